Context: an optimization exercise on an open-source flow, tuned for small area. The choices shown serve that exercise and are no tape-out recipe.
RTL that was checked went through simulation tests only; none was proved equivalent to the original.
Order is by start time. A run may have started before the one above it ended, and the first run may already hold edits.
Some runs may be left out. An edit can pass the tests and still lose a function that they never use.
Only the layout flow was run in run 1; the RTL was not checked for function there.
Power figures rest on the tool's default switching activity, not on a simulated workload.

$ cat flow/design.v
`timescale 1ns / 1ps
module display_controller(
	input clk,
	input rst,
	output hSync, vSync,
	output reg bright,
	output reg[9:0] hCount, 
	output reg [9:0] vCount  
	);
	reg [1:0] div;
	wire clk25 = (div == 2'd0);
	always @(posedge clk)
		if (rst)
			div <= 2'd0;
		else
			div <= div + 2'd1;
	always @ (posedge clk)
		if (rst)
			begin
			hCount <= 0;
			vCount <= 0;
			end
		else if (clk25)
		begin
		if (hCount < 10'd799)
			begin
			hCount <= hCount + 1;
			end
		else if (vCount < 10'd524)
			begin
			hCount <= 0;
			vCount <= vCount + 1;
			end
		else
			begin
			hCount <= 0;
			vCount <= 0;
			end
		end
	assign hSync = (hCount < 96) ? 1:0;
	assign vSync = (vCount < 2) ? 1:0;
	always @(posedge clk)
		if (rst)
			bright <= 0;
		else if (clk25)
		begin
		if(hCount > 10'd143 && hCount < 10'd784 && vCount > 10'd34 && vCount < 10'd516)
			bright <= 1;
		else
			bright <= 0;
		end	
endmodule
`timescale 1ns / 1ps
module vga_bitchange(
	input clk,
	input rst,
	input [18:0] fallDiv,
	input bright,
	input button,
	input [9:0] hCount, vCount,
	output reg [11:0] rgb,
	output reg [15:0] score
   );
	parameter BLACK  = 12'b0000_0000_0000;
	parameter RED    = 12'b1111_0000_0000;
	parameter PINK   = 12'b1111_0010_1000;
	parameter PURPLE = 12'b0111_0000_1011;
	parameter BLUE   = 12'b0011_0000_1010;
	parameter TEAL   = 12'b0100_1100_1111;
	wire bottomLineZone;
	wire pinkBlock, purpleBlock, blueBlock, tealBlock;
	reg reset;
	reg[9:0] pinkBlockY, purpleBlockY, blueBlockY, tealBlockY;
	reg[49:0] pinkBlockSpeed, purpleBlockSpeed, blueBlockSpeed, tealBlockSpeed;
	wire[49:0] pinkBlockSpeedNext   = pinkBlockSpeed + 1'b1;
	wire[49:0] purpleBlockSpeedNext = purpleBlockSpeed + 1'b1;
	wire[49:0] blueBlockSpeedNext   = blueBlockSpeed + 1'b1;
	wire[49:0] tealBlockSpeedNext   = tealBlockSpeed + 1'b1;
	wire[9:0] pinkBlockYNext   = pinkBlockY + 10'd1;
	wire[9:0] purpleBlockYNext = purpleBlockY + 10'd1;
	wire[9:0] blueBlockYNext   = blueBlockY + 10'd1;
	wire[9:0] tealBlockYNext   = tealBlockY + 10'd1;
    always@ (*)
    if (~bright)
        rgb = BLACK;
    else if (pinkBlock)
        rgb = PINK;
    else if (purpleBlock)
        rgb = PURPLE;
    else if (blueBlock == 1)
        rgb = BLUE;
    else if (tealBlock)
        rgb = TEAL;
	else if (bottomLineZone == 1)
		rgb = RED;
	else
		rgb = BLACK;
	always@ (posedge clk)
		if (rst)
			begin
			pinkBlockSpeed <= 50'd0;
			pinkBlockY <= 10'd0;
			end
		else if (pinkBlockSpeedNext >= {31'd0, fallDiv})
			begin
			pinkBlockSpeed <= 50'd0;
			pinkBlockY <= (pinkBlockYNext == 10'd999) ? 10'd0 : pinkBlockYNext;
			end
		else
			pinkBlockSpeed <= pinkBlockSpeedNext;
	always@ (posedge clk)
		if (rst)
			begin
			purpleBlockSpeed <= 50'd0;
			purpleBlockY <= 10'd0;
			end
		else if (purpleBlockSpeedNext >= {31'd0, fallDiv})
			begin
			purpleBlockSpeed <= 50'd0;
			purpleBlockY <= (purpleBlockYNext == 10'd900) ? 10'd0 : purpleBlockYNext;
			end
		else
			purpleBlockSpeed <= purpleBlockSpeedNext;
	always@ (posedge clk)
		if (rst)
			begin
			blueBlockSpeed <= 50'd0;
			blueBlockY <= 10'd320;
			end
		else if (blueBlockSpeedNext >= {31'd0, fallDiv})
			begin
			blueBlockSpeed <= 50'd0;
			blueBlockY <= (blueBlockYNext == 10'd950) ? 10'd0 : blueBlockYNext;
			end
		else
			blueBlockSpeed <= blueBlockSpeedNext;
	always@ (posedge clk)
		if (rst)
			begin
			tealBlockSpeed <= 50'd0;
			tealBlockY <= 10'd0;
			end
		else if (tealBlockSpeedNext >= {31'd0, fallDiv})
			begin
			tealBlockSpeed <= 50'd0;
			tealBlockY <= (tealBlockYNext == 10'd859) ? 10'd0 : tealBlockYNext;
			end
		else
			tealBlockSpeed <= tealBlockSpeedNext;
	always@ (posedge clk)
		if (rst)
			begin
			score <= 16'd0;
			reset <= 1'b0;
			end
		else if ((reset == 1'b0) && (button == 1'b1) && (hCount >= 10'd144) && (hCount <= 10'd784) && (blueBlockY >= 10'd400) && (blueBlockY <= 10'd475))
			begin
			score <= score + 16'd1;
			reset <= 1'b1;
			end
		else if (blueBlockY <= 10'd20)
			begin
			reset <= 1'b0;
			end
	assign pinkBlock = ((10'd220 <= hCount) && (hCount <= 10'd280)) && ((pinkBlockY <= vCount) && (vCount <= pinkBlockY + 10'd60)) ? 1 : 0;
	assign purpleBlock = ((10'd320 <= hCount) && (hCount <= 10'd380)) && ((purpleBlockY <= vCount) && (vCount <= purpleBlockY + 10'd90)) ? 1 : 0;
	assign blueBlock = ((10'd420 <= hCount) && (hCount <= 10'd480)) && ((blueBlockY <= vCount) && (vCount <= blueBlockY + 10'd70)) ? 1 : 0;
	assign tealBlock = ((10'd520 <= hCount) && (hCount <= 10'd580)) && ((tealBlockY <= vCount) && (vCount <= tealBlockY + 10'd100)) ? 1 : 0;
	assign bottomLineZone = ((10'd144 <= hCount) && (hCount <= 10'd784)) && ((10'd500 <= vCount) && (vCount <= 10'd516)) ? 1 : 0;
endmodule
`timescale 1ns / 1ps
module counter(
	input clk,
	input rst,
	input[15:0] displayNumber,
	output reg [3:0] anode,
	output reg [6:0] ssdOut	
    );
	reg [20:0] refresh;
	reg [3:0] LEDNumber;
	wire [1:0] LEDCounter;
	always @ (posedge clk)
	begin
		if (rst)
			refresh <= 21'd0;
		else
			refresh <= refresh + 21'd1;
	end
	assign LEDCounter = refresh[20:19];
	always @ (*)
	 begin
		case (LEDCounter)
		2'b00: begin
			anode = 4'b0111;
			LEDNumber = displayNumber/1000;
				end
		2'b01: begin
			anode = 4'b1011;
			LEDNumber = (displayNumber % 1000)/100;
				end
		2'b10: begin
			anode = 4'b1101;
			LEDNumber = ((displayNumber % 1000)%100)/10;
				end
		2'b11: begin
			anode = 4'b1110;
			LEDNumber = ((displayNumber % 1000)%100)%10;
				end		
		endcase
	end
	always @ (*)
    begin
        case (LEDNumber)
        4'b0000: ssdOut = 7'b0000001;     
        4'b0001: ssdOut = 7'b1001111; 
        4'b0010: ssdOut = 7'b0010010; 
        4'b0011: ssdOut = 7'b0000110;  
        4'b0100: ssdOut = 7'b1001100;  
        4'b0101: ssdOut = 7'b0100100; 
        4'b0110: ssdOut = 7'b0100000;  
        4'b0111: ssdOut = 7'b0001111;  
        4'b1000: ssdOut = 7'b0000000;     
        4'b1001: ssdOut = 7'b0000100; 
        default: ssdOut = 7'b0000001; 
        endcase
    end
endmodule
`timescale 1ns / 1ps
module vga_top(
	input ClkPort,
	input BtnC,                  
        input BtnU, BtnD, BtnL, BtnR,
	input [18:0] FallDiv,        
	output hSync, vSync,
	output [3:0] vgaR, vgaG, vgaB,
	output An0, An1, An2, An3, An4, An5, An6, An7,
	output Ca, Cb, Cc, Cd, Ce, Cf, Cg, Dp,
	output MemOE, MemWR, RamCS, QuadSpiFlashCS
	);
	wire bright;
	wire[9:0] hc, vc;
	wire[15:0] score;
	wire [6:0] ssdOut;
	wire [3:0] anode;
	wire [11:0] rgb;
	wire button = BtnU | BtnD | BtnL | BtnR;
	display_controller dc(.clk(ClkPort), .rst(BtnC), .hSync(hSync), .vSync(vSync), .bright(bright), .hCount(hc), .vCount(vc));
        vga_bitchange vbc(.clk(ClkPort), .rst(BtnC), .fallDiv(FallDiv), .bright(bright), .button(button), .hCount(hc), .vCount(vc), .rgb(rgb), .score(score));
	counter cnt(.clk(ClkPort), .rst(BtnC), .displayNumber(score), .anode(anode), .ssdOut(ssdOut));
	assign Dp = 1;
	assign {Ca, Cb, Cc, Cd, Ce, Cf, Cg} = ssdOut[6 : 0];
    assign {An7, An6, An5, An4, An3, An2, An1, An0} = {4'b1111, anode};
	assign vgaR = rgb[11 : 8];
	assign vgaG = rgb[7  : 4];
	assign vgaB = rgb[3  : 0];
	assign {MemOE, MemWR, RamCS, QuadSpiFlashCS} = 4'b1111;
endmodule
$ cat flow/run.sh
#!/bin/bash
# synth_recipe.tcl (not shown) runs the flow's synth.tcl, then flattens the netlist and writes it again
# the make line also repeats each setting of config.mk as NAME=value (left out here)
make -C /OpenROAD-flow-scripts/flow DESIGN_CONFIG=/design/flow/config.mk WORK_HOME=/design/flow/orfs CLKGATE_MAP_FILE= SYNTH_SCRIPT=/design/flow/synth_recipe.tcl finish
$ cat flow/config.mk
export PLATFORM = sky130hd
export DESIGN_NAME = vga_top
export DESIGN_NICKNAME = vga_top
export VERILOG_FILES = /design/flow/design.v
export SDC_FILE = /design/flow/constraint.sdc
export NUM_CORES = 4
export LEC_CHECK = 0
export CAP_MARGIN = 20
export CORE_MARGIN = 2
export CORE_UTILIZATION = 40
export SLEW_MARGIN = 20
$ cat flow/constraint.sdc
create_clock -name core_clock -period 100.0 [get_ports {ClkPort}]
set_input_delay 20.0000 -clock core_clock [delete_from_list [all_inputs] [get_ports {ClkPort}]]
set_output_delay 20.0000 -clock core_clock [all_outputs]
set_load 0.01 [all_outputs]
==> results of run 1 <==
critical path, delay by kind of cell, from the launching register on:
kind / cells / cell delay [ps]
adders and majority gates: 2 / 460
and+or+nand+nor: 8 / 2220
AOI/OAI and AO/OA: 25 / 6640
xor gates and xnor gates: 2 / 1130
DFF: 1 / 640
buffers and inverters: 3 / 770
muxes: 6 / 1970
metrics by stage:
step           instances  cell area, um2  hold WS [ps]  setup slack [ps]
6_report            3595           24600           409             65600
5_1_grt             3595           24600           432             64490
4_1_cts             3595           24600           413             65690
3_5_place_dp        3534           23500           405             66300
3_3_place_gp        3534           23500           401             66770
2_1_floorplan       2884           22600           393             68890
power groups by stage:
stage,combinational (mW),sequential [mW],clock (mW)
final,0.0161,0.128,0.124
after global routing,0.0187,0.129,0.132
after CTS,0.0162,0.128,0.128
after detailed placement,0.0160,0.130,0
after global placement,0.0155,0.130,0
after floorplan,0.0125,0.129,0
Yosys cell counts (all sizes together) (14+ instances only):
cell    count
a211oi     23
a21o       48
a21oi     153
a31oi      36
and2       22
and3       89
and4       14
buf        37
clkbuf     71
dfxtp     301
ha        189
inv       111
mux2i      27
nand2     194
nand2b     34
nand3     155
nand4      87
nor2      275
nor2b      89
nor3       89
nor4       24
o211ai     19
o21ai     130
o22ai      31
o31ai      23
or2        18
or3        25
xnor2     137
xor2       79
layout make-up:
| class | count | area share |
|---|---|---|
| Multi-Input combinational cell | 2360 | 0.636 |
| Sequential cell | 301 | 0.245 |
| Clock buffer | 51 | 0.0409 |
| Tap cell | 704 | 0.0357 |
| Timing Repair Buffer | 54 | 0.0211 |
| Inverter | 115 | 0.0175 |
| Clock inverter | 10 | 0.00386 |
cells in the final DEF (no fill, tap or decap), types with 25 or more instances in the layout:
cell and n:
dfxtp_1 301, nor2_1 272, nand2_1 193, ha_1 189
nand3_1 153, a21oi_1 145, xnor2_1 135, conb_1 134
o21ai_0 113, inv_1 111, nor2b_1 89, and3_1 88
nor3_1 86, nand4_1 85, xor2_1 79, a21o_1 48
clkdlybuf4s50_1 47, clkbuf_16 36, a31oi_1 34, nand2b_1 33
o22ai_1 31, mux2i_1 27, or3_1 25
kinds of logic after synthesis:
family                   count (synthesis)  share of synthesized area
AO/OA/AOI/OAI                          631                      0.206
multiplexers                            36                     0.0170
buffers and inverters                  223                     0.0424
XOR/XNOR                               217                     0.0871
AND/OR/NAND/NOR                       1151                      0.267
flip-flops                             301                      0.272
adder cells (fa/ha/maj)                191                      0.108
other                                    2                   0.000339
state kept, by name, summed over array words and instances, names as in the netlist:
register and cells:
vbc.blueBlockY 10, vbc.purpleBlockSpeed 50, vbc.tealBlockSpeed 50, vbc.tealBlockY 10, dc.hCount 10, dc.vCount 10, dc.div 2, vbc.pinkBlockSpeed 50
vbc.purpleBlockY 10, vbc.blueBlockSpeed 50, cnt.refresh 21, dc.bright 1, vbc.pinkBlockY 10, vbc.score 16, vbc.reset 1
path summary, 6_finish.rpt:
path	startpoint	to	slack [ps]	cells past startpoint
max	vbc.score[14]	Ce	65600	46
min	dc.div[0]	dc.div[0]	410	1
min reg2reg	dc.div[0]	dc.div[0]	410	1
max reg2reg	vbc.pinkBlockSpeed[0]	vbc.pinkBlockY[4]	94380	20
metal layers:
metal / share of wire / global-route usage
met5: 0 / 0
met3: 0.046 / 0.0233
met4: 0.023 / 0.0574
met2: 0.47 / 0.331
met1: 0.46 / 0.255
==> implementation parameters, run 1 <==
Parameter                              Value

Status
  Run status  timing/DRC/antenna clean

Clock tree
  Clock Path Buffers    3
  Clock Tree Root    clkbuf_16
  Clock-pin slew reported for the worst setup and hold paths after clock tree synthesis    approximately 60 ps
  Post-CTS repair timing setup buffer count    0
  Worst-skew pair later-pin latency    between 500 and 600 ps
  Number of buffers created by CTS    36
  Total number of clock tree sinks    around 300
  H-tree depth reported by CTS    2
  Hold-fix buffer count after cts    0
  TritonCTS clock tree    yes
  Post-cts resize count    0

STA
  Fmax    between 20 and 30 MHz
  Worst Skew    between 20 and 30 ps
  Post-route setup TNS    0 ps
  Unrepaired setup endpoints after global routing    no
  Max-slew violation count    0
  Remaining max-slew budget at the tightest pin    0.294
  Share of the clock period used by the worst path    0.344
  Final setup fails    0
  Transition time at the pin with the least slew margin    around 1100 ps
  Time the worst path needs with I/O delays and setup    roughly 34,000 ps
  Fin. Hold Viols    0

Drt
  DRC violations left    0
  Detailed-router iteration count before antenna repair    8
  Antenna-violating nets left    0
  Final routed wire length divided by cell count    15.5 um
  Sum of routed wire length over all layers    roughly 56,000 um
  Drt initial violations    between 1,000 and 1,500
  Via count    roughly 20,000
  Number of vias per cell    roughly 5.6

Placement
  Number of buffers inserted by port buffering    48
  Post-DP HPWL    41,800 um
  Weighted congestion reported at the end of routability-driven placement    between 0.8 and 0.9

Power and ir drop
  Gate power share    0.060
  Part of the power in the clock network    0.462
  Total leakage power    around 10 nW
  Switching portion of total power    0.240
  Portion of total power attributed to sequential cells    0.478
  Power consumption    0.268 mW
  Pwr dens    10.9 mW/mm2
  Power spent charging and discharging nets    0.0641 mW
  Largest vdd supply drop    between 0.01 and 0.015 mV
  Cell-internal power    between 0.2 and 0.25 mW

Die
  Effective utilization at floorplan    0.403
  Die extent in x    between 200 and 250 um
  Ports placed on the boundary    slightly below 60
  Die H    approximately 240 um
  Cell Rows    86
  Die footprint    between 0.05 and 0.06 mm2
  Core area    0.0549 mm2

Global route
  Initial antenna violation count    0
  Vias in the first global route    19,000
  Maximum number of pins on one net before global-route repair    60
  Global route total overflow    0
  Global-route wire length before repair    93,300 um
  Global router's overall resource usage    0.194

Synthesis
  Proportion of synthesized flip-flops having asynchronous set or reset    0
  Fraction of post-synthesis cell area in the top cell type by area    0.272
  Cells taking the most area after synthesis    dfxtp_1 27%, ha_1 11%, xnor2_1 5.3%, nor2_1 4.6%, nand3_1 3.5%
  Synth area leader    dfxtp_1
  Cell count after synthesis    2,752
  Yosys cell types    about 130
  Warnings, synthesis    3
  Netlist area before placement    around 0.022 mm2
  Avg Inst Size Synth    just over 8 um2
  Flip-flop cell with the highest count after synthesis    dfxtp_1
  Count of state elements after synthesis    between 300 and 400
  Sequential area share after synthesis    0.272
  Count of flip-flops with a built-in enable after synthesis    0

Layout
  Filler cell count    about 5,400
  Combined flip-flop and latch cell area    about 0.006 mm2
  Net count reported at finish    between 3,000 and 4,000
  Area of the multi-input gates    around 0.016 mm2
  Layout cells sized above 1    0.0533
  Area growth from synthesis to layout    11.3%
  Diode count    0
  Post-layout utilization of the core    0.449

Worst setup path
  Crit Path Category    register to output port
  Arrival time of data at the critical path endpoint    14,400 ps
  Master of the slowest instance on the critical path    xnor2_1
  Type of element launching the critical path    register
  Delay of the slowest cell on the worst path    between 700 and 800 ps
  Max FO, Critical Path    16
  Data required time at the worst endpoint    80,000 ps
  Setup crit end kind    output port

Hold path
  Type of the worst min-delay path    register to register

Job
  # Max-Cap Violations    0
==> run 2, diff against run 1 <==
==> flow/design.v (replaced) <==
module display_controller(
	input clk,
	input rst,
	input tick,
	output hSync, vSync,
	output reg [9:0] hCount,
	output reg [9:0] vCount
	);
	wire hEnd = &{hCount[9:8], hCount[4:0]};
	wire vEnd = vCount[9] & vCount[3] & vCount[2];
	wire vStep = tick & hEnd;
	wire [9:0] hInc, vInc;
	ripple_inc #(10) hi(.q(hCount), .cin(tick & ~hEnd), .d(hInc));
	ripple_inc #(10) vi(.q(vCount), .cin(vStep), .d(vInc));
	always @(posedge clk) begin
		hCount <= (rst | vStep) ? 10'd0 : hInc;
		vCount <= (rst | (vStep & vEnd)) ? 10'd0 : vInc;
	end
	assign hSync = (hCount < 10'd96);
	assign vSync = (vCount < 10'd2);
endmodule
module ripple_inc #(parameter W = 10) (
	input [W-1:0] q,
	input cin,
	output [W-1:0] d
	);
	wire [W:0] c;
	assign c[0] = cin;
	genvar i;
	generate
		for (i = 0; i < W; i = i + 1) begin : bit_
			assign d[i] = q[i] ^ c[i];
			assign c[i+1] = q[i] & c[i];
		end
	endgenerate
endmodule
module vga_bitchange(
	input clk,
	input rst,
	input [18:0] fallDiv,
	input button,
	input [9:0] hCount, vCount,
	output reg [11:0] rgb,
	output reg [6:0] kilo,       
	output reg [3:0] hund,       
	output reg [3:0] tens,
	output reg [3:0] ones
	);
	parameter BLACK  = 12'b0000_0000_0000;
	parameter RED    = 12'b1111_0000_0000;
	parameter PINK   = 12'b1111_0010_1000;
	parameter PURPLE = 12'b0111_0000_1011;
	parameter BLUE   = 12'b0011_0000_1010;
	parameter TEAL   = 12'b0100_1100_1111;
	reg [18:0] speed;
	wire [18:0] speedInc;
	ripple_inc #(19) si(.q(speed), .cin(1'b1), .d(speedInc));
	wire [19:0] cmp;
	assign cmp[0] = 1'b1;
	genvar i;
	generate
		for (i = 0; i < 19; i = i + 1) begin : cmp_
			assign cmp[i+1] = (speedInc[i] & ~fallDiv[i]) | (cmp[i] & (speedInc[i] | ~fallDiv[i]));
		end
	endgenerate
	wire fall = cmp[19];
	always @(posedge clk)
		speed <= (rst | fall) ? 19'd0 : speedInc;
	reg [9:0] pinkY, purpleY, blueY, tealY;
	wire pinkEnd   = &{pinkY[9:5], pinkY[2:1]};                     
	wire purpleEnd = &{purpleY[9:7], purpleY[1:0]};                 
	wire blueEnd   = &{blueY[9:7], blueY[5:4], blueY[2], blueY[0]};  
	wire tealEnd   = &{tealY[9:8], tealY[6], tealY[4:3], tealY[1]};  
	wire [9:0] pinkInc, purpleInc, blueInc, tealInc;
	ripple_inc #(10) pi(.q(pinkY),   .cin(fall), .d(pinkInc));
	ripple_inc #(10) ui(.q(purpleY), .cin(fall), .d(purpleInc));
	ripple_inc #(10) bi(.q(blueY),   .cin(fall), .d(blueInc));
	ripple_inc #(10) ti(.q(tealY),   .cin(fall), .d(tealInc));
	always @(posedge clk) begin
		pinkY   <= (rst | (fall & pinkEnd))   ? 10'd0 : pinkInc;
		purpleY <= (rst | (fall & purpleEnd)) ? 10'd0 : purpleInc;
		blueY   <= rst ? 10'd320 : (fall & blueEnd) ? 10'd0 : blueInc;
		tealY   <= (rst | (fall & tealEnd))   ? 10'd0 : tealInc;
	end
	reg hitFlag;
	wire hZone = (hCount >= 10'd144) && (hCount <= 10'd784);
	wire hit = !hitFlag && button && hZone && (blueY >= 10'd400) && (blueY <= 10'd475);
	wire o9 = ones[3] & ones[0];
	wire t9 = tens[3] & tens[0];
	wire h9 = hund[3] & hund[0];
	wire wrap = kilo[6] & kilo[0] & (hund == 4'd5) & (tens == 4'd3) & (ones == 4'd5);
	wire clrAll = rst | (hit & wrap);
	wire [3:0] onesInc, tensInc, hundInc;
	wire [6:0] kiloInc;
	ripple_inc #(4) oi(.q(ones), .cin(hit), .d(onesInc));
	ripple_inc #(4) tni(.q(tens), .cin(hit & o9), .d(tensInc));
	ripple_inc #(4) hdi(.q(hund), .cin(hit & o9 & t9), .d(hundInc));
	ripple_inc #(7) ki(.q(kilo), .cin(hit & o9 & t9 & h9), .d(kiloInc));
	always @(posedge clk) begin
		ones <= (clrAll | (hit & o9)) ? 4'd0 : onesInc;
		tens <= (clrAll | (hit & o9 & t9)) ? 4'd0 : tensInc;
		hund <= (clrAll | (hit & o9 & t9 & h9)) ? 4'd0 : hundInc;
		kilo <= clrAll ? 7'd0 : kiloInc;
		hitFlag <= rst ? 1'b0 : hit ? 1'b1 : (blueY <= 10'd20) ? 1'b0 : hitFlag;
	end
	wire bright = (hCount >= 10'd145) && (hCount <= 10'd784) && (vCount >= 10'd35) && (vCount <= 10'd515);
	wire selTeal   = hCount[9];
	wire selBlue   = ~hCount[9] & hCount[8] & hCount[7];
	wire selPurple = ~hCount[9] & hCount[8] & ~hCount[7] & hCount[6];
	wire selPink   = ~selTeal & ~selBlue & ~selPurple;
	wire [9:0] ySel = selTeal ? tealY : selBlue ? blueY : selPurple ? purpleY : pinkY;
	wire [10:0] dy = {1'b0, vCount} - {1'b0, ySel};
	wire rowHit = !dy[10] && (selTeal   ? dy[9:0] <= 10'd100 :
	                          selBlue   ? dy[9:0] <= 10'd70 :
	                          selPurple ? dy[9:0] <= 10'd90 : dy[9:0] <= 10'd60);
	wire colHit = ((hCount >= 10'd220) && (hCount <= 10'd280)) ||
	              ((hCount >= 10'd320) && (hCount <= 10'd380)) ||
	              ((hCount >= 10'd420) && (hCount <= 10'd480)) ||
	              ((hCount >= 10'd520) && (hCount <= 10'd580));
	wire [11:0] blockColor = selTeal ? TEAL : selBlue ? BLUE : selPurple ? PURPLE : PINK;
	wire bottomLineZone = (vCount >= 10'd500);
	always @(*)
		if (~bright)
			rgb = BLACK;
		else if (colHit & rowHit)
			rgb = blockColor;
		else if (bottomLineZone)
			rgb = RED;
		else
			rgb = BLACK;
endmodule
module counter(
	input clk,
	input rst,
	input [3:0] kilo, hund, tens, ones,
	output tick,
	output reg [3:0] anode,
	output reg [6:0] ssdOut
	);
	reg [20:0] refresh;
	reg [3:0] LEDNumber;
	wire [20:0] refreshInc;
	ripple_inc #(21) ri(.q(refresh), .cin(1'b1), .d(refreshInc));
	always @(posedge clk)
		refresh <= rst ? 21'd0 : refreshInc;
	assign tick = (refresh[1:0] == 2'd0);
	always @(*)
		case (refresh[20:19])
		2'b00: begin anode = 4'b0111; LEDNumber = kilo; end
		2'b01: begin anode = 4'b1011; LEDNumber = hund; end
		2'b10: begin anode = 4'b1101; LEDNumber = tens; end
		default: begin anode = 4'b1110; LEDNumber = ones; end
		endcase
	always @(*)
		case (LEDNumber)
		4'b0000: ssdOut = 7'b0000001;
		4'b0001: ssdOut = 7'b1001111;
		4'b0010: ssdOut = 7'b0010010;
		4'b0011: ssdOut = 7'b0000110;
		4'b0100: ssdOut = 7'b1001100;
		4'b0101: ssdOut = 7'b0100100;
		4'b0110: ssdOut = 7'b0100000;
		4'b0111: ssdOut = 7'b0001111;
		4'b1000: ssdOut = 7'b0000000;
		4'b1001: ssdOut = 7'b0000100;
		default: ssdOut = 7'b0000001;
		endcase
endmodule
module vga_top(
	input ClkPort,
	input BtnC,                  
	input BtnU, BtnD, BtnL, BtnR,
	input [18:0] FallDiv,        
	output hSync, vSync,
	output [3:0] vgaR, vgaG, vgaB,
	output An0, An1, An2, An3, An4, An5, An6, An7,
	output Ca, Cb, Cc, Cd, Ce, Cf, Cg, Dp,
	output MemOE, MemWR, RamCS, QuadSpiFlashCS
	);
	wire tick;
	wire [9:0] hc, vc;
	wire [6:0] k;
	wire [3:0] dH, dT, dO;
	wire [6:0] ssdOut;
	wire [3:0] anode;
	wire [11:0] rgb;
	wire button = BtnU | BtnD | BtnL | BtnR;
	display_controller dc(.clk(ClkPort), .rst(BtnC), .tick(tick), .hSync(hSync), .vSync(vSync), .hCount(hc), .vCount(vc));
	vga_bitchange vbc(.clk(ClkPort), .rst(BtnC), .fallDiv(FallDiv), .button(button), .hCount(hc), .vCount(vc),
		.rgb(rgb), .kilo(k), .hund(dH), .tens(dT), .ones(dO));
	counter cnt(.clk(ClkPort), .rst(BtnC), .kilo(k[3:0]), .hund(dH), .tens(dT), .ones(dO), .tick(tick), .anode(anode), .ssdOut(ssdOut));
	assign Dp = 1;
	assign {Ca, Cb, Cc, Cd, Ce, Cf, Cg} = ssdOut[6 : 0];
	assign {An7, An6, An5, An4, An3, An2, An1, An0} = {4'b1111, anode};
	assign vgaR = rgb[11 : 8];
	assign vgaG = rgb[7  : 4];
	assign vgaB = rgb[3  : 0];
	assign {MemOE, MemWR, RamCS, QuadSpiFlashCS} = 4'b1111;
endmodule
==> implementation parameters, run 2 <==
Parameter                              Value

Clock tree
  H-tree depth reported by CTS    4 (was 2)
  Clock Tree Root    clkbuf_16 (unchanged)
  Clock-pin slew reported for the worst setup and hold paths after clock tree synthesis    50 ps (was 60 ps)
  Post-cts resize count    0 (unchanged)
  Number of buffers created by CTS    17 (was 36)
  Hold-fix buffer count after cts    0 (unchanged)
  Worst-skew pair later-pin latency    410 ps (was 540 ps)
  TritonCTS clock tree    yes (unchanged)
  Post-CTS repair timing setup buffer count    0 (unchanged)
  Total number of clock tree sinks    120 (was 301)
  Clock Path Buffers    2 (was 3)

Layout
  Number of flip-flops under the largest register name    21
  Largest register by flop count    cnt.refresh
  Area growth from synthesis to layout    17.9% (was 11.3%)
  Net count reported at finish    893 (was 3,082)
  Top library cells by usage in the layout, fill and taps aside    120 x ha_1, 120 x dfxtp_1, 55 x nor2b_1 (was 301 x dfxtp_1, 272 x nor2_1, 193 x nand2_1)
  Diode count    0 (unchanged)
  Registers with the most flip-flops    cnt.refresh: 21 flops, vbc.speed: 19 flops
  Layout cells sized above 1    0.0658 (was 0.0533)

Synthesis
  Count of flip-flops with a built-in enable after synthesis    0 (unchanged)
  Warnings, synthesis    3 (unchanged)
  Fraction of post-synthesis cell area in the top cell type by area    0.355 (was 0.272)
  Leading cell types by count after synthesis    120 x dfxtp_1, 120 x ha_1, 55 x nor2b_1, 41 x and2_1, 38 x inv_1 (was 301 x dfxtp_1, 272 x nor2_1, 193 x nand2_1, 189 x ha_1, 153 x nand3_1)
  Yosys cell types    64 (was 129)
  Count of state elements after synthesis    120 (was 301)
  Proportion of synthesized flip-flops having asynchronous set or reset    0 (unchanged)
  Avg Inst Size Synth    9.67 um2 (was 8.05 um2)
  Cells taking the most area after synthesis    dfxtp_1 36%, ha_1 22%, nor2b_1 5.1%, and2_1 3.8%, inv_1 2.1% (was dfxtp_1 27%, ha_1 11%, xnor2_1 5.3%, nor2_1 4.6%, nand3_1 3.5%)
  Synth area leader    dfxtp_1 (unchanged)
  Cell count after synthesis    699 (was 2,752)
  Netlist area before placement    0.00676 mm2 (was 0.0221 mm2)
  Flip-flop cell with the highest count after synthesis    dfxtp_1 (unchanged)
  Sequential area share after synthesis    0.355 (was 0.272)

STA
  Transition time at the pin with the least slew margin    1020 ps (was 1060 ps)
  Post-route setup TNS    0 ps (unchanged)
  Fin. Hold Viols    0 (unchanged)
  Final setup fails    0 (unchanged)
  Max-slew violation count    0 (unchanged)
  Time the worst path needs with I/O delays and setup    25,570 ps (was 34,400 ps)
  Share of the clock period used by the worst path    0.256 (was 0.344)
  Remaining max-slew budget at the tightest pin    0.315 (was 0.294)
  Unrepaired setup endpoints after global routing    no (unchanged)
  Fmax    39.1 MHz (was 29.1 MHz)
  Final worst setup slack    74,430 ps (was 65,600 ps)
  Worst Skew    5.70 ps (was 26.9 ps)

Worst setup path
  Type of element launching the critical path    register (unchanged)
  Master of the slowest instance on the critical path    or4_1 (was xnor2_1)
  Cell breakdown of the critical path    nor2b_1 > nand2_1 > o22ai_1 > nor3_1 > ha_1 > fa_1 > nor2b_1 > o211ai_1 > a31oi_1 > o221ai_1 > a22oi_2 > nand4_2 > or4_1 > nor2_1 > clkdlybuf4s50_1
  Setup crit end kind    output port (unchanged)
  Delay of the slowest cell on the worst path    690 ps (was 750 ps)
  Number of buffer and inverter instances along the worst setup path    1 (was 3)
  Crit Path Category    register to output port (unchanged)
  Data required time at the worst endpoint    80,000 ps (about the same)
  Critical Path Most Common Cell    nor2b_1
  Top Family by Delay on Critical Path    simple AND/OR/NAND/NOR gates (was compound AO/OA/AOI/OAI gates)
  Max FO, Critical Path    15 (was 16)
  Arrival time of data at the critical path endpoint    5570 ps (was 14,400 ps)

Die
  Core area    0.0165 mm2 (was 0.0549 mm2)
  Ports placed on the boundary    59 (unchanged)
  Die footprint    0.0180 mm2 (was 0.0573 mm2)
  Cell Rows    47 (was 86)
  Die H    134 um (was 239 um)
  Die extent in x    134 um (was 239 um)
  Effective utilization at floorplan    0.409 (was 0.403)

Placement
  Number of buffers inserted by port buffering    48 (unchanged)
  Weighted congestion reported at the end of routability-driven placement    0.913 (was 0.867)
  Worst setup slack before clock tree synthesis    74,900 ps (was 66,300 ps)
  Post-DP HPWL    10,800 um (was 41,800 um)

Job
  # Max-Cap Violations    0 (unchanged)

Power and ir drop
  Total leakage power    3.81 nW (was 9.97 nW)
  Pwr dens    13.9 mW/mm2 (was 10.9 mW/mm2)
  Largest vdd supply drop    0.0125 mV (was 0.0123 mV)

Status
  Run status  timing/DRC/antenna clean (unchanged)

Drt
  Detailed-router iteration count before antenna repair    5 (was 8)
  Amount of wire on met3 after detailed routing    576 um (was 2580 um)
  Drt initial violations    273 (was 1,258)
  Via count    5,139 (was 20,100)
  Met2 wire length    7060 um (was 26,100 um)
  DRC violations left    0 (unchanged)
  Antenna-violating nets left    0 (unchanged)
  Number of vias per cell    5.24 (was 5.60)
  Sum of routed wire length over all layers    14,300 um (was 55,900 um)
  Top sig layer    met4 (unchanged)
  Final routed wire length divided by cell count    14.5 um (was 15.5 um)
  M1 wire length    6300 um (was 25,900 um)

Global route
  Vias in the first global route    4,969 (was 19,000)
  Global router's overall resource usage    0.166 (was 0.194)
  Global route total overflow    0 (unchanged)
  Initial antenna violation count    0 (unchanged)
  Maximum number of pins on one net before global-route repair    52 (was 60)
  Global-route wire length before repair    23,600 um (was 93,300 um)

Hold path
  Type of the worst min-delay path    register to register (unchanged)
run 2: layer usage:
metal / up-vias / GRT usage
met5: - / 0
met4: 0 / 0.0680
met3: 27 / 0.0514
met2: 88 / 0.284
met1: 2446 / 0.194
li1: 2578 / -
run 2: cells by family (layout without fill, tap and decap cells):
logic type / Yosys count / after routing / synth area share
flip-flops: 120 / 120 / 0.355
adder cells (fa/ha/maj): 127 / 127 / 0.234
XOR/XNOR: 18 / 18 / 0.0233
multiplexers: 9 / 9 / 0.0207
other: 2 / 10 / 0.00111
buffers and inverters: 67 / 120 / 0.0448
AND/OR/NAND/NOR: 259 / 259 / 0.219
AO/OA/AOI/OAI: 97 / 97 / 0.102
run 2: report_power, final:
part / switching (mW) / leakage [nW] / internal [mW] / total [mW]
Sequential: 0.000362 / 0.968 / 0.0482 / 0.0486
Clock: 0.0210 / 0.278 / 0.0378 / 0.0588
Combinational: 0.00179 / 2.57 / 0.00166 / 0.00346
run 2: cell type report:
class	instances	area (um2)
timing repair buffer	50	490
tap	220	275
fill	1511	8550
clock inverter	8	96.3
multi-input combinational	520	4090
sequential	120	2400
inverter	38	143
clock buffer	24	472
run 2: stage by stage:
step	std cells	power [mW]	hold slack (ps)	utilization	area [um2]
6_report	980	0.111	452	0.482	7970
5_1_grt	980	0.115	467	0.482	7970
4_1_cts	980	0.112	461	0.482	7960
3_5_place_dp	948	0.0530	449	0.448	7400
3_3_place_gp	948	0.0529	427	0.448	7400
2_1_floorplan	707	0.0517	417	-	6790
run 2: path summary, 6_finish.rpt:
check | start | end | slack (ps) | cells past startpoint
hold / removal | cnt.refresh[0] | cnt.refresh[0] | 450 | 1
hold reg to reg | cnt.refresh[0] | cnt.refresh[0] | 450 | 1
setup / recovery | dc.hCount[9] | vgaG[2] | 74430 | 15
setup reg to reg | vbc.speed[0] | vbc.blueY[9] | 93070 | 34
==> run 3, diff against run 2 <==
==> flow/flow/run.sh (new file) <==
#!/bin/bash
# Layout flow: the standard synthesis, then an area-oriented re-mapping of
# its combinational logic (registers untouched), then the standard ORFS steps
# with minimum-size port buffers and a clock tree of small buffers.
set -euo pipefail
HERE=$(pwd)
FLOWDIR=$HERE/flow
RES=$HERE/orfs/results/$FLOW_PLATFORM/vga_top/base
LIB=$FLOW_HOME/platforms/$FLOW_PLATFORM/lib/sky130_fd_sc_hd__tt_025C_1v80.lib

# 1. standard synthesis
bash standard.sh synth > synth.log 2>&1

# 2. re-map the combinational logic for area; flip-flops keep their names and cells
cp $RES/1_2_yosys.v $HERE/std_synth.v
DU="-dont_use sky130_fd_sc_hd__lpflow_bleeder_1 -dont_use sky130_fd_sc_hd__lpflow_clkbufkapwr_1 -dont_use sky130_fd_sc_hd__lpflow_clkbufkapwr_16 -dont_use sky130_fd_sc_hd__lpflow_clkbufkapwr_2 -dont_use sky130_fd_sc_hd__lpflow_clkbufkapwr_4 -dont_use sky130_fd_sc_hd__lpflow_clkbufkapwr_8 -dont_use sky130_fd_sc_hd__lpflow_clkinvkapwr_1 -dont_use sky130_fd_sc_hd__lpflow_clkinvkapwr_16 -dont_use sky130_fd_sc_hd__lpflow_clkinvkapwr_2 -dont_use sky130_fd_sc_hd__lpflow_clkinvkapwr_4 -dont_use sky130_fd_sc_hd__lpflow_clkinvkapwr_8 -dont_use sky130_fd_sc_hd__lpflow_decapkapwr_12 -dont_use sky130_fd_sc_hd__lpflow_decapkapwr_3 -dont_use sky130_fd_sc_hd__lpflow_decapkapwr_4 -dont_use sky130_fd_sc_hd__lpflow_decapkapwr_6 -dont_use sky130_fd_sc_hd__lpflow_decapkapwr_8 -dont_use sky130_fd_sc_hd__lpflow_inputiso0n_1 -dont_use sky130_fd_sc_hd__lpflow_inputiso0p_1 -dont_use sky130_fd_sc_hd__lpflow_inputiso1n_1 -dont_use sky130_fd_sc_hd__lpflow_inputiso1p_1 -dont_use sky130_fd_sc_hd__lpflow_inputisolatch_1 -dont_use sky130_fd_sc_hd__lpflow_isobufsrc_1 -dont_use sky130_fd_sc_hd__lpflow_isobufsrc_16 -dont_use sky130_fd_sc_hd__lpflow_isobufsrc_2 -dont_use sky130_fd_sc_hd__lpflow_isobufsrc_4 -dont_use sky130_fd_sc_hd__lpflow_isobufsrc_8 -dont_use sky130_fd_sc_hd__lpflow_isobufsrckapwr_16 -dont_use sky130_fd_sc_hd__lpflow_lsbuf_lh_hl_isowell_tap_1 -dont_use sky130_fd_sc_hd__lpflow_lsbuf_lh_hl_isowell_tap_2 -dont_use sky130_fd_sc_hd__lpflow_lsbuf_lh_hl_isowell_tap_4 -dont_use sky130_fd_sc_hd__lpflow_lsbuf_lh_isowell_4 -dont_use sky130_fd_sc_hd__lpflow_lsbuf_lh_isowell_tap_1 -dont_use sky130_fd_sc_hd__lpflow_lsbuf_lh_isowell_tap_2 -dont_use sky130_fd_sc_hd__lpflow_lsbuf_lh_isowell_tap_4 -dont_use sky130_fd_sc_hd__probe_p_8 -dont_use sky130_fd_sc_hd__probec_p_8"
cat > reopt.ys <<EOS
read_liberty -ignore_miss_func -ignore_miss_dir $LIB
setattr -mod -set keep_hierarchy 1 sky130_fd_sc_hd__dfxtp_1
read_verilog $HERE/std_synth.v
hierarchy -top vga_top
flatten
rename -hide w:_*_.*
opt_clean -purge
select vga_top
techmap
opt -fast -purge
abc -script $FLOWDIR/reopt.abc -liberty $LIB $DU
opt_clean -purge
hilomap -singleton -hicell sky130_fd_sc_hd__conb_1 HI -locell sky130_fd_sc_hd__conb_1 LO
splitnets
opt_clean -purge
select -clear
tee -o $HERE/reopt_stat.txt stat -liberty $LIB
delete sky130_fd_sc_hd__dfxtp_1
write_verilog -noattr -nohex -nodec $HERE/reopt.v
EOS
yosys -s reopt.ys > reopt.log 2>&1
cp $HERE/reopt.v $RES/1_2_yosys.v
rm -f $RES/1_synth.odb $RES/1_synth.sdc

# 3. the rest of the standard flow
bash standard.sh BUFFER_PORTS_ARGS="-buffer_cell sky130_fd_sc_hd__buf_1" \
  CTS_BUF_LIST="sky130_fd_sc_hd__clkbuf_4" finish > layout.log 2>&1
==> flow/flow/reopt.abc (new file) <==
strash
&get -n
&st
&deepsyn -T 20
&dch -f
&nf -a
&put
topo
==> flow/standard.sh (new file) <==
#!/bin/bash
# synth_recipe.tcl (not shown) runs the flow's synth.tcl, then flattens the netlist and writes it again
# the make line also repeats each setting of config.mk as NAME=value (left out here)
make -C /OpenROAD-flow-scripts/flow DESIGN_CONFIG=/design/flow/config.mk WORK_HOME=/design/flow/orfs CLKGATE_MAP_FILE= SYNTH_SCRIPT=/design/flow/synth_recipe.tcl "${@:-finish}"
removed: flow/run.sh
==> implementation parameters, run 3 <==
Parameter                              Value

Status
  Run status  timing/DRC/antenna clean (unchanged)

Global route
  Global route total overflow    0 (unchanged)
  Global router's overall resource usage    0.184 (was 0.166)
  Vias in the first global route    4,728 (was 4,969)
  Initial antenna violation count    1 (was 0)
  Maximum number of pins on one net before global-route repair    41 (was 52)
  Global-route wire length before repair    22,100 um (was 23,600 um)

Power and ir drop
  Total leakage power    2.35 nW (was 3.81 nW)
  Largest vdd supply drop    0.00605 mV (was 0.0125 mV)
  Pwr dens    12.8 mW/mm2 (was 13.9 mW/mm2)

Worst setup path
  Crit Path Category    register to output port (unchanged)
  Delay of the slowest cell on the worst path    540 ps (was 690 ps)
  Master of the slowest instance on the critical path    dfxtp_1 (was or4_1)
  Cell breakdown of the critical path    nand3b_1 > nand3_1 > nor2_1 > or4_1 > o21ai_0 > and3_1 > o21a_1 > a21oi_1 > maj3_1 > maj3_1 > maj3_1 > a221o_1 > and4b_1 > nand2b_1 > o21a_1 > buf_1 (was nor2b_1 > nand2_1 > o22ai_1 > nor3_1 > ha_1 > fa_1 > nor2b_1 > o211ai_1 > a31oi_1 > o221ai_1 > a22oi_2 > nand4_2 > or4_1 > nor2_1 > clkdlybuf4s50_1)
  Data required time at the worst endpoint    80,000 ps (about the same)
  Type of element launching the critical path    register (unchanged)
  Max FO, Critical Path    12 (was 15)
  Top Family by Delay on Critical Path    simple AND/OR/NAND/NOR gates (unchanged)
  Arrival time of data at the critical path endpoint    5610 ps (was 5570 ps)
  Setup crit end kind    output port (unchanged)
  Critical Path Most Common Cell    maj3_1 (was nor2b_1)
  Number of buffer and inverter instances along the worst setup path    1 (unchanged)

Clock tree
  Hold-fix buffer count after cts    0 (unchanged)
  Worst-skew pair later-pin latency    520 ps (was 410 ps)
  Clock Tree Root    clkbuf_4 (was clkbuf_16)
  Number of buffers created by CTS    17 (unchanged)
  H-tree depth reported by CTS    4 (unchanged)
  Clock-pin slew reported for the worst setup and hold paths after clock tree synthesis    100 ps (was 50 ps)
  Post-cts resize count    0 (unchanged)
  TritonCTS clock tree    yes (unchanged)
  Clock Path Buffers    2 (unchanged)
  Post-CTS repair timing setup buffer count    0 (unchanged)
  Total number of clock tree sinks    120 (unchanged)

Drt
  Final routed wire length divided by cell count    14.0 um (was 14.5 um)
  Number of vias per cell    5.60 (was 5.24)
  DRC violations left    0 (unchanged)
  Antenna-violating nets left    0 (unchanged)
  Detailed-router iteration count before antenna repair    8 (was 5)
  Sum of routed wire length over all layers    13,300 um (was 14,300 um)
  Drt initial violations    346 (was 273)
  Via count    5,324 (was 5,139)

Layout
  Most common cell after layout, fill and taps aside    dfxtp_1
  Registers with the most flip-flops    cnt.refresh: 21 flops, vbc.speed: 19 flops (unchanged)
  Area growth from synthesis to layout    12.4% (was 17.9%)
  Largest register by flop count    cnt.refresh (unchanged)
  Layout cells sized above 1    0.0429 (was 0.0658)
  Net count reported at finish    781 (was 893)
  Post-layout utilization of the core    0.459 (was 0.482)
  Number of flip-flops under the largest register name    21 (unchanged)
  Top library cells by usage in the layout, fill and taps aside    120 x dfxtp_1, 95 x nor2_1, 63 x a21oi_1 (was 120 x ha_1, 120 x dfxtp_1, 55 x nor2b_1)

Die
  Die extent in x    123 um (was 134 um)
  Ports placed on the boundary    59 (unchanged)
  Die H    123 um (was 134 um)
  Cell Rows    43 (was 47)
  Core area    0.0139 mm2 (was 0.0165 mm2)
  Die footprint    0.0152 mm2 (was 0.0180 mm2)
  Effective utilization at floorplan    0.409 (about the same)

STA
  Post-route setup TNS    0 ps (unchanged)
  Unrepaired setup endpoints after global routing    no (unchanged)
  Hold slack final    462 ps (was 452 ps)
  Time the worst path needs with I/O delays and setup    25,610 ps (was 25,570 ps)
  Worst Skew    11.2 ps (was 5.70 ps)
  Share of the clock period used by the worst path    0.256 (about the same)
  Transition time at the pin with the least slew margin    641 ps (was 1020 ps)
  Fin. Hold Viols    0 (unchanged)
  Final worst setup slack    74,390 ps (was 74,430 ps)
  Remaining max-slew budget at the tightest pin    0.573 (was 0.315)
  Fmax    39.0 MHz (was 39.1 MHz)
  Final setup fails    0 (unchanged)
  Max-slew violation count    0 (unchanged)

Synthesis
  Cell count after synthesis    678 (was 699)
  Warnings, synthesis    3 (unchanged)
  Avg Inst Size Synth    8.37 um2 (was 9.67 um2)
  Netlist area before placement    0.00568 mm2 (was 0.00676 mm2)

Hold path
  Type of the worst min-delay path    register to register (unchanged)

Placement
  Weighted congestion reported at the end of routability-driven placement    0.923 (was 0.913)
  Post-DP HPWL    9850 um (was 10,800 um)
  Worst setup slack before clock tree synthesis    75,060 ps (was 74,900 ps)
  Number of buffers inserted by port buffering    48 (unchanged)

Job
  # Max-Cap Violations    0 (unchanged)
[run 3: worst paths after layout]
check / startpoint / to / slack (ps) / cells past startpoint
setup / recovery: dc.hCount[6] / vgaR[2] / 74390 / 16
hold / removal: cnt.refresh[0] / cnt.refresh[0] / 460 / 1
setup reg to reg: vbc.speed[0] / vbc.pinkY[5] / 94910 / 16
hold reg to reg: cnt.refresh[0] / cnt.refresh[0] / 460 / 1
[run 3: where the power goes]
| part | internal [mW] | leakage, nW | switching [mW] | total (mW) |
|---|---|---|---|---|
| clock | 0.0130 | 0.139 | 0.0173 | 0.0303 |
| combinational | 0.000983 | 1.24 | 0.00167 | 0.00266 |
| sequential | 0.0481 | 0.968 | 0.000378 | 0.0484 |
[run 3: per-stage QoR]
step	cell area, um2	total power, mW	instances
3_3_place_gp	6130	0.0521	917
4_1_cts	6370	0.0828	949
2_1_floorplan	5710	0.0511	686
6_report	6380	0.0814	950
5_1_grt	6380	0.0856	950
3_5_place_dp	6130	0.0522	917
[run 3: final cells by class]
| type | count | area, um2 |
|---|---|---|
| fillers | 1432 | 7500 |
| multi-input cells | 552 | 3250 |
| flip-flops and latches | 120 | 2400 |
| well taps | 180 | 225 |
| repair buffers | 51 | 204 |
| clock buffers | 21 | 158 |
| clock inverters | 11 | 82.6 |
| inverters | 14 | 52.6 |
| diodes | 1 | 2.50 |
[run 3: worst register-to-register path: stages (launching register included)]
cell and delay [ps]:
dfxtp_1 380, and4_1 260, and3_1 230, or2_0 310, a222oi_1 330, o32a_1 190
o21ai_0 90, a222oi_1 300, o21ai_0 150, a222oi_1 310, o21ai_0 160, a222oi_1 440
o21a_1 620, or2_0 440, buf_4 280, and2_0 380, nor3_1 110
[run 3: metal layers]
metal,routed length [um],track usage,vias up,share of wire
met2,6230,0.291,144,0.47
met3,672,0.0540,18,0.050
met4,207,0.0675,0,0.016
met1,6210,0.238,2466,0.47
met5,0,0,-,0
li1,-,-,2696,-
==> run 4, diff against run 3 <==
--- a/flow/flow/run.sh
+++ b/flow/flow/run.sh
@@ -2,5 +2,6 @@
 # Layout flow: the standard synthesis, then an area-oriented re-mapping of
 # its combinational logic (registers untouched), then the standard ORFS steps
-# with minimum-size port buffers and a clock tree of small buffers.
+# with minimum-size port buffers and a clock tree of small buffers without
+# dummy balancing loads.
 set -euo pipefail
 HERE=$(pwd)
@@ -42,3 +43,4 @@
 # 3. the rest of the standard flow
 bash standard.sh BUFFER_PORTS_ARGS="-buffer_cell sky130_fd_sc_hd__buf_1" \
-  CTS_BUF_LIST="sky130_fd_sc_hd__clkbuf_4" finish > layout.log 2>&1
+  CTS_ARGS="-sink_clustering_enable -repair_clock_nets -buf_list sky130_fd_sc_hd__clkbuf_4 -dont_use_dummy_load" \
+  finish > layout.log 2>&1
==> flow/flow/reopt.abc (replaced) <==
strash
&get -n
&deepsyn -T 20
&put
dch -f
amap
topo
==> implementation parameters, run 4 <==
Parameter                              Value

Status
  Run status  timing/DRC/antenna clean (unchanged)

Synthesis
  Cell count after synthesis    754 (was 678)
  Avg Inst Size Synth    7.33 um2 (was 8.37 um2)
  Netlist area before placement    0.00553 mm2 (was 0.00568 mm2)
  Warnings, synthesis    3 (unchanged)

Die
  Die footprint    0.0148 mm2 (was 0.0152 mm2)
  Core area    0.0133 mm2 (was 0.0139 mm2)
  Die extent in x    122 um (was 123 um)
  Die H    122 um (was 123 um)
  Ports placed on the boundary    59 (unchanged)
  Effective utilization at floorplan    0.414 (was 0.409)
  Cell Rows    42 (was 43)

Job
  # Max-Cap Violations    0 (unchanged)

Layout
  Non-Filler Cell Area, Final    0.00610 mm2 (was 0.00638 mm2)
  Registers with the most flip-flops    cnt.refresh: 21 flops, vbc.speed: 19 flops (unchanged)
  Number of flip-flops under the largest register name    21 (unchanged)
  Filler cell count    1,385 (was 1,432)
  Layout cells sized above 1    0.0241 (was 0.0429)
  Most common cell after layout, fill and taps aside    nor2_1 (was dfxtp_1)
  Top library cells by usage in the layout, fill and taps aside    178 x nor2_1, 120 x dfxtp_1, 77 x clkinv_1 (was 120 x dfxtp_1, 95 x nor2_1, 63 x a21oi_1)
  Combined flip-flop and latch cell area    0.00240 mm2 (unchanged)
  Area growth from synthesis to layout    10.5% (was 12.4%)
  Area of the multi-input gates    0.00287 mm2 (was 0.00325 mm2)
  Diode count    0 (was 1)
  Largest register by flop count    cnt.refresh (unchanged)
  Post-layout utilization of the core    0.457 (was 0.459)
  Net count reported at finish    856 (was 781)

Global route
  Global route total overflow    0 (unchanged)
  Global router's overall resource usage    0.187 (was 0.184)
  Global-route wire length before repair    22,000 um (was 22,100 um)
  Vias in the first global route    4,815 (was 4,728)
  Initial antenna violation count    0 (was 1)
  Maximum number of pins on one net before global-route repair    22 (was 41)

Worst setup path
  Setup crit end kind    output port (unchanged)
  Master of the slowest instance on the critical path    dfxtp_1 (unchanged)
  Type of element launching the critical path    register (unchanged)
  Crit Path Category    register to output port (unchanged)
  Critical Path Most Common Cell    nor2_1 (was maj3_1)
  Cell breakdown of the critical path    clkinv_1 > nor2_1 > clkinv_1 > nor2_1 > clkinv_1 > nand2_1 > o21ai_0 > nor2_1 > a21oi_1 > nor2_1 > nand2_1 > o21ai_0 > a21oi_1 > o21ai_0 > nand2_1 > a211oi_1 > nor2_1 > a21oi_1 > o2111ai_1 > clkinv_1 > nor2_1 > a31oi_1 > buf_1 (was nand3b_1 > nand3_1 > nor2_1 > or4_1 > o21ai_0 > and3_1 > o21a_1 > a21oi_1 > maj3_1 > maj3_1 > maj3_1 > a221o_1 > and4b_1 > nand2b_1 > o21a_1 > buf_1)
  Max FO, Critical Path    11 (was 12)
  Register-to-register path setup slack    94,290 ps (was 94,910 ps)
  Delay of the slowest cell on the worst path    400 ps (was 540 ps)
  Arrival time of data at the critical path endpoint    4870 ps (was 5610 ps)
  Data required time at the worst endpoint    80,000 ps (about the same)

Drt
  Via count    5,467 (was 5,324)
  Detailed-router iteration count before antenna repair    5 (was 8)
  Sum of routed wire length over all layers    13,300 um (about the same)
  Antenna-violating nets left    0 (unchanged)
  Final routed wire length divided by cell count    13.2 um (was 14.0 um)
  Number of vias per cell    5.44 (was 5.60)
  Drt initial violations    433 (was 346)
  DRC violations left    0 (unchanged)

Power and ir drop
  Pwr dens    12.0 mW/mm2 (was 12.8 mW/mm2)
  Total leakage power    2.05 nW (was 2.35 nW)
  Largest vdd supply drop    0.00690 mV (was 0.00605 mV)
  Power consumption    0.0731 mW (was 0.0814 mW)

Placement
  Weighted congestion reported at the end of routability-driven placement    0.901 (was 0.923)
  Number of buffers inserted by port buffering    48 (unchanged)
  Post-DP HPWL    10,000 um (was 9850 um)
  Post-detailed-placement cell area    0.00597 mm2 (was 0.00613 mm2)
  Worst setup slack before clock tree synthesis    75,480 ps (was 75,060 ps)

STA
  Time the worst path needs with I/O delays and setup    24,870 ps (was 25,610 ps)
  Post-route setup TNS    0 ps (unchanged)
  Remaining max-slew budget at the tightest pin    0.385 (was 0.573)
  Final worst setup slack    75,130 ps (was 74,390 ps)
  Max-slew violation count    0 (unchanged)
  Transition time at the pin with the least slew margin    923 ps (was 641 ps)
  Fin. Hold Viols    0 (unchanged)
  Worst Skew    35.7 ps (was 11.2 ps)
  Unrepaired setup endpoints after global routing    no (unchanged)
  Final setup fails    0 (unchanged)
  Fmax    40.2 MHz (was 39.0 MHz)
  Share of the clock period used by the worst path    0.249 (was 0.256)

Hold path
  Type of the worst min-delay path    register to register (unchanged)

Clock tree
  Post-cts resize count    0 (unchanged)
  Clock Path Buffers    2 (unchanged)
  Clock Tree Root    clkbuf_4 (unchanged)
  H-tree depth reported by CTS    4 (unchanged)
  TritonCTS clock tree    yes (unchanged)
  Post-CTS repair timing setup buffer count    0 (unchanged)
  Clock-pin slew reported for the worst setup and hold paths after clock tree synthesis    90 ps (was 100 ps)
  Number of buffers created by CTS    17 (unchanged)
  Worst-skew pair later-pin latency    510 ps (was 520 ps)
  Hold-fix buffer count after cts    0 (unchanged)
  Total number of clock tree sinks    120 (unchanged)
run 4: metal layers:
layer  wire (um)  GRT usage  vias to the layer above  share of wire
li1            -          -                     2828              -
met1        6630      0.251                     2476           0.50
met2        5670      0.297                      143           0.43
met3         726     0.0473                       20          0.055
met4         227     0.0568                        0          0.017
met5           0          0                        -              0
run 4: layout make-up:
class	count	area share
clock buffers	17	0.0209
inverters	77	0.0474
multi-input cells	565	0.470
flip-flops and latches	120	0.394
well taps	176	0.0361
repair buffers	50	0.0320
run 4: through the flow:
stage                     instances  hold slack, ps
after floorplan                 762             418
after global placement          988             435
after detailed placement        988             443
after CTS                      1005             460
after global routing           1005             486
final                          1005             458
run 4: final timing paths:
path                                startpoint              to  cells past startpoint
worst max-delay path              dc.hCount[6]         vgaR[2]                     23
worst min-delay path            cnt.refresh[0]  cnt.refresh[0]                      1
worst max register to register    vbc.speed[0]    vbc.blueY[8]                     47
worst min register to register  cnt.refresh[0]  cnt.refresh[0]                      1
run 4: report_power, final:
part           leakage, nW  internal, mW  switching, mW  total (mW)
Clock               0.0782       0.00777         0.0148      0.0225
Sequential           0.968        0.0480       0.000172      0.0482
Combinational        0.999      0.000714        0.00170     0.00242
run 4: critical path: cells and delay by family (launching register included):
kind	cells	cell delay (ps)
flip-flops	1	400
AO/OA/AOI/OAI	9	1710
buffers and inverters	5	920
AND/OR/NAND/NOR	9	1360
==> run 5, diff against run 4 <==
--- a/flow/flow/run.sh
+++ b/flow/flow/run.sh
@@ -44,3 +44,3 @@
 bash standard.sh BUFFER_PORTS_ARGS="-buffer_cell sky130_fd_sc_hd__buf_1" \
   CTS_ARGS="-sink_clustering_enable -repair_clock_nets -buf_list sky130_fd_sc_hd__clkbuf_4 -dont_use_dummy_load" \
-  finish > layout.log 2>&1
+  SKIP_REPAIR_TIE_FANOUT=1 finish > layout.log 2>&1
==> implementation parameters, run 5 <==
Parameter                              Value

Clock tree
  Worst-skew pair later-pin latency    520 ps (was 510 ps)
  Clock Tree Root    clkbuf_4 (unchanged)
  Total number of clock tree sinks    120 (unchanged)
  Clock Path Buffers    2 (unchanged)
  Clock-pin slew reported for the worst setup and hold paths after clock tree synthesis    90 ps (about the same)
  Post-CTS repair timing setup buffer count    0 (unchanged)
  TritonCTS clock tree    yes (unchanged)
  H-tree depth reported by CTS    4 (unchanged)
  Hold-fix buffer count after cts    0 (unchanged)
  Number of buffers created by CTS    17 (unchanged)
  Post-cts resize count    0 (unchanged)

STA
  Remaining max-slew budget at the tightest pin    0.361 (was 0.385)
  Final setup fails    0 (unchanged)
  Time the worst path needs with I/O delays and setup    25,000 ps (was 24,870 ps)
  Transition time at the pin with the least slew margin    959 ps (was 923 ps)
  Post-route setup TNS    0 ps (unchanged)
  Share of the clock period used by the worst path    0.250 (was 0.249)
  Fmax    40.0 MHz (was 40.2 MHz)
  Unrepaired setup endpoints after global routing    no (unchanged)
  Final worst setup slack    75,000 ps (was 75,130 ps)
  Max-slew violation count    0 (unchanged)
  Worst Skew    26.1 ps (was 35.7 ps)
  Fin. Hold Viols    0 (unchanged)
  Hold slack final    457 ps (was 458 ps)

Drt
  Number of vias per cell    5.42 (was 5.44)
  Sum of routed wire length over all layers    13,100 um (was 13,300 um)
  DRC violations left    0 (unchanged)
  Via count    5,408 (was 5,467)
  Detailed-router iteration count before antenna repair    6 (was 5)
  Final routed wire length divided by cell count    13.1 um (was 13.2 um)
  Antenna-violating nets left    0 (unchanged)
  Drt initial violations    404 (was 433)

Synthesis
  Cell count after synthesis    754 (unchanged)
  Netlist area before placement    0.00553 mm2 (unchanged)
  Warnings, synthesis    3 (unchanged)
  Avg Inst Size Synth    7.33 um2 (unchanged)

Layout
  Top library cells by usage in the layout, fill and taps aside    178 x nor2_1, 120 x dfxtp_1, 77 x clkinv_1 (unchanged)
  Area growth from synthesis to layout    9.92% (was 10.5%)
  Combined flip-flop and latch cell area    0.00240 mm2 (unchanged)
  Area of the multi-input gates    0.00284 mm2 (was 0.00287 mm2)
  Largest register by flop count    cnt.refresh (unchanged)
  Net count reported at finish    848 (was 856)
  Most common cell after layout, fill and taps aside    nor2_1 (unchanged)
  Number of flip-flops under the largest register name    21 (unchanged)
  Filler cell count    1,382 (was 1,385)
  Layout cells sized above 1    0.0244 (was 0.0241)
  Post-layout utilization of the core    0.455 (was 0.457)
  Diode count    0 (unchanged)
  Registers with the most flip-flops    cnt.refresh: 21 flops, vbc.speed: 19 flops (unchanged)

Die
  Core area    0.0133 mm2 (unchanged)
  Die H    122 um (unchanged)
  Effective utilization at floorplan    0.414 (unchanged)
  Ports placed on the boundary    59 (unchanged)
  Die footprint    0.0148 mm2 (unchanged)
  Cell Rows    42 (unchanged)
  Die extent in x    122 um (unchanged)

Power and ir drop
  Pwr dens    12.0 mW/mm2 (about the same)
  Total leakage power    2.02 nW (was 2.05 nW)
  Largest vdd supply drop    0.00668 mV (was 0.00690 mV)

Placement
  Weighted congestion reported at the end of routability-driven placement    0.903 (was 0.901)
  Number of buffers inserted by port buffering    48 (unchanged)
  Post-DP HPWL    10,000 um (about the same)
  Worst setup slack before clock tree synthesis    75,440 ps (was 75,480 ps)

Global route
  Vias in the first global route    4,782 (was 4,815)
  Global route total overflow    0 (unchanged)
  Global-route wire length before repair    21,800 um (was 22,000 um)
  Initial antenna violation count    0 (unchanged)
  Global router's overall resource usage    0.185 (was 0.187)
  Maximum number of pins on one net before global-route repair    22 (unchanged)

Worst setup path
  Max FO, Critical Path    11 (unchanged)
  Arrival time of data at the critical path endpoint    5000 ps (was 4870 ps)
  Crit Path Category    register to output port (unchanged)
  Type of element launching the critical path    register (unchanged)
  Data required time at the worst endpoint    80,000 ps (about the same)
  Setup crit end kind    output port (unchanged)

Job
  # Max-Cap Violations    0 (unchanged)

Hold path
  Type of the worst min-delay path    register to register (unchanged)

Status
  Run status  timing/DRC/antenna clean (unchanged)
run 5: per-layer routing:
metal  track usage  routed length (um)  vias up
met5             0                   0        -
met2         0.290                5710      137
li1              -                   -     2807
met3        0.0407                 753       14
met4        0.0675                 182        0
met1         0.251                6430     2450
run 5: power breakdown:
| group | total, mW | switching, mW | internal, mW |
|---|---|---|---|
| logic | 0.00239 | 0.00167 | 0.000713 |
| clock network | 0.0224 | 0.0146 | 0.00775 |
| registers | 0.0482 | 0.000181 | 0.0480 |
| total | 0.0729 | 0.0165 | 0.0565 |
run 5: through the flow:
| step | cells | total power, mW | cell area (um2) |
|---|---|---|---|
| floorplan | 754 | 0.0507 | 5530 |
| global placement | 980 | 0.0516 | 5940 |
| detailed placement | 980 | 0.0517 | 5940 |
| CTS | 997 | 0.0741 | 6070 |
| global route | 997 | 0.0765 | 6070 |
| finish | 997 | 0.0729 | 6070 |
run 5: critical path, cell delays in order (launching register included):
cell,delay (ps)
dfxtp_1,410
clkinv_1,160
nor2_1,260
clkinv_1,150
nor2_1,190
clkinv_1,330
nand2_1,350
o21ai_0,170
nor2_1,150
a21oi_1,50
nor2_1,110
nand2_1,70
o21ai_0,140
a21oi_1,160
o21ai_0,410
nand2_1,100
a211oi_1,230
nor2_1,60
a21oi_1,200
o2111ai_1,250
nor2_1,260
nor2_1,110
buf_1,140
run 5: layout make-up:
class	count	share of cell area
multi-input cells	557	0.467
well taps	176	0.0363
clock buffers	17	0.0210
inverters	77	0.0476
repair buffers	50	0.0321
flip-flops and latches	120	0.396
run 5: path summary, 6_finish.rpt:
path,to,start,slack (ps),depth (start not counted)
hold reg to reg,cnt.refresh[18],cnt.refresh[18],460,1
setup reg to reg,vbc.blueY[8],vbc.speed[0],94280,47
setup / recovery,vgaR[0],dc.hCount[6],75000,22
hold / removal,cnt.refresh[18],cnt.refresh[18],460,1
==> run 6, diff against run 5 <==
--- a/flow/flow/run.sh
+++ b/flow/flow/run.sh
@@ -44,3 +44,4 @@
 bash standard.sh BUFFER_PORTS_ARGS="-buffer_cell sky130_fd_sc_hd__buf_1" \
   CTS_ARGS="-sink_clustering_enable -repair_clock_nets -buf_list sky130_fd_sc_hd__clkbuf_4 -dont_use_dummy_load" \
-  SKIP_REPAIR_TIE_FANOUT=1 finish > layout.log 2>&1
+  SKIP_REPAIR_TIE_FANOUT=1 GPL_TIMING_DRIVEN=0 CAP_MARGIN=0 SLEW_MARGIN=0 \
+  finish > layout.log 2>&1
==> implementation parameters, run 6 <==
Parameter                              Value

Job
  # Max-Cap Violations    0 (unchanged)

Layout
  Filler cell count    1,373 (was 1,382)
  Most common cell after layout, fill and taps aside    nor2_1 (unchanged)
  Layout cells sized above 1    0.0232 (was 0.0244)
  Largest register by flop count    cnt.refresh (unchanged)
  Non-Filler Cell Area, Final    0.00607 mm2 (about the same)
  Area growth from synthesis to layout    9.87% (was 9.92%)
  Number of flip-flops under the largest register name    21 (unchanged)
  Registers with the most flip-flops    cnt.refresh: 21 flops, vbc.speed: 19 flops (unchanged)
  Top library cells by usage in the layout, fill and taps aside    178 x nor2_1, 120 x dfxtp_1, 77 x clkinv_1 (unchanged)
  Net count reported at finish    846 (was 848)

Die
  Cell Rows    42 (unchanged)
  Effective utilization at floorplan    0.414 (unchanged)
  Die H    122 um (unchanged)
  Die extent in x    122 um (unchanged)
  Ports placed on the boundary    59 (unchanged)
  Core area    0.0133 mm2 (unchanged)
  Die footprint    0.0148 mm2 (unchanged)

Placement
  Worst setup slack before clock tree synthesis    75,420 ps (was 75,440 ps)
  Post-DP HPWL    9800 um (was 10,000 um)
  Weighted congestion reported at the end of routability-driven placement    0.920 (was 0.903)
  Number of buffers inserted by port buffering    48 (unchanged)
  Post-detailed-placement cell area    0.00594 mm2 (unchanged)

Global route
  Maximum number of pins on one net before global-route repair    22 (unchanged)
  Global router's overall resource usage    0.187 (was 0.185)
  Initial antenna violation count    1 (was 0)
  Global route total overflow    0 (unchanged)
  Vias in the first global route    4,872 (was 4,782)
  Global-route wire length before repair    22,100 um (was 21,800 um)

Drt
  Number of vias per cell    5.37 (was 5.42)
  Sum of routed wire length over all layers    13,000 um (was 13,100 um)
  DRC violations left    0 (unchanged)
  Antenna-violating nets left    0 (unchanged)
  Via count    5,346 (was 5,408)
  Detailed-router iteration count before antenna repair    5 (was 6)
  Final routed wire length divided by cell count    13.0 um (was 13.1 um)
  Drt initial violations    352 (was 404)

Worst setup path
  Cell breakdown of the critical path    clkinv_1 > nor2_1 > clkinv_1 > nor2_1 > clkinv_1 > nand2_1 > o21ai_0 > nor2_1 > a21oi_1 > nor2_1 > nand2_1 > o21ai_0 > a21oi_1 > o21ai_0 > nand2_1 > a211oi_1 > nor2_1 > a21oi_1 > o2111ai_1 > clkinv_1 > nor2_1 > a31oi_1 > buf_1 (was clkinv_1 > nor2_1 > clkinv_1 > nor2_1 > clkinv_1 > nand2_1 > o21ai_0 > nor2_1 > a21oi_1 > nor2_1 > nand2_1 > o21ai_0 > a21oi_1 > o21ai_0 > nand2_1 > a211oi_1 > nor2_1 > a21oi_1 > o2111ai_1 > nor2_1 > nor2_1 > buf_1)
  Max FO, Critical Path    11 (unchanged)
  Arrival time of data at the critical path endpoint    5230 ps (was 5000 ps)
  Delay of the slowest cell on the worst path    410 ps (about the same)
  Top Family by Delay on Critical Path    compound AO/OA/AOI/OAI gates (was simple AND/OR/NAND/NOR gates)
  Type of element launching the critical path    register (unchanged)
  Master of the slowest instance on the critical path    dfxtp_1 (unchanged)
  Critical Path Most Common Cell    nor2_1 (unchanged)
  Data required time at the worst endpoint    80,000 ps (about the same)
  Crit Path Category    register to output port (unchanged)
  Number of buffer and inverter instances along the worst setup path    5 (was 4)
  Setup crit end kind    output port (unchanged)

Clock tree
  Clock Path Buffers    2 (unchanged)
  Worst-skew pair later-pin latency    530 ps (was 520 ps)
  Post-CTS repair timing setup buffer count    0 (unchanged)
  Hold-fix buffer count after cts    0 (unchanged)
  Clock-pin slew reported for the worst setup and hold paths after clock tree synthesis    70 ps (was 90 ps)
  Clock Tree Root    clkbuf_4 (unchanged)
  Post-cts resize count    0 (unchanged)
  H-tree depth reported by CTS    4 (unchanged)
  TritonCTS clock tree    yes (unchanged)
  Total number of clock tree sinks    120 (unchanged)
  Number of buffers created by CTS    17 (unchanged)

Status
  Run status  timing/DRC/antenna clean (unchanged)

Hold path
  Type of the worst min-delay path    register to register (unchanged)

STA
  Transition time at the pin with the least slew margin    1140 ps (was 959 ps)
  Fin. Hold Viols    0 (unchanged)
  Unrepaired setup endpoints after global routing    no (unchanged)
  Remaining max-slew budget at the tightest pin    0.232 (was 0.361)
  Max-slew violation count    0 (unchanged)
  Worst Skew    36.5 ps (was 26.1 ps)
  Final worst setup slack    74,770 ps (was 75,000 ps)
  Share of the clock period used by the worst path    0.252 (was 0.250)
  Final setup fails    0 (unchanged)
  Fmax    39.6 MHz (was 40.0 MHz)
  Post-route setup TNS    0 ps (unchanged)
  Time the worst path needs with I/O delays and setup    25,230 ps (was 25,000 ps)

Power and ir drop
  Total leakage power    2.02 nW (about the same)
  Largest vdd supply drop    0.00926 mV (was 0.00668 mV)
  Power consumption    0.0733 mW (was 0.0729 mW)
  Pwr dens    12.1 mW/mm2 (was 12.0 mW/mm2)

Synthesis
  Warnings, synthesis    3 (unchanged)
  Avg Inst Size Synth    7.33 um2 (unchanged)
  Cell count after synthesis    754 (unchanged)
  Netlist area before placement    0.00553 mm2 (unchanged)
-- run 6: cell type report --
class                      count  area, um2  share of cell area
multi-input combinational    557       2850               0.469
sequential                   120       2400               0.396
inverter                      77        289              0.0476
tap                          176        220              0.0363
timing repair buffer          48        180              0.0297
clock buffer                  17        128              0.0210
antenna                        1       2.50            0.000412
-- run 6: final timing paths --
path             startpoint              to  slack, ps  cells after the start
max            dc.hCount[6]         vgaR[2]      74770                     23
min          cnt.refresh[0]  cnt.refresh[0]        450                      1
max reg2reg    vbc.speed[0]    vbc.blueY[8]      94360                     38
min reg2reg  cnt.refresh[0]  cnt.refresh[0]        450                      1
-- run 6: through the flow --
| stage | hold slack (ps) | std cells | utilization |
|---|---|---|---|
| 2_1_floorplan | 418 | 754 | - |
| 3_3_place_gp | 430 | 978 | 0.444 |
| 3_5_place_dp | 439 | 978 | 0.445 |
| 4_1_cts | 457 | 995 | 0.455 |
| 5_1_grt | 492 | 996 | 0.455 |
| 6_report | 453 | 996 | 0.455 |
-- run 6: per-layer routing --
layer / vias up / global-route usage / part of all wire
li1: 2827 / - / -
met1: 2396 / 0.252 / 0.50
met2: 104 / 0.295 / 0.44
met3: 19 / 0.0501 / 0.046
met4: 0 / 0.0524 / 0.013
met5: - / 0 / 0
-- run 6: power breakdown --
group	internal (mW)	total (mW)	switching (mW)
Combinational	0.000674	0.00236	0.00168
Sequential	0.0480	0.0482	0.000174
Clock	0.00774	0.0228	0.0150
Total	0.0564	0.0733	0.0169
==> run 7, diff against run 6 <==
--- a/flow/design.v
+++ b/flow/design.v
@@ -2,17 +2,21 @@
 	input clk,
 	input rst,
-	input tick,
+	input [4:0] hLow,          
+	input hLowWrap,            
 	output hSync, vSync,
-	output reg [9:0] hCount,
+	output [9:0] hCount,
 	output reg [9:0] vCount
 	);
-	wire hEnd = &{hCount[9:8], hCount[4:0]};
+	reg [4:0] hHigh;
+	assign hCount = {hHigh, hLow};
+	wire hHighEnd = hHigh[4] & hHigh[3];
 	wire vEnd = vCount[9] & vCount[3] & vCount[2];
-	wire vStep = tick & hEnd;
-	wire [9:0] hInc, vInc;
-	ripple_inc #(10) hi(.q(hCount), .cin(tick & ~hEnd), .d(hInc));
+	wire vStep = hLowWrap & hHighEnd;    
+	wire [4:0] hHighInc;
+	wire [9:0] vInc;
+	ripple_inc #(5) hi(.q(hHigh), .cin(hLowWrap), .d(hHighInc));
 	ripple_inc #(10) vi(.q(vCount), .cin(vStep), .d(vInc));
 	always @(posedge clk) begin
-		hCount <= (rst | vStep) ? 10'd0 : hInc;
+		hHigh <= (rst | vStep) ? 5'd0 : hHighInc;
 		vCount <= (rst | (vStep & vEnd)) ? 10'd0 : vInc;
 	end
@@ -134,17 +138,20 @@
 	input rst,
 	input [3:0] kilo, hund, tens, ones,
-	output tick,
+	output [4:0] hLow,         
+	output hLowWrap,           
 	output reg [3:0] anode,
 	output reg [6:0] ssdOut
 	);
-	reg [20:0] refresh;
+	reg [20:0] rfsh3;
 	reg [3:0] LEDNumber;
-	wire [20:0] refreshInc;
-	ripple_inc #(21) ri(.q(refresh), .cin(1'b1), .d(refreshInc));
+	wire [20:0] rfsh3Inc;
+	ripple_inc #(21) ri(.q(rfsh3), .cin(1'b1), .d(rfsh3Inc));
 	always @(posedge clk)
-		refresh <= rst ? 21'd0 : refreshInc;
-	assign tick = (refresh[1:0] == 2'd0);
+		rfsh3 <= rst ? 21'd3 : rfsh3Inc;
+	assign hLow = rfsh3[6:2];
+	assign hLowWrap = &rfsh3[6:0];
+	wire [1:0] digit = rfsh3[20:19] - {1'b0, ~(|rfsh3[18:2]) & ~(rfsh3[1] & rfsh3[0])};
 	always @(*)
-		case (refresh[20:19])
+		case (digit)
 		2'b00: begin anode = 4'b0111; LEDNumber = kilo; end
 		2'b01: begin anode = 4'b1011; LEDNumber = hund; end
@@ -178,5 +185,6 @@
 	output MemOE, MemWR, RamCS, QuadSpiFlashCS
 	);
-	wire tick;
+	wire hLowWrap;
+	wire [4:0] hLow;
 	wire [9:0] hc, vc;
 	wire [6:0] k;
@@ -186,8 +194,8 @@
 	wire [11:0] rgb;
 	wire button = BtnU | BtnD | BtnL | BtnR;
-	display_controller dc(.clk(ClkPort), .rst(BtnC), .tick(tick), .hSync(hSync), .vSync(vSync), .hCount(hc), .vCount(vc));
+	display_controller dc(.clk(ClkPort), .rst(BtnC), .hLow(hLow), .hLowWrap(hLowWrap), .hSync(hSync), .vSync(vSync), .hCount(hc), .vCount(vc));
 	vga_bitchange vbc(.clk(ClkPort), .rst(BtnC), .fallDiv(FallDiv), .button(button), .hCount(hc), .vCount(vc),
 		.rgb(rgb), .kilo(k), .hund(dH), .tens(dT), .ones(dO));
-	counter cnt(.clk(ClkPort), .rst(BtnC), .kilo(k[3:0]), .hund(dH), .tens(dT), .ones(dO), .tick(tick), .anode(anode), .ssdOut(ssdOut));
+	counter cnt(.clk(ClkPort), .rst(BtnC), .kilo(k[3:0]), .hund(dH), .tens(dT), .ones(dO), .hLow(hLow), .hLowWrap(hLowWrap), .anode(anode), .ssdOut(ssdOut));
 	assign Dp = 1;
 	assign {Ca, Cb, Cc, Cd, Ce, Cf, Cg} = ssdOut[6 : 0];
==> implementation parameters, run 7 <==
Parameter                              Value

Die
  Die H    120 um (was 122 um)
  Die footprint    0.0144 mm2 (was 0.0148 mm2)
  Core area    0.0132 mm2 (was 0.0133 mm2)
  Effective utilization at floorplan    0.407 (was 0.414)
  Cell Rows    42 (unchanged)
  Ports placed on the boundary    59 (unchanged)
  Die extent in x    120 um (was 122 um)

Worst setup path
  Critical Path Most Common Cell    nor2_1 (unchanged)
  Max FO, Critical Path    15 (was 11)
  Data required time at the worst endpoint    80,000 ps (about the same)
  Setup crit end kind    output port (unchanged)
  Arrival time of data at the critical path endpoint    5900 ps (was 5230 ps)
  Crit Path Category    register to output port (unchanged)
  Type of element launching the critical path    register (unchanged)
  Delay of the slowest cell on the worst path    450 ps (was 410 ps)
  Master of the slowest instance on the critical path    dfxtp_1 (unchanged)

Global route
  Global router's overall resource usage    0.186 (was 0.187)
  Global route total overflow    0 (unchanged)
  Initial antenna violation count    0 (was 1)
  Vias in the first global route    4,852 (was 4,872)
  Global-route wire length before repair    21,500 um (was 22,100 um)
  Maximum number of pins on one net before global-route repair    22 (unchanged)

Clock tree
  Total number of clock tree sinks    115 (was 120)
  H-tree depth reported by CTS    4 (unchanged)
  Clock Tree Root    clkbuf_4 (unchanged)
  Number of buffers created by CTS    17 (unchanged)
  Post-CTS repair timing setup buffer count    0 (unchanged)
  Post-cts resize count    0 (unchanged)
  Hold-fix buffer count after cts    0 (unchanged)
  Clock-pin slew reported for the worst setup and hold paths after clock tree synthesis    100 ps (was 70 ps)
  Clock Path Buffers    2 (unchanged)
  Worst-skew pair later-pin latency    520 ps (was 530 ps)
  TritonCTS clock tree    yes (unchanged)

Drt
  Sum of routed wire length over all layers    12,600 um (was 13,000 um)
  Final routed wire length divided by cell count    12.7 um (was 13.0 um)
  Via count    5,247 (was 5,346)
  Antenna-violating nets left    0 (unchanged)
  Amount of wire on met3 after detailed routing    666 um (was 600 um)
  DRC violations left    0 (unchanged)
  Drt initial violations    440 (was 352)
  Met2 wire length    5690 um (was 5700 um)
  Top sig layer    met4 (unchanged)
  M1 wire length    5950 um (was 6510 um)
  Number of vias per cell    5.31 (was 5.37)
  Detailed-router iteration count before antenna repair    7 (was 5)

Synthesis
  Avg Inst Size Synth    7.20 um2 (was 7.33 um2)
  Cell count after synthesis    746 (was 754)
  Netlist area before placement    0.00537 mm2 (was 0.00553 mm2)
  Warnings, synthesis    3 (unchanged)

Power and ir drop
  Power consumption    0.0710 mW (was 0.0733 mW)
  Largest vdd supply drop    0.00939 mV (was 0.00926 mV)
  Total leakage power    1.91 nW (was 2.02 nW)
  Pwr dens    12.0 mW/mm2 (was 12.1 mW/mm2)

Layout
  Non-Filler Cell Area, Final    0.00591 mm2 (was 0.00607 mm2)
  Layout cells sized above 1    0.0234 (was 0.0232)
  Area growth from synthesis to layout    10.1% (was 9.87%)
  Post-layout utilization of the core    0.448 (was 0.455)
  Top library cells by usage in the layout, fill and taps aside    167 x nor2_1, 115 x dfxtp_1, 95 x clkinv_1 (was 178 x nor2_1, 120 x dfxtp_1, 77 x clkinv_1)
  Most common cell after layout, fill and taps aside    nor2_1 (unchanged)
  Non-filler instance count after layout    988 (was 996)
  Number of flip-flops under the largest register name    21 (unchanged)
  Net count reported at finish    839 (was 846)
  Registers with the most flip-flops    cnt.rfsh3: 21 flops, vbc.speed: 19 flops (was cnt.refresh: 21 flops, vbc.speed: 19 flops)
  Diode count    0 (was 1)
  Filler cell count    1,335 (was 1,373)
  Largest register by flop count    cnt.rfsh3 (was cnt.refresh)

Job
  # Max-Cap Violations    0 (unchanged)

Placement
  Post-DP HPWL    9670 um (was 9800 um)
  Worst setup slack before clock tree synthesis    74,680 ps (was 75,420 ps)
  Placed insts    971 (was 978)
  Number of buffers inserted by port buffering    48 (unchanged)
  Weighted congestion reported at the end of routability-driven placement    0.877 (was 0.920)
  Post-detailed-placement cell area    0.00578 mm2 (was 0.00594 mm2)

STA
  Unrepaired setup endpoints after global routing    no (unchanged)
  Final setup fails    0 (unchanged)
  Remaining max-slew budget at the tightest pin    0.188 (was 0.232)
  Fin. Hold Viols    0 (unchanged)
  Post-route setup TNS    0 ps (unchanged)
  Max-slew violation count    0 (unchanged)
  Fmax    38.6 MHz (was 39.6 MHz)
  Worst Skew    30.3 ps (was 36.5 ps)
  Hold slack final    417 ps (was 453 ps)
  Transition time at the pin with the least slew margin    1210 ps (was 1140 ps)
  Share of the clock period used by the worst path    0.259 (was 0.252)
  Time the worst path needs with I/O delays and setup    25,900 ps (was 25,230 ps)
  Final worst setup slack    74,100 ps (was 74,770 ps)

Status
  Run status  timing/DRC/antenna clean (unchanged)

Hold path
  Type of the worst min-delay path    register to register (unchanged)
## run 7: cell count changes in the layout (fill, tap and decap cells not counted), moves of 9 or more
cell	change
and3_1	-14
o21ai_0	+11
nor2_1	-11
nor3_1	-15
a21oi_1	-9
clkinv_1	+18
## run 7: path summary, 6_finish.rpt
kind	slack, ps	cells after the start	to	start
max	74100	28	vgaR[0]	dc.hHigh[4]
min	420	1	cnt.rfsh3[0]	cnt.rfsh3[0]
max reg2reg	94310	50	vbc.blueY[8]	vbc.speed[0]
min reg2reg	420	1	cnt.rfsh3[0]	cnt.rfsh3[0]
## run 7: report_power, final
group	internal, mW	switching (mW)	total, mW	leakage (nW)
clock	0.00774	0.0140	0.0218	0.0782
combinational	0.000834	0.00220	0.00304	0.902
sequential	0.0460	0.000152	0.0462	0.928
## run 7: critical path: cells and delay by family (launching register included)
kind,cells,cell delay [ps]
flip-flops,1,450
buffers and inverters,5,1050
AO/OA/AOI/OAI,7,1140
AND/OR/NAND/NOR,16,2780
## run 7: final cells by class
class | instances | area, um2 | area share
repair buffers | 49 | 185 | 0.0313
flip-flops and latches | 115 | 2300 | 0.390
clock buffers | 17 | 128 | 0.0216
well taps | 176 | 220 | 0.0373
multi-input cells | 536 | 2720 | 0.460
inverters | 95 | 357 | 0.0603
## run 7: per-layer routing
metal	vias up	track usage
met2	132	0.299
li1	2759	-
met1	2331	0.236
met4	0	0.0772
met3	25	0.0523
met5	-	0
==> run 8, diff against run 7 <==
--- a/flow/design.v
+++ b/flow/design.v
@@ -71,5 +71,7 @@
 	always @(posedge clk)
 		speed <= (rst | fall) ? 19'd0 : speedInc;
-	reg [9:0] pinkY, purpleY, blueY, tealY;
+	reg [9:0] pinkY, purpleY, tealY;
+	reg [9:1] blueY1;
+	wire [9:0] blueY = {blueY1, purpleY[0]};
 	wire pinkEnd   = &{pinkY[9:5], pinkY[2:1]};                     
 	wire purpleEnd = &{purpleY[9:7], purpleY[1:0]};                 
@@ -84,5 +86,5 @@
 		pinkY   <= (rst | (fall & pinkEnd))   ? 10'd0 : pinkInc;
 		purpleY <= (rst | (fall & purpleEnd)) ? 10'd0 : purpleInc;
-		blueY   <= rst ? 10'd320 : (fall & blueEnd) ? 10'd0 : blueInc;
+		blueY1  <= rst ? 9'd160 : (fall & blueEnd) ? 9'd0 : blueInc[9:1];
 		tealY   <= (rst | (fall & tealEnd))   ? 10'd0 : tealInc;
 	end
==> implementation parameters, run 8 <==
Parameter                              Value

Clock tree
  Clock Tree Root    clkbuf_4 (unchanged)
  Number of buffers created by CTS    17 (unchanged)
  Post-CTS repair timing setup buffer count    0 (unchanged)
  Clock Path Buffers    2 (unchanged)
  Clock-pin slew reported for the worst setup and hold paths after clock tree synthesis    90 ps (was 100 ps)
  TritonCTS clock tree    yes (unchanged)
  Hold-fix buffer count after cts    0 (unchanged)
  H-tree depth reported by CTS    4 (unchanged)
  Post-cts resize count    0 (unchanged)
  Total number of clock tree sinks    114 (was 115)
  Worst-skew pair later-pin latency    530 ps (was 520 ps)

Worst setup path
  Type of element launching the critical path    register (unchanged)
  Arrival time of data at the critical path endpoint    5250 ps (was 5900 ps)
  Crit Path Category    register to output port (unchanged)
  Setup crit end kind    output port (unchanged)
  Data required time at the worst endpoint    80,000 ps (about the same)
  Max FO, Critical Path    11 (was 15)

STA
  Final setup fails    0 (unchanged)
  Remaining max-slew budget at the tightest pin    0.239 (was 0.188)
  Post-route setup TNS    0 ps (unchanged)
  Fin. Hold Viols    0 (unchanged)
  Time the worst path needs with I/O delays and setup    25,250 ps (was 25,900 ps)
  Unrepaired setup endpoints after global routing    no (unchanged)
  Worst Skew    27.4 ps (was 30.3 ps)
  Fmax    39.6 MHz (was 38.6 MHz)
  Transition time at the pin with the least slew margin    1130 ps (was 1210 ps)
  Share of the clock period used by the worst path    0.252 (was 0.259)
  Max-slew violation count    0 (unchanged)
  Hold slack final    409 ps (was 417 ps)

Die
  Die extent in x    121 um (was 120 um)
  Die H    121 um (was 120 um)
  Cell Rows    42 (unchanged)
  Effective utilization at floorplan    0.412 (was 0.407)
  Die footprint    0.0146 mm2 (was 0.0144 mm2)
  Core area    0.0133 mm2 (was 0.0132 mm2)
  Ports placed on the boundary    59 (unchanged)

Hold path
  Type of the worst min-delay path    register to register (unchanged)

Power and ir drop
  Portion of total power attributed to sequential cells    0.640 (was 0.651)
  Total leakage power    1.92 nW (was 1.91 nW)
  Cell-internal power    0.0542 mW (was 0.0546 mW)
  Power consumption    0.0715 mW (was 0.0710 mW)
  Gate power share    0.044 (was 0.043)
  Largest vdd supply drop    0.00754 mV (was 0.00939 mV)
  Power spent charging and discharging nets    0.0173 mW (was 0.0164 mW)
  Switching portion of total power    0.242 (was 0.231)
  Pwr dens    11.9 mW/mm2 (was 12.0 mW/mm2)
  Part of the power in the clock network    0.316 (was 0.307)

Layout
  Largest register by flop count    cnt.rfsh3 (unchanged)
  Diode count    0 (unchanged)
  Registers with the most flip-flops    cnt.rfsh3: 21 flops, vbc.speed: 19 flops (unchanged)
  Layout cells sized above 1    0.0205 (was 0.0234)
  Combined flip-flop and latch cell area    0.00228 mm2 (was 0.00230 mm2)
  Area of the multi-input gates    0.00278 mm2 (was 0.00272 mm2)
  Most common cell after layout, fill and taps aside    nor2_1 (unchanged)
  Net count reported at finish    855 (was 839)
  Number of flip-flops under the largest register name    21 (unchanged)
  Top library cells by usage in the layout, fill and taps aside    157 x nor2_1, 114 x dfxtp_1, 111 x clkinv_1 (was 167 x nor2_1, 115 x dfxtp_1, 95 x clkinv_1)
  Area growth from synthesis to layout    9.64% (was 10.1%)
  Post-layout utilization of the core    0.452 (was 0.448)
  Filler cell count    1,350 (was 1,335)

Drt
  Drt initial violations    347 (was 440)
  Sum of routed wire length over all layers    13,300 um (was 12,600 um)
  Number of vias per cell    5.36 (was 5.31)
  Detailed-router iteration count before antenna repair    5 (was 7)
  Antenna-violating nets left    0 (unchanged)
  Via count    5,379 (was 5,247)
  DRC violations left    0 (unchanged)
  Final routed wire length divided by cell count    13.2 um (was 12.7 um)

Global route
  Vias in the first global route    4,891 (was 4,852)
  Global router's overall resource usage    0.190 (was 0.186)
  Initial antenna violation count    0 (unchanged)
  Maximum number of pins on one net before global-route repair    22 (unchanged)
  Global route total overflow    0 (unchanged)
  Global-route wire length before repair    22,100 um (was 21,500 um)

Placement
  Post-DP HPWL    10,100 um (was 9670 um)
  Weighted congestion reported at the end of routability-driven placement    0.896 (was 0.877)
  Number of buffers inserted by port buffering    48 (unchanged)

Synthesis
  Avg Inst Size Synth    7.18 um2 (was 7.20 um2)
  Cell count after synthesis    763 (was 746)
  Warnings, synthesis    3 (unchanged)
  Netlist area before placement    0.00548 mm2 (was 0.00537 mm2)

Job
  # Max-Cap Violations    0 (unchanged)

Status
  Run status  timing/DRC/antenna clean (unchanged)
==> run 8: cell count changes in the layout (fill, tap and decap cells not counted), moves of 4 or more <==
cell      change
nor2b_1       -6
a21oi_1       +7
o221ai_1      +8
nor2_1       -10
and3_1        -5
clkinv_1     +16
nor3_1        -9
or2_0         -4
o22ai_1       -6
==> run 8: final cells by class <==
type / instances / share of cell area
Tap cell: 176 / 0.0367
Clock buffer: 17 / 0.0213
Multi-Input combinational cell: 538 / 0.463
Inverter: 111 / 0.0694
Sequential cell: 114 / 0.380
Timing Repair Buffer: 48 / 0.0300
==> run 8: power by group through the flow <==
stage	logic, mW	clock network [mW]	registers, mW
5_1_grt	0.00358	0.0248	0.0458
2_1_floorplan	0.00193	0	0.0468
6_report	0.00315	0.0226	0.0458
3_5_place_dp	0.00316	0	0.0468
4_1_cts	0.00317	0.0234	0.0458
3_3_place_gp	0.00308	0	0.0468
==> run 8: final timing paths <==
path	from	end	slack, ps	depth (start not counted)
worst max-delay path	dc.hHigh[2]	vgaR[3]	74750	21
worst max register to register	vbc.speed[0]	vbc.purpleY[9]	94460	49
worst min register to register	cnt.rfsh3[0]	cnt.rfsh3[0]	410	1
worst min-delay path	cnt.rfsh3[0]	cnt.rfsh3[0]	410	1
==> run 8: metal layers <==
metal	routed length (um)	global-route usage
met5	0	0
met4	340	0.0799
met3	569	0.0451
met2	6010	0.307
met1	6340	0.241
==> run 8: worst max-delay path, stage by stage, from the launching register on <==
cell and delay, ps:
dfxtp_1 460, clkinv_1 170, nor2_1 650, clkinv_1 440
o221ai_1 390, or2_0 230, nand2_1 90, nor2_1 140
nand2_1 90, o211ai_1 130, o21ai_0 140, nand2_1 90
nand2_1 70, a2111oi_0 380, o221ai_1 250, a31oi_1 220
o21ai_0 140, nor2_1 180, clkinv_1 130, nor2_1 140
nor2_1 70, buf_1 120
==> run 8: stage by stage <==
stage	worst slack, ps	instance area [um2]	std cells
after detailed placement	75320	5880	987
after floorplan	76100	5480	763
after global routing	74040	6000	1004
final	74750	6000	1004
after global placement	75410	5880	987
after CTS	74730	6000	1004
==> run 9, diff against run 8 <==
--- a/flow/design.v
+++ b/flow/design.v
@@ -71,7 +71,5 @@
 	always @(posedge clk)
 		speed <= (rst | fall) ? 19'd0 : speedInc;
-	reg [9:0] pinkY, purpleY, tealY;
-	reg [9:1] blueY1;
-	wire [9:0] blueY = {blueY1, purpleY[0]};
+	reg [9:0] pinkY, purpleY, blueY, tealY;
 	wire pinkEnd   = &{pinkY[9:5], pinkY[2:1]};                     
 	wire purpleEnd = &{purpleY[9:7], purpleY[1:0]};                 
@@ -86,5 +84,5 @@
 		pinkY   <= (rst | (fall & pinkEnd))   ? 10'd0 : pinkInc;
 		purpleY <= (rst | (fall & purpleEnd)) ? 10'd0 : purpleInc;
-		blueY1  <= rst ? 9'd160 : (fall & blueEnd) ? 9'd0 : blueInc[9:1];
+		blueY   <= rst ? 10'd320 : (fall & blueEnd) ? 10'd0 : blueInc;
 		tealY   <= (rst | (fall & tealEnd))   ? 10'd0 : tealInc;
 	end
--- a/flow/flow/run.sh
+++ b/flow/flow/run.sh
@@ -18,5 +18,5 @@
 cat > reopt.ys <<EOS
 read_liberty -ignore_miss_func -ignore_miss_dir $LIB
-setattr -mod -set keep_hierarchy 1 sky130_fd_sc_hd__dfxtp_1
+setattr -mod -set keep_hierarchy 1 sky130_fd_sc_hd__df* sky130_fd_sc_hd__edf* sky130_fd_sc_hd__sdf*
 read_verilog $HERE/std_synth.v
 hierarchy -top vga_top
@@ -34,9 +34,16 @@
 select -clear
 tee -o $HERE/reopt_stat.txt stat -liberty $LIB
-delete sky130_fd_sc_hd__dfxtp_1
+delete sky130_fd_sc_hd__df* sky130_fd_sc_hd__edf* sky130_fd_sc_hd__sdf*
 write_verilog -noattr -nohex -nodec $HERE/reopt.v
 EOS
-yosys -s reopt.ys > reopt.log 2>&1
-cp $HERE/reopt.v $RES/1_2_yosys.v
+yosys -s reopt.ys > reopt.log 2>&1 || echo "yosys re-mapping failed" >> reopt.log
+# keep the re-mapped netlist only if it has the same flip-flop instances
+flops() { grep -oE '^ *sky130_fd_sc_hd__(df|edf|sdf)[a-z0-9_]+ +[^ ]+' "$1" | sed 's/^ *//' | sort; }
+if [[ -s $HERE/reopt.v ]] && cmp -s <(flops $HERE/std_synth.v) <(flops $HERE/reopt.v); then
+  cp $HERE/reopt.v $RES/1_2_yosys.v
+else
+  echo "re-mapped netlist rejected: flip-flops differ" >> reopt.log
+  cp $HERE/std_synth.v $RES/1_2_yosys.v
+fi
 rm -f $RES/1_synth.odb $RES/1_synth.sdc
 
==> flow/flow/reopt.abc (replaced) <==
strash
&get -n
&deepsyn -J 50 -T 120
&put
dch -f
amap
topo
==> implementation parameters, run 9 <==
Parameter                              Value

Worst setup path
  Type of element launching the critical path    register (unchanged)
  Top Family by Delay on Critical Path    simple AND/OR/NAND/NOR gates (unchanged)
  Arrival time of data at the critical path endpoint    5900 ps (was 5250 ps)
  Reg2Reg Launch Point    vbc.speed[0] (unchanged)
  Timing startpoint of the critical path    dc.hHigh[4] (was dc.hHigh[2])
  Number of buffer and inverter instances along the worst setup path    5 (was 4)
  Data required time at the worst endpoint    80,000 ps (about the same)
  Setup crit end kind    output port (unchanged)
  Max FO, Critical Path    15 (was 11)
  Crit Path Category    register to output port (unchanged)
  Master of the slowest instance on the critical path    dfxtp_1 (was nor2_1)
  Delay of the slowest cell on the worst path    450 ps (was 650 ps)
  Critical Path Most Common Cell    nor2_1 (unchanged)

Placement
  Post-DP HPWL    9670 um (was 10,100 um)
  Post-detailed-placement cell area    0.00578 mm2 (was 0.00588 mm2)
  Weighted congestion reported at the end of routability-driven placement    0.877 (was 0.896)
  Number of buffers inserted by port buffering    48 (unchanged)

Die
  Core area    0.0132 mm2 (was 0.0133 mm2)
  Die H    120 um (was 121 um)
  Cell Rows    42 (unchanged)
  Effective utilization at floorplan    0.407 (was 0.412)
  Die footprint    0.0144 mm2 (was 0.0146 mm2)
  Ports placed on the boundary    59 (unchanged)
  Die extent in x    120 um (was 121 um)

Layout
  Number of flip-flops under the largest register name    21 (unchanged)
  Registers with the most flip-flops    cnt.rfsh3: 21 flops, vbc.speed: 19 flops (unchanged)
  Top library cells by usage in the layout, fill and taps aside    167 x nor2_1, 115 x dfxtp_1, 95 x clkinv_1 (was 157 x nor2_1, 114 x dfxtp_1, 111 x clkinv_1)
  Diode count    0 (unchanged)
  Net count reported at finish    839 (was 855)
  Layout cells sized above 1    0.0234 (was 0.0205)
  Filler cell count    1,335 (was 1,350)
  Post-layout utilization of the core    0.448 (was 0.452)
  Non-Filler Cell Area, Final    0.00591 mm2 (was 0.00600 mm2)
  Area growth from synthesis to layout    10.1% (was 9.64%)
  Largest register by flop count    cnt.rfsh3 (unchanged)
  Most common cell after layout, fill and taps aside    nor2_1 (unchanged)

Global route
  Global-route wire length before repair    21,500 um (was 22,100 um)
  Vias in the first global route    4,852 (was 4,891)
  Global route total overflow    0 (unchanged)
  Maximum number of pins on one net before global-route repair    22 (unchanged)
  Initial antenna violation count    0 (unchanged)
  Global router's overall resource usage    0.186 (was 0.190)

Clock tree
  H-tree depth reported by CTS    4 (unchanged)
  Hold-fix buffer count after cts    0 (unchanged)
  Clock-pin slew reported for the worst setup and hold paths after clock tree synthesis    100 ps (was 90 ps)
  Clock Tree Root    clkbuf_4 (unchanged)
  Post-CTS repair timing setup buffer count    0 (unchanged)
  Post-cts resize count    0 (unchanged)
  TritonCTS clock tree    yes (unchanged)
  Total number of clock tree sinks    115 (was 114)
  Number of buffers created by CTS    17 (unchanged)
  Clock Path Buffers    2 (unchanged)
  Worst-skew pair later-pin latency    520 ps (was 530 ps)

STA
  Final setup fails    0 (unchanged)
  Transition time at the pin with the least slew margin    1210 ps (was 1130 ps)
  Worst Skew    30.3 ps (was 27.4 ps)
  Post-route setup TNS    0 ps (unchanged)
  Max-slew violation count    0 (unchanged)
  Share of the clock period used by the worst path    0.259 (was 0.252)
  Unrepaired setup endpoints after global routing    no (unchanged)
  Fin. Hold Viols    0 (unchanged)
  Time the worst path needs with I/O delays and setup    25,900 ps (was 25,250 ps)
  Fmax    38.6 MHz (was 39.6 MHz)
  Remaining max-slew budget at the tightest pin    0.188 (was 0.239)

Synthesis
  Avg Inst Size Synth    7.20 um2 (was 7.18 um2)
  Netlist area before placement    0.00537 mm2 (was 0.00548 mm2)
  Warnings, synthesis    3 (unchanged)
  Cell count after synthesis    746 (was 763)

Drt
  Via count    5,247 (was 5,379)
  DRC violations left    0 (unchanged)
  Number of vias per cell    5.31 (was 5.36)
  Detailed-router iteration count before antenna repair    7 (was 5)
  Final routed wire length divided by cell count    12.7 um (was 13.2 um)
  Antenna-violating nets left    0 (unchanged)
  Sum of routed wire length over all layers    12,600 um (was 13,300 um)
  Drt initial violations    440 (was 347)

Job
  # Max-Cap Violations    0 (unchanged)

Power and ir drop
  Largest vdd supply drop    0.00939 mV (was 0.00754 mV)
  Total leakage power    1.91 nW (was 1.92 nW)
  Pwr dens    12.0 mW/mm2 (was 11.9 mW/mm2)

Status
  Run status  timing/DRC/antenna clean (unchanged)

Hold path
  Type of the worst min-delay path    register to register (unchanged)
  Launch point of the worst hold path    cnt.rfsh3[0] (unchanged)
## run 9: cell count changes in the layout (fill, tap and decap cells not counted), moves of 4 or more
| cell | change |
|---|---|
| clkinv_1 | -16 |
| nor2_1 | +10 |
| nor3_1 | +9 |
| o221ai_1 | -8 |
| a21oi_1 | -7 |
| nor2b_1 | +6 |
| o22ai_1 | +6 |
| and3_1 | +5 |
| or2_0 | +4 |
## run 9: metrics by stage
stage / power, mW / hold WS, ps / worst slack (ps) / cells
after floorplan: 0.0490 / 380 / 75550 / 746
after global placement: 0.0501 / 389 / 74730 / 970
after detailed placement: 0.0503 / 395 / 74680 / 971
after CTS: 0.0722 / 420 / 74060 / 988
after global routing: 0.0747 / 449 / 73340 / 988
final: 0.0710 / 417 / 74100 / 988
## run 9: worst register-to-register path: cells and delay by family, from the launching register on
family,cells,cell delay (ps)
AND/OR/NAND/NOR,28,2930
buffers and inverters,15,1310
flip-flops,1,330
AO/OA/AOI/OAI,7,1030
## run 9: final cells by class
class | instances | area (um2) | share of cell area
Multi-Input combinational cell | 536 | 2720 | 0.460
Sequential cell | 115 | 2300 | 0.390
Inverter | 95 | 357 | 0.0603
Tap cell | 176 | 220 | 0.0373
Timing Repair Buffer | 49 | 185 | 0.0313
Clock buffer | 17 | 128 | 0.0216
## run 9: final timing paths
kind                            slack, ps           end  cells after the start
worst max register to register      94310  vbc.blueY[8]                     50
worst min-delay path                  420  cnt.rfsh3[0]                      1
worst max-delay path                74100       vgaR[0]                     28
worst min register to register        420  cnt.rfsh3[0]                      1
## run 9: routing by layer
metal | vias to the layer above | part of all wire | track usage
met5 | - | 0 | 0
met4 | 0 | 0.021 | 0.0772
li1 | 2759 | - | -
met1 | 2331 | 0.47 | 0.236
met3 | 25 | 0.053 | 0.0523
met2 | 132 | 0.45 | 0.299
## run 9: power by group
part	switching (mW)	total, mW	internal, mW
logic	0.00220	0.00304	0.000834
registers	0.000152	0.0462	0.0460
clock network	0.0140	0.0218	0.00774
total	0.0164	0.0710	0.0546

re-timing with driven ports:
The flow's constraints put no driver on any port. The routed layouts listed below were extracted and timed again, unchanged, in two steps. Step 1: set_driving_cell puts a clkbuf_16 on ClkPort and a buf_2 on each other input, an assumption about the parent block. Step 2 moves the port delays by t, midway between the first and last clock arrival at a register: inputs arrive t later, outputs are due t later. That takes back most of the time a late clock gives input paths. Three values: ideal, step 1, step 2; two values: the first two.
run	t, ns	setup slack, ns	clock arrival spread, ns	pins driven straight from the clock port
run 1	0.579	65.600 / 65.549 / 66.127	0.027 / 0.027	1
run 2	0.453	74.428 / 74.386 / 74.839	0.005 / 0.006	1
run 3	0.551	74.386 / 74.347 / 74.898	0.012 / 0.012	1
run 4	0.521	75.132 / 75.100 / 75.438	0.036 / 0.036	1
run 5	0.543	74.998 / 74.962 / 75.415	0.026 / 0.026	1
run 6	0.540	74.769 / 74.737 / 75.277	0.037 / 0.036	1
run 7	0.533	74.102 / 74.067 / 74.600	0.036 / 0.036	1
run 8	0.551	74.751 / 74.717 / 75.269	0.033 / 0.033	1
run 9	0.533	74.102 / 74.067 / 74.600	0.036 / 0.036	1
After both steps setup and hold are still met in every run listed.
